Background: an optimization exercise with open tools, aiming at a short achievable clock period. Do not read the settings as production practice.
In this exercise RTL edits were held to simulation tests only and were not proved equivalent to the original.
The runs stand in the order in which they began. Some may have run side by side, so a run need not build on the results above it, and the first need not be the original design.
Some runs may be left out. An edit can pass the tests and still lose a function that they never use.

==> design.v <==
`timescale 1ns / 1ps
module OM_top(x,y,z,clk,nReset,xY,yX);
parameter Stage_all = 19;
parameter N = Stage_all - 3;
parameter WL = 2*N;
parameter WL_out = 2*Stage_all;
	input [WL-1:0] x;
	input [WL-1:2] y;
	output [WL_out-1:0] z;
	input clk;
	input nReset;
	input [(N+1)*(N-3)+8:0] xY;
	input [(N+1)*(N-3)+6:0] yX;
	reg [WL-1:0] x_reg;
	reg [WL-1:2] y_reg;
	reg [WL-1:0] z_reg;
	wire [WL-1:0] temp_z;
	function dec(input [1:0] dg, input b);
		dec = (dg[1] & ~dg[0] & b) | (~dg[1] & dg[0] & ~b);
	endfunction
	wire [2:0] Ws1;
	assign Ws1[0] = (x_reg[1] ^ x_reg[0]) & xY[0];
	assign Ws1[1] = (x_reg[0] & (xY[1] ^ xY[0])) | (x_reg[1] & xY[1]);
	assign Ws1[2] = (~xY[1] & xY[0] & x_reg[0]) | (xY[1] & x_reg[1]);
	wire [4:0] a2, d2, b2, s2;
	wire [5:0] h2;
	genvar i, j;
	generate
		for (i=0;i<5;i=i+1) begin:g2
			assign a2[i] = dec(x_reg[3:2], xY[2+(i<3?i:2)]);
			assign d2[i] = dec(y_reg[3:2], yX[(i<3?i:2)]);
		end
	endgenerate
	assign b2 = {Ws1, 2'b00};
	assign s2[0] = a2[0] ^ d2[0] ^ y_reg[2];
	wire [5:1] c2o;    
	assign c2o[1] = (a2[0] & d2[0]) | (a2[0] & y_reg[2]) | (d2[0] & y_reg[2]);
	assign h2[0] = 1'b0;
	generate
		for (i=1;i<5;i=i+1) begin:g2c
			wire s1 = a2[i] ^ b2[i];
			assign h2[i] = a2[i] & b2[i];
			assign s2[i] = s1 ^ d2[i] ^ h2[i-1];
			assign c2o[i+1] = (s1 & d2[i]) | (s1 & h2[i-1]) | (d2[i] & h2[i-1]);
		end
	endgenerate
	wire [5:0] Ws_s2 = {s2, 1'b0};
	wire [5:0] Wc_s2 = {c2o[4:1], x_reg[2], 1'b0};
	wire [6:0] a3, d3, s3;
	wire [6:0] h3;
	wire [7:1] c3o;
	generate
		for (i=0;i<7;i=i+1) begin:g3
			assign a3[i] = dec(x_reg[5:4], xY[5+(i<4?i:3)]);
			assign d3[i] = dec(y_reg[5:4], yX[3+(i<4?i:3)]);
		end
	endgenerate
	assign s3[0] = a3[0] ^ d3[0] ^ y_reg[4];
	assign c3o[1] = (a3[0] & d3[0]) | (a3[0] & y_reg[4]) | (d3[0] & y_reg[4]);
	assign h3[0] = 1'b0;
	generate
		for (i=1;i<7;i=i+1) begin:g3c
			wire bb = Ws_s2[i-1];
			wire cc = Wc_s2[i-1];
			wire s1 = a3[i] ^ bb ^ cc;
			assign h3[i] = (a3[i] & bb) | (a3[i] & cc) | (bb & cc);
			assign s3[i] = s1 ^ d3[i] ^ h3[i-1];
			assign c3o[i+1] = (s1 & d3[i]) | (s1 & h3[i-1]) | (d3[i] & h3[i-1]);
		end
	endgenerate
	wire [6:0] Ws_s3 = s3;
	wire [6:0] Wc_s3 = {c3o[6:1], x_reg[4]};
	wire [20:1] Ws [0:16];
	wire [20:1] Wc [0:16];
	assign Ws[0] = {Ws_s3, 13'b0};
	assign Wc[0] = {Wc_s3, 13'b0};
	generate
		for (j=0;j<16;j=j+1) begin:row
			wire [2:0] W = Ws[j][20:18] + Wc[j][20:18];
			assign temp_z[2*j+1] = ~W[2] & (W[1] | W[0]);
			assign temp_z[2*j]   = W[2] & (~W[1] | ~W[0]);
			wire p = ((W[2] | W[0]) & ~W[1]) | (W[2] & W[0]);
			if (j < 13) begin:csa
				wire [1:0] xd = x_reg[2*j+7:2*j+6];
				wire [1:0] yd = y_reg[2*j+7:2*j+6];
				wire [17:0] a, d, s;
				wire [17:0] h;
				wire [18:1] co;
				for (i=0;i<18;i=i+1) begin:dd
					assign a[i] = dec(xd, xY[17*j+9+(i<17?i:16)]);
					assign d[i] = dec(yd, yX[17*j+7+(i<17?i:16)]);
				end
				assign s[0] = a[0] ^ d[0] ^ yd[0];
				assign co[1] = (a[0] & d[0]) | (a[0] & yd[0]) | (d[0] & yd[0]);
				assign h[0] = 1'b0;
				for (i=1;i<18;i=i+1) begin:cc
					wire bb = Ws[j][i];
					wire cc = Wc[j][i];
					wire s1 = a[i] ^ bb ^ cc;
					assign h[i] = (a[i] & bb) | (a[i] & cc) | (bb & cc);
					assign s[i] = s1 ^ d[i] ^ h[i-1];
					assign co[i+1] = (s1 & d[i]) | (s1 & h[i-1]) | (d[i] & h[i-1]);
				end
				assign Ws[j+1] = {p, W[0], s};
				assign Wc[j+1] = {2'b00, co[17:1], xd[0]};
			end else begin:lsb
				assign Ws[j+1] = {p, W[0], Ws[j][17:1], 1'b0};
				assign Wc[j+1] = {2'b00, Wc[j][17:1], 1'b0};
			end
		end
	endgenerate
	always @ (posedge clk or negedge nReset)
	begin
		if(!nReset)
			{x_reg,y_reg,z_reg} <= 'b0;
		else begin
			z_reg	<= temp_z;
			x_reg	<= x;
			y_reg	<= y;
		end
	end
	assign z = {z_reg,6'b0};
endmodule
==> flow/run.sh <==
#!/bin/bash
set -euo pipefail
bash standard.sh ADDER_MAP_FILE= finish > standard_flow.log 2>&1
==> standard.sh <==
#!/bin/bash
# synth_recipe.tcl (not shown) runs the flow's synth.tcl, then flattens the netlist and writes it again
# the make line also repeats each setting of config.mk as NAME=value (left out here)
make -C /OpenROAD-flow-scripts/flow DESIGN_CONFIG=/design/flow/config.mk WORK_HOME=/design/flow/orfs CLKGATE_MAP_FILE= SYNTH_SCRIPT=/design/flow/synth_recipe.tcl "${@:-finish}"
==> config.mk <==
export PLATFORM = sky130hd
export DESIGN_NAME = OM_top
export DESIGN_NICKNAME = OM_top
export VERILOG_FILES = /design/flow/design.v
export SDC_FILE = /design/flow/constraint.sdc
export NUM_CORES = 4
export LEC_CHECK = 0
export CAP_MARGIN = 20
export CORE_MARGIN = 2
export CORE_UTILIZATION = 40
export SLEW_MARGIN = 20
==> constraint.sdc <==
create_clock -name core_clock -period 22.0 [get_ports {clk}]
set_input_delay 4.4000 -clock core_clock [delete_from_list [all_inputs] [get_ports {clk}]]
set_output_delay 4.4000 -clock core_clock [all_outputs]
set_load 0.01 [all_outputs]
==> results list, run 1 <==
* Signed area change from the synthesized netlist to the final layout: 27.0%
* Total of hold buffers inserted after clock tree synthesis: 0
* Maximum fanout along the worst path: 8
- Crit Path Class: primary input to flop
* Total number of H-tree levels: 3
- Setup repair after global routing left no endpoint under its margin.
- At the pin with the least slew margin, the transition time is 1.06 ns.
- Count of cells along the worst register-to-register path: 33
- Critical Path Source: yX[24]
- Synthesis inferred 94 register bits.
- The worst setup path is captured at a flop.
* Die height: 236 um
- For this design the top-level I/O count stands at 560.
- WP data required: 22.31 ns
- The slowest stage of the critical path belongs to the cell o311ai_0.
- The cell family contributing the most delay on the critical path is XOR/XNOR gates.
- The cell count after synthesis came out at 2858.
- STA classifies the critical path startpoint as a primary input.
* # Max-Cap Violations: 0
* Total Wirelength: 70000 um
- After synthesis, the cell types taking the most area are xnor2_1 16%, dfrtp_1 11%, maj3_1 9.4%.
- Worst setup slack before clock tree synthesis: around 7 ns
* Share of synthesized flip-flops with an asynchronous set or reset: 100%
* Number of port buffers: 478
- Count of final setup violators: 0
- The first TritonRoute pass finished after 5 iterations.
- Count of warnings emitted by yosys: 1
* Post-synth top area share: 16.2%
- Distinct cell type count of the synthesized netlist: 102
* Final setup slack of the worst path: around 7.3 ns
* Worst path bufs/invs: 1
* Total congestion overflow after global routing: 0
* Max incr delay on CP: 0.65 ns
- The number of hold violations in the final report is 0.
- Final weighted congestion in routability-driven placement: 0.892
- The count of nets left with antenna violations once routing finished came out at 0.
- Clock sink count: 94
- Proportion of layout cells with a drive suffix above 1: 4.59%
- Synthesized area divided by synthesized cell count: 7.51 um^2
* Post-CTS setup-driven buffer insertion count: 0
* Clock tree from TritonCTS: yes
- The initialized floorplan defines 84 standard-cell rows.
- The cell area that synthesis handed to floorplanning was 21500 um^2.
* Routed len/inst: approximately 17 um
- The number of antenna violations at the first check in global routing is 32.
- The most used flip-flop cell after synthesis is dfrtp_1.
- The die covers 55500 um^2.
* Crit path DAT: ~15 ns
- The clock passes through at most 2 buffers.
* Last element of the critical path: z_reg[31]
* First-pass GRT wire length: 109000 um
* DR DRC count: 0
- Using the TritonRoute via totals, the vias-per-cell ratio works out to 5.35.
- Worst r2r src: y_reg[7]
- Counting flops with a built-in enable in the synthesized netlist gives 0.
- Summed over all instances, the cell type with the most area after synthesis is xnor2_1.
* Tightest slew margin relative to the limit: 29.4%
- Maximum operating frequency: 68.0 MHz
- The region available for standard cell placement spans 52800 um^2.
- After routing, the total negative slack on setup checks comes to 0 ns.
- Share of synthesized area occupied by flip-flops and latches: 11.0%
- Post-CTS resize count: 0
- After clock tree synthesis, the clock-pin slew on the worst setup and hold paths is 0.08 ns.
- Setup slack on the worst reg-to-reg path comes out at about 11 ns.
* Source-to-sink clock delay at the later pin of the worst-skew pair: 0.42 ns
- The clock period could shrink to 14.71 ns.
- Status: no timing/DRC/antenna violations
- Class of the tightest hold or removal check: flop to flop
- Summing over every cut layer, the via total after detailed routing is 21400.
* Capture point of the worst reg-to-reg path: z_reg[31]
- From left edge to right edge, the die measures ~240 um.
* HPWL after DPL: 59900 um
- Cts bufs inserted: 9
* Via count of the first global-routing pass: 20700
- After the last flow step, the layout net total stands at 3810.
- The final critical path takes up roughly two thirds of the cycle.
- Global routing used 24.6% of the available tracks.
- Layout Skew: approximately 0.032 ns
- The total count of max-transition violations in the final report was 0.
- Cell chosen for the clock root: clkbuf_16
- For this configuration, the core starts out at a cell density of 40.7%.
- Entering global routing, the biggest net connects 59 pins.
- The critical path runs through a total of 33 cells.
* Iter 0 DRT Violations: 1030
cells in the final DEF (no fill, tap or decap), drive strengths merged, types with 13 or more instances in the layout:
cell / netlist / layout
o21ai: 224 / 224
clkdlybuf4s50: 0 / 477
and3: 18 / 18
a21oi: 272 / 272
mux2: 13 / 13
xor2: 131 / 131
diode: 0 / 23
maj3: 222 / 222
nand3b: 15 / 15
nor2b: 41 / 41
o21a: 47 / 47
xnor3: 53 / 53
nor2: 349 / 349
inv: 76 / 79
o22ai: 16 / 16
a31oi: 13 / 13
or2: 26 / 26
dfrtp: 94 / 94
xnor2: 416 / 416
xor3: 18 / 18
and3b: 13 / 13
a21o: 25 / 25
and2: 24 / 24
a211oi: 18 / 18
nand2b: 43 / 43
nor3b: 19 / 19
nand3: 37 / 37
nor3: 37 / 37
buf: 16 / 16
nand2: 296 / 296
mux2i: 39 / 39
o211ai: 13 / 13
per-layer routing:
layer,vias up,global-route usage (%),share of wire (%)
met5,-,0,0.22
met2,429,43.9,49
met3,98,3.73,4.0
li1,10900,-,-
met4,22,8.70,2.7
met1,9953,29.8,44
final cells by class:
cell class | count | area [um^2]
repair buffers | 493 | 4890
well taps | 688 | 861
clock inverters | 7 | 67.6
inverters | 76 | 285
diodes | 23 | 57.6
clock buffers | 9 | 225
flip-flops and latches | 94 | 2350
multi-input cells | 2614 | 18500
fillers | 5124 | 25500
cell families (layout without fill, tap and decap cells):
family / Yosys count / in the layout / synth area share, %
buffers and inverters: 155 / 585 / 2.91
flip-flops: 94 / 94 / 11.0
AND/OR/NAND/NOR: 974 / 974 / 21.3
multiplexers: 52 / 52 / 2.50
AO/OA/AOI/OAI: 742 / 742 / 21.1
adder cells (fa/ha/maj): 222 / 222 / 10.5
other: 1 / 29 / 0.0175
XOR/XNOR: 618 / 618 / 30.8
worst min path at each step:
stage | depth (start not counted) | slack [ns] | startpoint | end
final | 8 | 1.16 | y_reg[30] | z_reg[30]
after global routing | 8 | 1.24 | y_reg[30] | z_reg[30]
after CTS | 8 | 1.15 | y_reg[30] | z_reg[30]
after detailed placement | 8 | 1.13 | y_reg[30] | z_reg[30]
after global placement | 8 | 1.10 | y_reg[30] | z_reg[30]
after floorplan | 8 | 0.99 | y_reg[30] | z_reg[30]
per-stage QoR:
stage                     std cells  hold WS, ns  instance area (um^2)  util (%)
after floorplan                2863        0.994                 21500         -
after global placement         3964         1.10                 26900      51.0
after detailed placement       3965         1.13                 26900      51.0
after CTS                      3981         1.15                 27200      51.5
after global routing           4000         1.24                 27200      51.6
final                          4004         1.16                 27300      51.7
cell usage after synthesis, drive strengths merged (7+ instances only):
library cell  number
maj3             222
and3              18
or4                8
a211oi            18
nand3b            15
nor2             349
a2111oi           10
a21o              25
o31ai             10
o21a              47
nor4               7
xnor2            416
nor3b             19
mux2i             39
and3b             13
xor2             131
nor3              37
dfrtp             94
nand4             10
o211ai            13
a221oi            10
or2               26
xnor3             53
clkbuf            63
inv               76
nand2            296
o21ai            224
nor2b             41
or3                8
a31oi             13
nand3             37
o22ai             16
or3b              10
a211o             10
mux2              13
xor3              18
buf               16
and2              24
nand2b            43
and4               9
a21oi            272
o211a              7
worst min-delay path, delay by kind of cell (launching register included):
kind	cells	cell delay, ns
DFF	1	0.35
AOI/OAI and AO/OA	2	0.18
and+or+nand+nor	6	0.58
Power of run 1 is not shown: default switching activity piles up to over one toggle a cycle in this logic, so the estimate is an artifact.
==> run 2: changes to the inputs <==
==> flow/run.sh (replaced) <==
#!/bin/bash
set -euo pipefail
bash standard.sh ADDER_MAP_FILE= SETUP_SLACK_MARGIN=12 finish > standard_flow.log 2>&1
==> run 2 against run 1 <==
Compared with the run above:
- critical path type unchanged
- routed wire length grew 8.4%
- register-to-register slack better by 1.1 ns
- highest routed layer unchanged
- non-clock buffer count is 196 higher
- final area up 17%
- sequential cell count unchanged
- clock skew fell by 0.0070 ns
- synthesized cell count unchanged
- critical endpoint unchanged
- setup slack improved by 1.4 ns
- hold slack better by 0.050 ns
==> results list, run 2 <==
* Worst path bufs/invs: 2 (was 1)
- The post-synth design cell area came to 21500 um^2 (unchanged).
- Sum Neg Setup Slack: 0 ns (unchanged)
- Total global routing track utilization: 25.8% (was 24.6%)
* Overall die area: 55500 um^2 (unchanged)
* Synthesized area divided by synthesized cell count: 7.51 um^2 (unchanged)
- Slew Viols, Final: 0 (unchanged)
- The total core area is 52800 um^2 (unchanged).
- Initial cell density of the core: 40.7% (unchanged)
- Die outline width: 236 um (unchanged)
- The count of synthesis-stage warnings from yosys is 1 (unchanged).
- Top cells by area in the synthesized netlist: xnor2_1 16%, dfrtp_1 11%, maj3_1 9.4% (unchanged)
* Crit path DAT: 13.63 ns (was 15.01 ns)
- The number of global-route vias before repair was 21800 (was 20700).
- The distinct cell type count after synthesis came to 102 (unchanged).
- Total Wirelength: 75900 um (was 70000 um)
- The worst clock skew was 0.0247 ns (was 0.0317 ns).
- The primary flip-flop cell chosen by synthesis mapping is dfrtp_1 (unchanged).
* Clock tree from TritonCTS: yes (unchanged)
* Die height: 236 um (unchanged)
- Type of origin of the critical path: primary input (unchanged)
- Proportion of layout cells with a drive suffix above 1: 23.2% (was 4.59%)
- Final weighted congestion in routability-driven placement: 0.905 (was 0.892)
- Filler cells: 4652 (was 5124)
- Largest delay contributor family on the critical path: XOR/XNOR gates (unchanged)
- Crit Path Class: primary input to flop (unchanged)
- The number of hold violations in the final report was 0 (unchanged).
* Cell with the most instances after synthesis: xnor2_1 (unchanged)
- Leading cell types in the layout, fill and taps excluded: 447 x clkdlybuf4s50_1, 325 x nor2_1, 304 x xnor2_1, 285 x nand2_1, 251 x a21oi_1 (was 477 x clkdlybuf4s50_1, 396 x xnor2_1, 349 x nor2_1, 295 x nand2_1, 271 x a21oi_1).
- The residual overflow from global routing is 0 (unchanged).
- Share of synthesized flip-flops with an asynchronous set or reset: 100% (unchanged)
* Most frequent cell on the critical path: xnor2_2
- The post-detailed-route via-to-cell ratio came to 5.42 (was 5.35).
- Number of port buffers: 478 (unchanged)
- The worst path required time is 22.29 ns (was 22.31 ns).
* Cell with the largest stage delay on the worst path: xnor3_2 (was o311ai_0)
- The cell row count came to 84 (unchanged).
* Area of the multi-input gates: 21500 um^2 (was 18500 um^2)
- The post-route fraction of the period consumed by the critical path came to 60.6% (was 66.8%).
* Clock edge transition at the registers on the reported setup and hold paths: 0.08 ns (about the same)
- IO Pins: 560 (unchanged)
- The number of synthesized flops with an enable pin came to 0 (unchanged).
- The number of nets with antenna violations after routing came to 0 (unchanged).
* Post-synth top area share: 16.2% (unchanged)
- The number of H-tree levels came to 3 (unchanged).
- Source-to-sink clock delay at the later pin of the worst-skew pair: 0.41 ns (was 0.42 ns)
- Via count: 22700 (was 21400)
* Status: no timing/DRC/antenna violations (unchanged)
- Tightest slew margin relative to the limit: 19.1% (was 29.4%)
- The total number of clock tree sinks is 94 (unchanged).
* First-pass GRT wire length: 115000 um (was 109000 um)
- Sequential cell area in the final layout: 2350 um^2 (unchanged)
* Count of mapped cells out of synthesis: 2858 (unchanged)
- The kind of path behind the tightest hold check is flop to flop (unchanged).
* Worst Setup End Kind: flop (unchanged)
- Synth Register Bits: 94 (unchanged)
- The most common cell after layout, fill and taps aside is clkdlybuf4s50_1 (unchanged).
- Post-route minimum period: 13.33 ns (was 14.71 ns)
* Number of iterations in the first detailed-routing pass: 5 (unchanged)
* Maximum number of pins on one net before global-route repair: 58 (was 59)
- Cell chosen for the clock root: clkbuf_16 (unchanged)
- Unrepaired setup endpoints after global routing: true (was false)
- The transition time at the pin with the least slew margin was 1.20 ns (was 1.06 ns).
- Most numerous cell types in the synthesized netlist: 396 x xnor2_1, 349 x nor2_1, 295 x nand2_1, 271 x a21oi_1, 208 x o21ai_0 (unchanged)
- # Max-Cap Violations: 0 (unchanged)
* Worst setup slack before clock tree synthesis: 7.46 ns (was 6.94 ns)
- Maximum operating frequency: 75.0 MHz (was 68.0 MHz)
- The number of antenna violations at the first check in global routing is 34 (was 32).
* Cts bufs inserted: 9 (unchanged)
- Share of synthesized area occupied by flip-flops and latches: 11.0% (unchanged)
* Max incr delay on CP: 0.51 ns (was 0.65 ns)
- Post-synth top area cell: xnor2_1 (unchanged)
- The highest fanout seen on the critical path came to 5 (was 8).
- The DRC marker count from the first detailed-route iteration is 1018 (was 1030).
* Fin nets: 4006 (was 3810)
* Signed area change from the synthesized netlist to the final layout: 48.3% (was 27.0%)
- Final setup slack of the worst path: 8.67 ns (was 7.29 ns)
* HPWL after DPL: 60100 um (was 59900 um)
* Routed len/inst: 18.1 um (was 17.5 um)
* Count of final setup violators: 0 (unchanged)
- The clock tree buffer depth is 2 (unchanged).
- The count of unresolved DRC violations after routing came to 0 (unchanged).
## run 2: worst paths after layout
| check | from | to | slack (ns) | cells after the start |
|---|---|---|---|---|
| worst min-delay path | y_reg[30] | z_reg[29] | 1.21 | 8 |
| worst min register to register | y_reg[30] | z_reg[29] | 1.21 | 8 |
| worst max register to register | y_reg[7] | z_reg[29] | 11.58 | 34 |
| max in group asynchronous | nReset | x_reg[11] | 16.74 | 2 |
| min in group asynchronous | nReset | x_reg[2] | 4.00 | 1 |
| worst max-delay path | xY[26] | z_reg[31] | 8.67 | 36 |
## run 2: worst register-to-register path: cells and delay by family (launching register included)
family / cells / cell delay (ns)
adder cells (fa/ha/maj): 3 / 1.08
AO/OA/AOI/OAI: 3 / 0.87
XOR/XNOR: 16 / 4.93
multiplexers: 1 / 0.23
AND/OR/NAND/NOR: 8 / 2.11
flip-flops: 1 / 0.72
buffers and inverters: 3 / 0.40
## run 2: per-layer routing
metal | share of wire [%] | global-route usage [%]
met1 | 41 | 30.2
met2 | 51 | 47.3
met3 | 5.5 | 5.29
met4 | 2.3 | 7.26
met5 | 0.23 | 0
## run 2: through the flow
step | util (%) | hold slack (ns) | instance area [um^2] | instances
floorplan | - | 0.995 | 22100 | 2863
global placement | 52.1 | 1.11 | 27500 | 3965
detailed placement | 52.1 | 1.16 | 27500 | 3965
CTS | 57.7 | 1.14 | 30500 | 4124
global route | 60.3 | 1.30 | 31800 | 4192
finish | 60.4 | 1.21 | 31800 | 4200
## run 2: cells by family after synthesis
kind of cell,synth area share [%]
xor+xnor,30.8
other cells,0.0175
flops,11.0
mux,2.50
compound gates,21.1
buf+inv,2.91
simple gates,21.3
fa+ha+maj,10.5
## run 2: timing repair
action	4_1_cts	5_1_grt
setup endpoints to repair	20	20
pin swaps	187	95
hold buffers	0	0
buffers inserted	143	53
resized for setup	362	193
cloned	0	0
## run 2: cell type report
class | instances | share of cell area, %
Tap cell | 688 | 2.70
Clock buffer | 10 | 0.719
Inverter | 76 | 0.896
Timing Repair Buffer | 689 | 20.2
Antenna cell | 23 | 0.181
Clock inverter | 6 | 0.240
Multi-Input combinational cell | 2614 | 67.6
Sequential cell | 94 | 7.39
Power of run 2 is left out for the same reason.
==> run 3: changes to the inputs <==
--- a/config.mk
+++ b/config.mk
@@ -7,5 +7,5 @@
 export LEC_CHECK = 0
 export CAP_MARGIN = 20
 export CORE_MARGIN = 2
-export CORE_UTILIZATION = 40
+export CORE_UTILIZATION = 60
 export SLEW_MARGIN = 20
==> run 3 against run 2 <==
Compared with the run above:
- the flow now stops in global routing (5_1_grt)
- synthesized area unchanged
- synthesized cell count unchanged
==> results list, run 3 <==
- The global-route repair_timing pass left the worst setup endpoint at z_reg[29]$_DFF_PN0_/D.
- HPWL after DPL: 56000 um (was 60100 um)
- The post-synth design cell area came to 21500 um^2 (unchanged).
* Initial cell density of the core: 60.7% (was 40.7%)
- Die outline width: 193 um (was 236 um)
* Number of synthesized flops with an enable pin: 0 (unchanged)
- Entering global routing, the biggest net connects 68 pins.
- Number of placement rows: 69 (was 84)
- Total congestion overflow after global routing: about 150
* Count of mapped cells out of synthesis: 2858 (unchanged)
* Total global routing track utilization: 75.9%
- The primary flip-flop cell chosen by synthesis mapping is dfrtp_1 (unchanged).
* Final weighted congestion in routability-driven placement: 0.927 (was 0.905)
- IO Pins: 560 (unchanged)
- Total number of H-tree levels: 3 (unchanged)
* Status: aborted with a tool error (was no timing/DRC/antenna violations)
- Top cells by area in the synthesized netlist: xnor2_1 16%, dfrtp_1 11%, maj3_1 9.4% (unchanged).
- Synthesized area divided by synthesized cell count: 7.51 um^2 (unchanged)
- The fraction of registers with async set or reset after synthesis is 100% (unchanged).
- Die height: 193 um (was 236 um)
* Instance area after placement: 27200 um^2 (was 27500 um^2)
- Err: [ERROR GRT-0232] Routing congestion too high. Check the congestion heatmap in the GUI.
* Longest Clk Path Bufs: 2 (unchanged)
- Share of synthesized area occupied by flip-flops and latches: 11.0% (unchanged)
* Synth Register Bits: 94 (unchanged)
* Count of warnings emitted by yosys: 1 (unchanged)
* Clock sink count: 94 (unchanged)
- Halt Stage: global routing (5_1_grt)
* Post-synth top area cell: xnor2_1 (unchanged)
- The number of clock buffers inserted by TritonCTS came to 9 (unchanged).
- The clock root buffer is clkbuf_16 (unchanged).
* Kind of the worst endpoint: sequential cell input
- Distinct cell type count of the synthesized netlist: 102 (unchanged)
- Cell with the most instances after synthesis: xnor2_1 (unchanged)
- The number of port buffers is 478 (unchanged).
- The fraction of synthesized cell area taken by the top area cell type was 16.2% (unchanged).
- Most numerous cell types in the synthesized netlist: 396 x xnor2_1, 349 x nor2_1, 295 x nand2_1, 271 x a21oi_1, 208 x o21ai_0 (unchanged)
run 3: cells by family after synthesis:
group / count (synthesis) / share of synthesized area, %
buffers and inverters: 155 / 2.91
AO/OA/AOI/OAI: 742 / 21.1
XOR/XNOR: 618 / 30.8
multiplexers: 52 / 2.50
AND/OR/NAND/NOR: 974 / 21.3
adder cells (fa/ha/maj): 222 / 10.5
flip-flops: 94 / 11.0
other: 1 / 0.0175
run 3: per-layer routing:
metal	GRT usage, %	overflow
met1	73.2	1
met2	94.5	99
met3	59.0	3
met4	81.0	42
met5	28.4	0
run 3: stage by stage:
stage,std cells,utilization [%],setup slack [ns]
4_1_cts,3897,84.7,8.77
3_5_place_dp,3735,76.8,7.46
2_1_floorplan,2863,-,9.02
3_3_place_gp,3735,76.8,7.85
run 3: what timing repair did:
action,CTS
cloned,0
endpoints found under the setup margin,20
pin swaps,184
setup buffers,146
resized for setup,325
hold buffers,0
run 3: how the worst max path moves through the flow:
stage,endpoint,slack [ns],depth (start not counted)
after floorplan,z_reg[31],9.02,34
after global placement,z_reg[31],7.85,33
after detailed placement,z_reg[31],7.46,35
after CTS,z_reg[31],8.77,36
==> run 4: changes to the inputs <==
==> flow/run.sh (replaced) <==
#!/bin/bash
set -euo pipefail
W=$PWD
R=$W/orfs/results/sky130hd/OM_top/base
LIB=$FLOW_HOME/platforms/sky130hd/lib/sky130_fd_sc_hd__tt_025C_1v80.lib
DU=$(cat $W/flow/dont_use.txt)
bash standard.sh ADDER_MAP_FILE= $R/1_2_yosys.v > synth_flow.log 2>&1
cp $R/1_2_yosys.v $W/1_2_yosys_std.v
printf 'set_driving_cell sky130_fd_sc_hd__buf_1\nset_load 5\n' > $W/abc_resynth.constr
cat > $W/resynth.ys <<EOT
read_liberty -ignore_miss_func $LIB
setattr -mod -set keep_hierarchy 1 sky130_fd_sc_hd__df*
read_verilog $W/1_2_yosys_std.v
hierarchy -top OM_top
flatten
opt_clean -purge
delete A:keep_hierarchy
read_liberty -lib -nooverwrite $LIB
abc -script $W/flow/abc_delay.script -liberty $LIB $DU -constr $W/abc_resynth.constr -D 10 OM_top
opt_clean -purge
hilomap -singleton -hicell sky130_fd_sc_hd__conb_1 HI -locell sky130_fd_sc_hd__conb_1 LO OM_top
splitnets OM_top
insbuf -buf sky130_fd_sc_hd__buf_4 A X OM_top
opt_clean -purge
check -assert OM_top
stat -liberty $LIB OM_top
select OM_top
write_verilog -noattr -nohex -nodec -selected $W/1_2_yosys_resynth.v
EOT
yosys -l $W/resynth.log -s $W/resynth.ys > /dev/null 2>&1
cp $W/1_2_yosys_resynth.v $R/1_2_yosys.v
bash standard.sh ADDER_MAP_FILE= SETUP_SLACK_MARGIN=12 finish > standard_flow.log 2>&1
==> flow/abc_delay.script (new file) <==
&get -n
&st
&b -d
&syn2
&dch -f
&if -g -K 6
&sopb
&dsdb
&synch2
&nf
&st
&b -d
&dch -f
&if -g -K 6
&sopb
&synch2
&nf
&st
&syn2
&if -g -K 6
&synch2
&nf
&st
&syn2
&if -g -K 6
&synch2
&nf
&put
buffer -c
topo
stime -c
upsize -c
dnsize -c
==> flow/dont_use.txt (new file) <==
-dont_use sky130_fd_sc_hd__probe_p_8 -dont_use sky130_fd_sc_hd__probec_p_8 -dont_use sky130_fd_sc_hd__lpflow_bleeder_1 -dont_use sky130_fd_sc_hd__lpflow_clkbufkapwr_1 -dont_use sky130_fd_sc_hd__lpflow_clkbufkapwr_16 -dont_use sky130_fd_sc_hd__lpflow_clkbufkapwr_2 -dont_use sky130_fd_sc_hd__lpflow_clkbufkapwr_4 -dont_use sky130_fd_sc_hd__lpflow_clkbufkapwr_8 -dont_use sky130_fd_sc_hd__lpflow_clkinvkapwr_1 -dont_use sky130_fd_sc_hd__lpflow_clkinvkapwr_16 -dont_use sky130_fd_sc_hd__lpflow_clkinvkapwr_2 -dont_use sky130_fd_sc_hd__lpflow_clkinvkapwr_4 -dont_use sky130_fd_sc_hd__lpflow_clkinvkapwr_8 -dont_use sky130_fd_sc_hd__lpflow_decapkapwr_12 -dont_use sky130_fd_sc_hd__lpflow_decapkapwr_3 -dont_use sky130_fd_sc_hd__lpflow_decapkapwr_4 -dont_use sky130_fd_sc_hd__lpflow_decapkapwr_6 -dont_use sky130_fd_sc_hd__lpflow_decapkapwr_8 -dont_use sky130_fd_sc_hd__lpflow_inputiso0n_1 -dont_use sky130_fd_sc_hd__lpflow_inputiso0p_1 -dont_use sky130_fd_sc_hd__lpflow_inputiso1n_1 -dont_use sky130_fd_sc_hd__lpflow_inputiso1p_1 -dont_use sky130_fd_sc_hd__lpflow_inputisolatch_1 -dont_use sky130_fd_sc_hd__lpflow_isobufsrc_1 -dont_use sky130_fd_sc_hd__lpflow_isobufsrc_16 -dont_use sky130_fd_sc_hd__lpflow_isobufsrc_2 -dont_use sky130_fd_sc_hd__lpflow_isobufsrc_4 -dont_use sky130_fd_sc_hd__lpflow_isobufsrc_8 -dont_use sky130_fd_sc_hd__lpflow_isobufsrckapwr_16 -dont_use sky130_fd_sc_hd__lpflow_lsbuf_lh_hl_isowell_tap_1 -dont_use sky130_fd_sc_hd__lpflow_lsbuf_lh_hl_isowell_tap_2 -dont_use sky130_fd_sc_hd__lpflow_lsbuf_lh_hl_isowell_tap_4 -dont_use sky130_fd_sc_hd__lpflow_lsbuf_lh_isowell_4 -dont_use sky130_fd_sc_hd__lpflow_lsbuf_lh_isowell_tap_1 -dont_use sky130_fd_sc_hd__lpflow_lsbuf_lh_isowell_tap_2 -dont_use sky130_fd_sc_hd__lpflow_lsbuf_lh_isowell_tap_4 -dont_use sky130_fd_sc_hd__fill_1 -dont_use sky130_fd_sc_hd__fill_2 -dont_use sky130_fd_sc_hd__fill_4 -dont_use sky130_fd_sc_hd__fill_8 
--- a/config.mk
+++ b/config.mk
@@ -7,5 +7,5 @@
 export LEC_CHECK = 0
 export CAP_MARGIN = 20
 export CORE_MARGIN = 2
-export CORE_UTILIZATION = 60
+export CORE_UTILIZATION = 40
 export SLEW_MARGIN = 20
==> run 4 against run 3 <==
Compared with the run above:
- now clean on timing, DRC and antenna
- synthesized area up 4.4%
- synthesized cell count up 9.5%
==> results list, run 4 <==
- Number of antenna violations at the first check in global routing: 34
- Count of final setup violators: 0
* Leading cell type in the layout, fill and taps excluded: clkdlybuf4s50_1
- Count of cells along the worst register-to-register path: 34
* DR DRC count: 0
- Proportion of layout cells with a drive suffix above 1: a little under a fifth
- Filler cells: 5069
- Placed instance count: 4269 (was 3735)
- Type of origin of the critical path: primary input
- Slack of the worst reg-to-reg path: 11.70 ns
- Clock edge transition at the registers on the reported setup and hold paths: roughly 0.1 ns
- Worst Setup End Kind: flop
- The post-synth design cell area was 22400 um^2 (was 21500 um^2).
- Clock sink count: 94 (unchanged)
- Routed len/inst: approximately 17 um
- The min-delay analysis places its worst path in the category flop to flop.
* Total global routing track utilization: between 20% and 30%
- The sequential cells in the finished layout cover a total of 2350 um^2.
- Detailed-route vias per instance: 5.33
- The clock tree buffer depth came to 2 (unchanged).
* Worst r2r src: x_reg[8]
* Synthesized area divided by synthesized cell count: 7.16 um^2 (was 7.51 um^2)
- The pre-antenna-repair detailed-routing pass consisted of 5 iterations.
- The total count of max-transition violations in the final report is 0.
* Cell chosen for the clock root: clkbuf_16 (unchanged)
* Core area: 55200 um^2
- Crit Path Class: primary input to flop
- The number of hold violations in the final report was 0.
* Slew at the pin with the worst max-slew slack: 1.16 ns
- Overall die area: 58000 um^2
- The first global-routing pass estimated 118000 um of wire.
* Area of the multi-input gates: 21900 um^2
- The top cell types in the final layout, fill and taps aside, are 448 x clkdlybuf4s50_1, 443 x nor2_1, 399 x nand2_1, 288 x xnor2_1, 278 x a21oi_1.
- The number of global-route vias before repair is between 20000 and 25000.
- The post-detailed-placement half-perimeter wirelength came to 62700 um (was 56000 um).
- Worst hold slack: 1.09 ns
- Max incr delay on CP: 0.52 ns
* Critical hold path startpoint: y_reg[30]
- Count of warnings emitted by yosys: 1 (unchanged)
- Source-to-sink clock delay at the later pin of the worst-skew pair: between 0.4 and 0.5 ns
- Capture point of the worst reg-to-reg path: z_reg[31]
- For the worst setup path, the data required time is around 22 ns.
* IO Pins: 560 (unchanged)
- The cell row count was 86 (was 69).
- Sum Neg Setup Slack: 0 ns
* Total number of H-tree levels: 3 (unchanged)
- The routed layout has 23700 vias.
* Fin nets: 4201
- In this run the tightest slew margin relative to its limit is 22.7%.
* Total Wirelength: 77100 um
- Maximum fanout along the worst path: 4
- The most critical setup path has its endpoint at z_reg[31].
- Maximum operating frequency: around 76 MHz
- The effective utilization at floorplan was 40.6% (was 60.7%).
* Layout Skew: 0.0288 ns
- The synthesized instance count was 3129 (was 2858).
- After global routing the overflow that remains totals 0.
- Setup repair after global routing could not meet its margin everywhere.
* Post-route minimum period: about 13 ns
* Most frequent cell on the critical path: maj3_2
- The chip width was 241 um (was 193 um).
- Crit path DAT: 13.44 ns
* Cts bufs inserted: 9 (unchanged)
- Critical Path Source: xY[9]
* Fraction of the cycle the final worst path needs: 59.9%
- TritonCTS built the clock tree.
- The die outline height was 241 um (was 193 um).
- # Max-Cap Violations: 0
- In this run the remaining antenna-violating nets after routing total 0.
* Post-layout instance count excluding filler cells: 4451
- Maximum number of pins on one net before global-route repair: 57
- The slowest stage of the critical path belongs to the cell or4b_4.
- Number of port buffers: 478 (unchanged)
- Status: no timing/DRC/antenna violations (was aborted with a tool error).
* Signed area change from the synthesized netlist to the final layout: 42.5%
- Counting instances, the worst hold path has a depth of 7.
- The last weighted congestion value of the routability-driven placer is 0.892 (was 0.927).
* Iter 0 DRT Violations: 1069
==> run 4: worst max-delay path: cells and delay by family <==
kind	cells	cell delay [ns]
adder cells (fa/ha/maj)	4	1.46
multiplexers	1	0.33
buffers and inverters	3	0.39
AO/OA/AOI/OAI	6	1.14
AND/OR/NAND/NOR	10	2.47
XOR/XNOR	12	3.24
==> run 4: metal layers <==
layer  GRT usage (%)  routed length [um]  vias up
met4            6.88                1740       30
met3            4.91                4190      120
li1                -                   -    12000
met5               0                 197        -
met2            46.2               38200      553
met1            31.6               32800    11100
==> run 4: repair_timing <==
item	in CTS	in global routing
endpoints found under the setup margin	18	22
resized for setup	325	181
hold buffers	0	0
setup buffers	111	36
pin swaps	185	109
==> run 4: worst min path at each step <==
stage | endpoint | slack (ns)
floorplan | z_reg[30] | 0.86
global placement | z_reg[30] | 0.97
detailed placement | z_reg[30] | 0.99
CTS | z_reg[30] | 1.06
global route | z_reg[30] | 1.22
finish | z_reg[30] | 1.09
==> run 4: final cells by class <==
| type | count | area share [%] |
|---|---|---|
| diodes | 19 | 0.149 |
| clock buffers | 10 | 0.748 |
| clock inverters | 6 | 0.306 |
| inverters | 75 | 0.897 |
| multi-input cells | 2860 | 68.7 |
| flip-flops and latches | 94 | 7.36 |
| well taps | 748 | 2.93 |
| repair buffers | 639 | 18.9 |
==> run 4: through the flow <==
| stage | utilization [%] | worst slack [ns] | cell area [um^2] |
|---|---|---|---|
| CTS | 55.8 | 8.92 | 30800 |
| global route | 57.8 | 8.45 | 31900 |
| floorplan | - | 8.90 | 22700 |
| detailed placement | 50.9 | 7.39 | 28100 |
| finish | 57.9 | 8.82 | 31900 |
| global placement | 50.9 | 7.52 | 28100 |
Power of run 4 is left out for the same reason.
==> run 5: changes to the inputs <==
==> flow/abc_delay.script (replaced) <==
strash
dch -f
map -D 10
topo
buffer -c
upsize -c
dnsize -c
==> run 5 against run 4 <==
Compared with the run above:
- die area grew 29%
- sequential share of layout area shrank 1.8 points
- final area grew 31%
- hold slack gained 0.068 ns
- synthesized area grew 30%
- clock-buffer cell count is the same
- first-iteration DRC count grew to 3.2 times the previous value
- routed wire length grew 59%
- critical path type unchanged
==> results list, run 5 <==
- Post-synthesis instance area: 29100 um^2 (was 22400 um^2)
* Source-to-sink clock delay at the later pin of the worst-skew pair: 0.42 ns (was 0.41 ns)
- The global-route wire length before repair was 186000 um (was 118000 um).
- The TritonCTS clock tree was yes (unchanged).
- Count of final setup violators: 0 (unchanged)
* Die height: 274 um (was 241 um)
- Clock edge transition at the registers on the reported setup and hold paths: 0.08 ns (was 0.10 ns)
- IO Pins: 560 (unchanged)
- WP data required: 22.33 ns (was 22.26 ns)
* Crit Path Class: primary input to flop (unchanged)
* Sum Neg Setup Slack: 0 ns (unchanged)
* Unrepaired setup endpoints after global routing: true (unchanged)
- Final weighted congestion in routability-driven placement: 0.911 (was 0.892)
* Slew Viols, Final: 0 (unchanged)
- Overall die area: 74900 um^2 (was 58000 um^2)
* Clock sink count: 94 (unchanged)
- The shortest clock period the worst path allows after layout is 11.17 ns (was 13.18 ns).
- Type of origin of the critical path: primary input (unchanged)
* Total congestion overflow after global routing: 0 (unchanged)
- Cell chosen for the clock root: clkbuf_16 (unchanged)
- Longest Clk Path Bufs: 2 (unchanged)
- Via count of the first global-routing pass: 36800 (was 22700)
* Signed area change from the synthesized netlist to the final layout: 44.0% (was 42.5%)
- Fraction of the cycle the final worst path needs: 50.8% (was 59.9%)
- The highest-delay cell along the critical path is nand4_1 (was or4b_4).
- Sequential cell area in the final layout: 2350 um^2 (unchanged)
- Via count: 41300 (was 23700)
- Synthesized area divided by synthesized cell count: 5.52 um^2 (was 7.16 um^2)
- Crit path DAT: 11.50 ns (was 13.44 ns)
- The cell repeated most along the worst path is nand4_1 (was maj3_2).
- Area of the multi-input gates: 29200 um^2 (was 21900 um^2)
* Number of antenna violations at the first check in global routing: 39 (was 34)
- Leading cell type in the layout, fill and taps excluded: nand2_1 (was clkdlybuf4s50_1)
* Worst path bufs/invs: 9 (was 3)
* Detailed-route vias per instance: 5.90 (was 5.33)
* Routed len/inst: 17.5 um (was 17.3 um)
* Number of placement rows: 98 (was 86)
* Class of the tightest hold or removal check: flop to flop (unchanged)
* Maximum fanout along the worst path: 6 (was 4)
- The count of unresolved DRC violations after routing was 0 (unchanged).
- The DRC marker count from the first detailed-route iteration was 3383 (was 1069).
* Fin nets: 6539 (was 4201)
- Die outline width: 274 um (was 241 um)
- The max-capacitance violation count came to 0 (unchanged).
- Maximum number of pins on one net before global-route repair: 52 (was 57)
- The transition time at the pin with the least slew margin is 1.11 ns (was 1.16 ns).
- The number of clock buffers inserted by TritonCTS was 9 (unchanged).
- The worst clock skew was 0.0211 ns (was 0.0288 ns).
* Max incr delay on CP: 0.28 ns (was 0.52 ns)
- The number of fillers in the final layout was 7099 (was 5069).
- Number of port buffers: 478 (unchanged)
* Tightest slew margin relative to the limit: 25.9% (was 22.7%)
- The count of synthesis-stage warnings from yosys was 1 (unchanged).
- Core area: 71700 um^2 (was 55200 um^2)
- The number of nets with antenna violations after routing came to 0 (unchanged).
- The fraction of final layout cells sized beyond drive strength 1 is 20.4% (was 19.1%).
* Count of mapped cells out of synthesis: 5272 (was 3129)
* Total global routing track utilization: 30.2% (was 25.8%)
* Total of hold buffers inserted after clock tree synthesis: 0 (unchanged)
- The number of H-tree levels came to 3 (unchanged).
* Largest delay contributor family on the critical path: simple AND/OR/NAND/NOR gates (was XOR/XNOR gates)
* Number of iterations in the first detailed-routing pass: 6 (was 5)
- The post-detailed-placement half-perimeter wirelength was 96100 um (was 62700 um).
- The type of destination of the critical path is a flop (unchanged).
* Status: no timing/DRC/antenna violations (unchanged)
- Total Wirelength: 123000 um (was 77100 um)
- Final hold violations: 0 (unchanged)
- The effective utilization at floorplan is 40.6% (about the same).
* Leading cell types in the layout, fill and taps excluded: 1153 x nand2_1, 808 x nand3_1, 484 x nand4_1, 450 x clkdlybuf4s50_1, 442 x inv_1 (was 448 x clkdlybuf4s50_1, 443 x nor2_1, 399 x nand2_1, 288 x xnor2_1, 278 x a21oi_1)
- Maximum operating frequency: 89.5 MHz (was 75.9 MHz)
-- run 5: changes by cell type in the layout (fill, tap and decap cells not counted), moves of 78 or more --
cell | before | now
nand4_1 | 9 | 484
xnor2_2 | 105 | 1
maj3_1 | 127 | 4
nand2_1 | 399 | 1153
nand3_2 | 3 | 349
nand3_1 | 33 | 808
nand3b_1 | 13 | 91
nand2_2 | 9 | 126
buf_4 | 146 | 277
inv_1 | 73 | 442
a21oi_1 | 278 | 188
xnor2_1 | 288 | 31
-- run 5: layer usage --
layer	up-vias	GRT usage, %	part of all wire, %
met5	-	0	0.19
li1	20600	-	-
met4	36	7.68	2.2
met2	1200	52.3	47
met1	19200	38.2	43
met3	177	5.97	7.8
-- run 5: final cells by class --
class                   count  area share (%)
flip-flops and latches     94            5.61
diodes                     23           0.137
repair buffers            771            16.8
multi-input cells        4667            69.7
inverters                 474            4.26
clock buffers              10           0.546
clock inverters             6           0.164
well taps                 950            2.84
-- run 5: tightest hold or removal path, stage by stage, from the launching register on --
cell and delay [ns]:
dfrtp_1 0.32, inv_1 0.04, nand2_1 0.09, nand2_1 0.05
o21ai_0 0.19, o21ai_2 0.12, nand2_2 0.10, a211o_1 0.13
nand3_1 0.07
-- run 5: timing repair --
| item | 4_1_cts | 5_1_grt |
|---|---|---|
| resized for setup | 556 | 428 |
| cloned | 3 | 0 |
| endpoints found under the setup margin | 16 | 18 |
| endpoints found under the hold margin | 0 | 0 |
| pin swaps | 231 | 240 |
| buffers inserted | 145 | 131 |
-- run 5: final timing paths --
| check | startpoint | to | slack (ns) | cells past startpoint |
|---|---|---|---|---|
| setup reg to reg | y_reg[7] | z_reg[29] | 13.28 | 41 |
| hold / removal | y_reg[30] | z_reg[30] | 1.15 | 8 |
| max in group asynchronous | nReset | z_reg[13] | 16.75 | 2 |
| min in group asynchronous | nReset | y_reg[6] | 4.01 | 1 |
| setup / recovery | xY[28] | z_reg[29] | 10.83 | 43 |
| hold reg to reg | y_reg[30] | z_reg[30] | 1.15 | 8 |
-- run 5: metrics by stage --
| step | util (%) | hold slack, ns | cell area, um^2 | worst slack (ns) | std cells |
|---|---|---|---|---|---|
| 2_1_floorplan | - | 0.986 | 29100 | 12.01 | 5277 |
| 3_3_place_gp | 48.7 | 1.15 | 34900 | 10.27 | 6677 |
| 3_5_place_dp | 48.7 | 1.16 | 34900 | 10.19 | 6677 |
| 4_1_cts | 54.2 | 1.18 | 38900 | 11.05 | 6841 |
| 5_1_grt | 58.4 | 1.32 | 41900 | 10.38 | 6988 |
| 6_report | 58.4 | 1.15 | 41900 | 10.83 | 6995 |
Power of run 5 is left out for the same reason.
==> run 6: changes to the inputs <==
--- a/flow/run.sh
+++ b/flow/run.sh
@@ -29,4 +29,4 @@
 EOT
 yosys -l $W/resynth.log -s $W/resynth.ys > /dev/null 2>&1
 cp $W/1_2_yosys_resynth.v $R/1_2_yosys.v
-bash standard.sh ADDER_MAP_FILE= SETUP_SLACK_MARGIN=12 finish > standard_flow.log 2>&1
+bash standard.sh ADDER_MAP_FILE= SETUP_SLACK_MARGIN=12 SETUP_MOVE_SEQUENCE=unbuffer,sizeup,swap,clone finish > standard_flow.log 2>&1
==> flow/abc_delay.script (replaced) <==
strash
dch -f
map -D 10
strash
dch -f
map -D 10
strash
dch -f
map -D 10
topo
buffer -c
upsize -c
dnsize -c
==> run 6 against run 5 <==
Compared with the run above:
- still clean
- fmax increased by 1.8%
- sequential cell count unchanged
- sequential share of layout area increased by 0.56 points
- largest cell class unchanged
==> results list, run 6 <==
- Status: no timing/DRC/antenna violations (unchanged)
- The shortest clock period the worst path allows after layout came to 10.98 ns (was 11.17 ns).
* Clock tree from TritonCTS: yes (unchanged)
- The count of buffers added by post-CTS timing repair for setup is 0 (was 145).
- The post-route fraction of the period consumed by the critical path came to 49.9% (was 50.8%).
- The I/O pin total came to 560 (unchanged).
* Worst setup slack before clock tree synthesis: 10.33 ns (was 10.19 ns)
* First-pass GRT wire length: 179000 um (was 186000 um)
- Leading cell types in the layout, fill and taps excluded: 1295 x nand2_1, 1135 x nand3_1, 453 x clkdlybuf4s50_1, 439 x nand4_1, 418 x inv_1 (was 1153 x nand2_1, 808 x nand3_1, 484 x nand4_1, 450 x clkdlybuf4s50_1, 442 x inv_1).
* Number of antenna violations at the first check in global routing: 48 (was 39)
* Max incr delay on CP: 0.66 ns (was 0.28 ns)
- The number of fillers in the final layout was 7323 (was 7099).
- Maximum fanout along the worst path: 7 (was 6)
- Total of hold buffers inserted after clock tree synthesis: 0 (unchanged)
* Type of origin of the critical path: primary input (unchanged)
- Largest delay contributor family on the critical path: simple AND/OR/NAND/NOR gates (unchanged)
* HPWL after DPL: 95300 um (was 96100 um)
- Number of port buffers: 478 (unchanged)
- Source-to-sink clock delay at the later pin of the worst-skew pair: 0.42 ns (about the same)
- The area occupied by registers is 2350 um^2 (unchanged).
* Detailed-route vias per instance: 5.96 (was 5.90)
* Cell with the largest stage delay on the worst path: o21ai_0 (was nand4_1)
- The pin count of the biggest net entering global routing is 60 (was 52).
- Proportion of layout cells with a drive suffix above 1: 11.4% (was 20.4%)
- The area of all placed cells without fillers was 38100 um^2 (was 41900 um^2).
- The clock slew seen by the registers of the worst setup and hold paths was 0.09 ns (was 0.08 ns).
* Die outline width: 273 um (was 274 um)
- Final hold violations: 0 (unchanged)
- The post-detailed-placement cell area was 34700 um^2 (was 34900 um^2).
- The routed length per instance came to 17.1 um (was 17.5 um).
- The most common cell after layout, fill and taps aside is nand2_1 (unchanged).
- The DRC marker count from the first detailed-route iteration came to 2968 (was 3383).
- The maximum clock frequency was 91.1 MHz (was 89.5 MHz).
- Cell chosen for the clock root: clkbuf_16 (unchanged)
* Class of the tightest hold or removal check: flop to flop (unchanged)
* WP data required: 22.31 ns (was 22.33 ns)
- The final setup violation count came to 0 (unchanged).
- The headroom to the max-slew limit is 18.8% (was 25.9%).
- Unrepaired setup endpoints after global routing: true (unchanged).
- The number of global-route vias before repair is 36500 (was 36800).
* Longest Clk Path Bufs: 2 (unchanged)
* Worst Setup End Kind: flop (unchanged)
- The growth of design area from synthesis to finish was 32.0% (was 44.0%).
* Final weighted congestion in routability-driven placement: 0.927 (was 0.911)
- The critical path buffer and inverter count was 1 (was 9).
- Area of the multi-input gates: 27700 um^2 (was 29200 um^2)
- Sum Neg Setup Slack: 0 ns (unchanged)
- The cell repeated most along the worst path is nand4_1 (unchanged).
- The max-capacitance violation count came to 0 (unchanged).
- The first-pass iteration count of the detailed router is 8 (was 6).
* Initial cell density of the core: 40.4% (was 40.6%)
* Count of mapped cells out of synthesis: 5372 (was 5272)
* Total Wirelength: 116000 um (was 123000 um)
* Overall die area: 74400 um^2 (was 74900 um^2)
- Layout Skew: 0.0252 ns (was 0.0211 ns)
* Number of placement rows: 98 (unchanged)
* Die height: 273 um (was 274 um)
- Slew at the pin with the worst max-slew slack: 1.22 ns (was 1.11 ns)
- Core area: 71500 um^2 (was 71700 um^2)
* Total congestion overflow after global routing: 0 (unchanged)
- The routed via count is 40600 (was 41300).
- The count of unresolved DRC violations after routing was 0 (unchanged).
- Crit path DAT: 11.28 ns (was 11.50 ns)
- The worst path setup slack after routing came to 11.02 ns (was 10.83 ns).
- The global-route total usage across every layer was 29.3% (was 30.2%).
* Total number of H-tree levels: 3 (unchanged)
- Synthesized area divided by synthesized cell count: 5.38 um^2 (was 5.52 um^2)
- The final layout net count is 6353 (was 6539).
- The kind of critical path is primary input to flop (unchanged).
- Cts bufs inserted: 9 (unchanged)
- The count of synthesis-stage warnings from yosys was 1 (unchanged).
- Slew Viols, Final: 0 (unchanged)
* Clock sink count: 94 (unchanged)
- The post-synth design cell area is 28900 um^2 (was 29100 um^2).
- Antenna violation net count after detailed routing: 0 (unchanged)
[run 6: what timing repair did]
action,in CTS,in global routing
gates cloned,2,1
pin swaps,181,215
resized for setup,371,314
endpoints found under the setup margin,14,18
[run 6: through the flow]
stage / hold slack (ns) / instances / utilization [%]
after CTS: 1.13 / 6785 / 51.2
after detailed placement: 1.12 / 6767 / 48.6
after floorplan: 0.975 / 5377 / -
after global placement: 1.14 / 6766 / 48.6
final: 1.17 / 6819 / 53.3
after global routing: 1.28 / 6811 / 53.3
[run 6: per-layer routing]
metal	up-vias	GRT usage [%]	part of all wire, %
met5	-	0	0.18
met4	34	10.3	2.6
met3	171	5.86	7.3
met2	1158	50.4	47
met1	18700	36.1	43
li1	20600	-	-
[run 6: final cells by class]
cell class / instances / area share [%]
multi-input combinational: 4796 / 72.6
timing repair buffer: 494 / 12.8
sequential: 94 / 6.17
inverter: 436 / 4.30
tap: 950 / 3.12
clock buffer: 9 / 0.591
antenna: 33 / 0.217
clock inverter: 7 / 0.187
[run 6: path summary, 6_finish.rpt]
| kind | endpoint | start | depth (start not counted) | slack, ns |
|---|---|---|---|---|
| setup / recovery | z_reg[28] | xY[48] | 34 | 11.02 |
| hold / removal | z_reg[24] | y_reg[28] | 6 | 1.17 |
| setup reg to reg | z_reg[28] | y_reg[7] | 37 | 13.58 |
| hold reg to reg | z_reg[24] | y_reg[28] | 6 | 1.17 |
| max in group asynchronous | y_reg[4] | nReset | 2 | 16.65 |
| min in group asynchronous | x_reg[7] | nReset | 1 | 3.98 |
[run 6: worst min-delay path: stages (launching register included)]
cell and delay (ns):
dfrtp_1 0.37, nor2_1 0.11, o21ai_0 0.16, buf_4 0.17
a21boi_2 0.09, nand4_1 0.16, nand2_1 0.08
Power of run 6 is not shown: the default activity estimate is doubtful for this run.
==> run 7: changes to the inputs <==
--- a/flow/run.sh
+++ b/flow/run.sh
@@ -29,4 +29,4 @@
 EOT
 yosys -l $W/resynth.log -s $W/resynth.ys > /dev/null 2>&1
 cp $W/1_2_yosys_resynth.v $R/1_2_yosys.v
-bash standard.sh ADDER_MAP_FILE= SETUP_SLACK_MARGIN=12 SETUP_MOVE_SEQUENCE=unbuffer,sizeup,swap,clone finish > standard_flow.log 2>&1
+bash standard.sh ADDER_MAP_FILE= SETUP_SLACK_MARGIN=12 finish > standard_flow.log 2>&1
==> run 7 against run 6 <==
Compared with the run above:
- still clean
- synthesized cell count is the same
- synthesized area unchanged
- via count rose by 3.7%
- sequential cell count is the same
- sequential share of layout area shrank 0.49 points
- register-to-register slack gained 0.11 ns
- final area increased by 8.5%
- die area unchanged
- critical path depth increased by 12
- routed wire length is 4.6% higher
==> results list, run 7 <==
* Status: no timing/DRC/antenna violations (unchanged)
- The post-detailed-route via-to-cell ratio came to 5.98 (was 5.96).
* Post-synthesis instance area: 28900 um^2 (unchanged)
- Slew at the pin with the worst max-slew slack: 1.20 ns (was 1.22 ns)
- The number of nets with antenna violations after routing is 0 (unchanged).
* Routed len/inst: 17.3 um (was 17.1 um)
* Number of antenna violations at the first check in global routing: 45 (was 48)
- Count of warnings emitted by yosys: 1 (unchanged)
* Number of port buffers: 478 (unchanged)
- The detailed-route wire length was 122000 um (was 116000 um).
- The count of unresolved DRC violations after routing was 0 (unchanged).
- The worst hold path startpoint was y_reg[28] (unchanged).
- The clock root buffer is clkbuf_16 (unchanged).
- IO Pins: 560 (unchanged)
* Count of final setup violators: 0 (unchanged)
* Proportion of layout cells with a drive suffix above 1: 19.1% (was 11.4%)
- The synthesized area divided by synthesized cell count was 5.38 um^2 (unchanged).
* Max incr delay on CP: 0.28 ns (was 0.66 ns)
* Filler cells: 6995 (was 7323)
- The worst reg-to-reg setup slack was 13.69 ns (was 13.58 ns).
* Worst Setup End Kind: flop (unchanged)
- The number of global-route vias before repair is 38400 (was 36500).
- Cell with the largest stage delay on the worst path: nand4_1 (was o21ai_0)
- Crit path DAT: 11.25 ns (was 11.28 ns)
- Source-to-sink clock delay at the later pin of the worst-skew pair: 0.42 ns (about the same)
* Via count: 42100 (was 40600)
* Initial cell density of the core: 40.4% (unchanged)
- Critical Path Source: xY[26] (was xY[48])
- The total count of max-transition violations in the final report came to 0 (unchanged).
- Maximum fanout along the worst path: 7 (unchanged)
- Number of iterations in the first detailed-routing pass: 6 (was 8)
- The chip width was 273 um (unchanged).
- Cts bufs inserted: 9 (unchanged)
- The hold buffer count at CTS is 0 (unchanged).
- The post-detailed-placement half-perimeter wirelength came to 95300 um (unchanged).
- Total global routing track utilization: 30.6% (was 29.3%)
* Final weighted congestion in routability-driven placement: 0.927 (unchanged)
- The total number of clock tree sinks came to 94 (unchanged).
* WP data required: 22.31 ns (about the same)
- Unrepaired setup endpoints after global routing: true (unchanged).
- Core area: 71500 um^2 (unchanged)
- The maximum clock frequency is 91.4 MHz (was 91.1 MHz).
- The residual overflow from global routing came to 0 (unchanged).
- Crit Path Class: primary input to flop (unchanged)
- Capture point of the worst reg-to-reg path: z_reg[28] (unchanged)
* Worst r2r src: y_reg[7] (unchanged)
- # Max-Cap Violations: 0 (unchanged)
- The worst clock skew came to 0.0260 ns (was 0.0252 ns).
* Type of origin of the critical path: primary input (unchanged)
* Clock edge transition at the registers on the reported setup and hold paths: 0.09 ns (about the same)
* Final hold violations: 0 (unchanged)
* Die height: 273 um (unchanged)
- Maximum number of pins on one net before global-route repair: 60 (unchanged)
- The global-route wire length before repair was 188000 um (was 179000 um).
- The clock tree buffer depth came to 2 (unchanged).
- Count of cells along the worst register-to-register path: 44 (was 37)
* Tightest slew margin relative to the limit: 19.5% (was 18.8%)
- The post-route fraction of the period consumed by the critical path came to 49.7% (was 49.9%).
- The shortest clock period the worst path allows after layout came to 10.94 ns (was 10.98 ns).
* Count of mapped cells out of synthesis: 5372 (unchanged)
- The TritonCTS clock tree is yes (unchanged).
* Leading cell type in the layout, fill and taps excluded: nand2_1 (unchanged)
- Fin nets: 6584 (was 6353)
* Hold endpoint: z_reg[24] (unchanged)
* Class of the tightest hold or removal check: flop to flop (unchanged)
* Cell depth of the worst hold path: 6 (unchanged)
* Total number of H-tree levels: 3 (unchanged)
- Leading cell types in the layout, fill and taps excluded: 1259 x nand2_1, 944 x nand3_1, 457 x clkdlybuf4s50_1, 439 x nand4_1, 427 x nand3_2 (was 1295 x nand2_1, 1135 x nand3_1, 453 x clkdlybuf4s50_1, 439 x nand4_1, 418 x inv_1).
- The growth of design area from synthesis to finish is 43.3% (was 32.0%).
- The cell row count came to 98 (unchanged).
- Iter 0 DRT Violations: 2935 (was 2968)
- Overall die area: 74400 um^2 (unchanged)
- The sum of negative setup slack was 0 ns (unchanged).
run 7: what timing repair did:
item	in CTS	in global routing
setup buffers	166	66
gates resized for setup	657	311
pin swaps	293	193
gates cloned	2	0
endpoints found under the setup margin	14	16
run 7: layout make-up:
class / instances / area (um^2) / area share, %
antenna: 27 / 67.6 / 0.163
clock buffer: 9 / 225 / 0.544
clock inverter: 7 / 71.3 / 0.172
inverter: 436 / 1640 / 3.96
multi-input combinational: 4795 / 29200 / 70.5
sequential: 94 / 2350 / 5.68
tap: 950 / 1190 / 2.87
timing repair buffer: 726 / 6680 / 16.1
run 7: how the worst max path moves through the flow:
stage,end,slack (ns)
after CTS,z_reg[28],11.51
after detailed placement,z_reg[28],10.33
after global placement,z_reg[28],10.47
final,z_reg[28],11.06
after global routing,z_reg[31],10.60
after floorplan,z_reg[28],12.29
run 7: worst max-delay path, delay by kind of cell:
| kind | cells | cell delay (ns) |
|---|---|---|
| AND/OR/NAND/NOR | 39 | 5.60 |
| buffers and inverters | 5 | 0.95 |
| AO/OA/AOI/OAI | 2 | 0.27 |
run 7: per-layer routing:
metal	part of all wire, %	vias up	GRT usage [%]
met5	0.24	-	0
met4	3.0	46	9.41
met3	7.3	235	6.33
met2	47	1272	54.0
met1	42	19500	37.0
li1	-	21000	-
run 7: stage by stage:
step           hold slack (ns)  setup WS, ns  util, %  cell area [um^2]  instances
4_1_cts                   1.13         11.51     54.9             39300       6951
2_1_floorplan            0.975         12.29        -             28900       5377
3_5_place_dp              1.12         10.33     48.6             34700       6767
6_report                  1.18         11.06     57.9             41400       7044
5_1_grt                   1.27         10.60     57.9             41400       7035
3_3_place_gp              1.14         10.47     48.6             34700       6766
Power of run 7 is not shown: the default activity estimate is doubtful for this run.
==> run 8: changes to the inputs <==
--- a/config.mk
+++ b/config.mk
@@ -8,4 +8,5 @@
 export CAP_MARGIN = 20
 export CORE_MARGIN = 2
 export CORE_UTILIZATION = 40
+export PLACE_DENSITY = 0.75
 export SLEW_MARGIN = 20
==> run 8 against run 7 <==
Compared with the run above:
- clock skew increased by 0.0063 ns
- synthesized area unchanged
- fmax decreased by 5.0%
- core utilization increased by 1.0 points
- largest cell class unchanged
- critical path type unchanged
- first-iteration DRC count increased by 48%
- via count increased by 4.9%
- non-clock buffer count increased by 1
- final cell count increased by 0.40%
- clock-buffer cell count increased by 1
==> results list, run 8 <==
- The highest-delay cell along the critical path is clkdlybuf4s50_1 (was nand4_1).
- The post-detailed-placement cell area came to 34700 um^2 (about the same).
- Post-route minimum period: 11.51 ns (was 10.94 ns)
* Fraction of the cycle the final worst path needs: 52.3% (was 49.7%)
* Core area: 71500 um^2 (unchanged)
- Class of the tightest hold or removal check: flop to flop (unchanged)
- The number of global-route vias before repair is 37400 (was 38400).
- The cell row count came to 98 (unchanged).
- IO Pins: 560 (unchanged)
- Via count: 44200 (was 42100)
- Clock sink count: 94 (unchanged)
- Clock tree from TritonCTS: yes (unchanged)
- Sequential cell area in the final layout: 2350 um^2 (unchanged)
- Total number of H-tree levels: 3 (unchanged)
- The effective utilization at floorplan was 40.4% (unchanged).
- The number of nets with antenna violations after routing was 0 (unchanged).
* Crit path DAT: 11.81 ns (was 11.25 ns)
- Total non-filler cell area in the finished layout: 42100 um^2 (was 41400 um^2)
* Signed area change from the synthesized netlist to the final layout: 45.7% (was 43.3%)
* # Max-Cap Violations: 0 (unchanged)
* Synthesized area divided by synthesized cell count: 5.38 um^2 (unchanged)
- First-pass GRT wire length: 179000 um (was 188000 um)
- The global-route total usage across every layer was 29.0% (was 30.6%).
- Total of hold buffers inserted after clock tree synthesis: 0 (unchanged)
* Slew at the pin with the worst max-slew slack: 1.38 ns (was 1.20 ns)
- The number of antenna violations at the first check in global routing was 74 (was 45).
* Die height: 273 um (unchanged)
- Detailed-route vias per instance: 6.25 (was 5.98)
* Leading cell type in the layout, fill and taps excluded: nand2_1 (unchanged)
* Count of warnings emitted by yosys: 1 (unchanged)
- Layout Skew: 0.0323 ns (was 0.0260 ns)
- Proportion of layout cells with a drive suffix above 1: 20.3% (was 19.1%)
- Cts bufs inserted: 9 (unchanged)
- Leading cell types in the layout, fill and taps excluded: 1227 x nand2_1, 913 x nand3_1, 456 x clkdlybuf4s50_1, 439 x nand4_1, 426 x nand3_2 (was 1259 x nand2_1, 944 x nand3_1, 457 x clkdlybuf4s50_1, 439 x nand4_1, 427 x nand3_2).
- Final hold violations: 0 (unchanged)
- The count of unresolved DRC violations after routing came to 0 (unchanged).
* HPWL after DPL: 93500 um (was 95300 um)
* Maximum operating frequency: 86.9 MHz (was 91.4 MHz)
- Number of port buffers: 478 (unchanged)
- Source-to-sink clock delay at the later pin of the worst-skew pair: 0.44 ns (was 0.42 ns)
- The last weighted congestion value of the routability-driven placer came to 0.943 (was 0.927).
* Iter 0 DRT Violations: 4345 (was 2935)
- The detailed-route wire length is 128000 um (was 122000 um).
- The residual overflow from global routing is 0 (unchanged).
- Most frequent cell on the critical path: nand4_1
- The routed length per instance was 18.2 um (was 17.3 um).
- Overall die area: 74400 um^2 (unchanged)
- The clock slew seen by the registers of the worst setup and hold paths came to 0.10 ns (was 0.09 ns).
* Sum Neg Setup Slack: 0 ns (unchanged)
- Type of origin of the critical path: primary input (unchanged)
* Tightest slew margin relative to the limit: 7.72% (was 19.5%)
- The startpoint of the lowest-slack register-to-register path was y_reg[7] (unchanged).
- The beginning of the critical path is xY[46] (was xY[26]).
* Longest Clk Path Bufs: 2 (unchanged)
- Post-synthesis instance area: 28900 um^2 (unchanged)
- Post-Route Utilization: 58.9% (was 57.9%)
* Area of the multi-input gates: 29800 um^2 (was 29200 um^2)
* Critical hold path startpoint: x_reg[2] (was y_reg[28])
* Cell chosen for the clock root: clkbuf_16 (unchanged)
* WP data required: 22.30 ns (was 22.31 ns)
- Slew Viols, Final: 0 (unchanged)
- Status: no timing/DRC/antenna violations (unchanged)
- The final layout net count came to 6586 (was 6584).
* Maximum fanout along the worst path: 5 (was 7)
- Count of final setup violators: 0 (unchanged)
- The chip width came to 273 um (unchanged).
* Unrepaired setup endpoints after global routing: true (unchanged)
- Crit Path Class: primary input to flop (unchanged)
* Maximum number of pins on one net before global-route repair: 57 (was 60)
- Max incr delay on CP: 0.45 ns (was 0.28 ns)
* Number of iterations in the first detailed-routing pass: 9 (was 6)
- Count of mapped cells out of synthesis: 5372 (unchanged)
* Filler cells: 6446 (was 6995)
- Worst hold slack: 1.20 ns (was 1.18 ns)
* Worst Setup End Kind: flop (unchanged)
==> run 8: final cells by class <==
cell class              count  share of cell area, %
diodes                     53                  0.315
clock buffers              10                  0.568
clock inverters             6                  0.163
inverters                 436                   3.89
multi-input cells        4796                   70.7
flip-flops and latches     94                   5.59
well taps                 950                   2.82
repair buffers            727                   16.0
==> run 8: worst paths after layout <==
path                             endpoint  slack [ns]  depth (start not counted)
worst min-delay path             z_reg[3]        1.20                          6
worst max-delay path            z_reg[28]       10.49                         35
min in group asynchronous       x_reg[27]        3.94                          1
worst min register to register   z_reg[3]        1.20                          6
worst max register to register  z_reg[28]       13.31                         37
max in group asynchronous        z_reg[2]       16.79                          2
==> run 8: routing by layer <==
layer,GRT usage (%),up-vias,wire length (um)
li1,-,21100,-
met1,33.7,20400,48600
met2,51.3,2178,60500
met3,7.08,531,12900
met4,11.0,52,6160
met5,0,-,328
==> run 8: metrics by stage <==
| stage | setup slack [ns] | instances |
|---|---|---|
| after global placement | 10.59 | 6768 |
| final | 10.49 | 7072 |
| after CTS | 11.30 | 6849 |
| after floorplan | 12.29 | 5377 |
| after global routing | 10.19 | 7056 |
| after detailed placement | 10.38 | 6768 |
==> run 8: timing repair <==
action / CTS / global route
setup endpoints to repair: 14 / 18
gates resized for setup: 216 / 866
pin swaps: 127 / 425
gates cloned: 0 / 3
setup buffers: 65 / 167
==> run 8: critical path: cells and delay by family <==
kind	cells	cell delay (ns)
AO/OA/AOI/OAI	6	1.38
buffers and inverters	4	0.90
AND/OR/NAND/NOR	25	5.08
Power of run 8 is not shown: the default activity estimate is doubtful for this run.
==> run 9: changes to the inputs <==
--- a/flow/run.sh
+++ b/flow/run.sh
@@ -29,4 +29,6 @@
 EOT
 yosys -l $W/resynth.log -s $W/resynth.ys > /dev/null 2>&1
 cp $W/1_2_yosys_resynth.v $R/1_2_yosys.v
-bash standard.sh ADDER_MAP_FILE= SETUP_SLACK_MARGIN=12 finish > standard_flow.log 2>&1
+# The layout also leaves out the platform's delay cells (dlygate, dlymetal, clkdlybuf),
+# which the resizer otherwise sometimes picks as the port buffer on the critical input path.
+bash standard.sh ADDER_MAP_FILE= SETUP_SLACK_MARGIN=12 "DONT_USE_CELLS=$(cat $W/flow/layout_dont_use.txt)" finish > standard_flow.log 2>&1
==> flow/layout_dont_use.txt (new file) <==
sky130_fd_sc_hd__probe_p_8 sky130_fd_sc_hd__probec_p_8 sky130_fd_sc_hd__lpflow_bleeder_1 sky130_fd_sc_hd__lpflow_clkbufkapwr_1 sky130_fd_sc_hd__lpflow_clkbufkapwr_16 sky130_fd_sc_hd__lpflow_clkbufkapwr_2 sky130_fd_sc_hd__lpflow_clkbufkapwr_4 sky130_fd_sc_hd__lpflow_clkbufkapwr_8 sky130_fd_sc_hd__lpflow_clkinvkapwr_1 sky130_fd_sc_hd__lpflow_clkinvkapwr_16 sky130_fd_sc_hd__lpflow_clkinvkapwr_2 sky130_fd_sc_hd__lpflow_clkinvkapwr_4 sky130_fd_sc_hd__lpflow_clkinvkapwr_8 sky130_fd_sc_hd__lpflow_decapkapwr_12 sky130_fd_sc_hd__lpflow_decapkapwr_3 sky130_fd_sc_hd__lpflow_decapkapwr_4 sky130_fd_sc_hd__lpflow_decapkapwr_6 sky130_fd_sc_hd__lpflow_decapkapwr_8 sky130_fd_sc_hd__lpflow_inputiso0n_1 sky130_fd_sc_hd__lpflow_inputiso0p_1 sky130_fd_sc_hd__lpflow_inputiso1n_1 sky130_fd_sc_hd__lpflow_inputiso1p_1 sky130_fd_sc_hd__lpflow_inputisolatch_1 sky130_fd_sc_hd__lpflow_isobufsrc_1 sky130_fd_sc_hd__lpflow_isobufsrc_16 sky130_fd_sc_hd__lpflow_isobufsrc_2 sky130_fd_sc_hd__lpflow_isobufsrc_4 sky130_fd_sc_hd__lpflow_isobufsrc_8 sky130_fd_sc_hd__lpflow_isobufsrckapwr_16 sky130_fd_sc_hd__lpflow_lsbuf_lh_hl_isowell_tap_1 sky130_fd_sc_hd__lpflow_lsbuf_lh_hl_isowell_tap_2 sky130_fd_sc_hd__lpflow_lsbuf_lh_hl_isowell_tap_4 sky130_fd_sc_hd__lpflow_lsbuf_lh_isowell_4 sky130_fd_sc_hd__lpflow_lsbuf_lh_isowell_tap_1 sky130_fd_sc_hd__lpflow_lsbuf_lh_isowell_tap_2 sky130_fd_sc_hd__lpflow_lsbuf_lh_isowell_tap_4 sky130_fd_sc_hd__fill_1 sky130_fd_sc_hd__fill_2 sky130_fd_sc_hd__fill_4 sky130_fd_sc_hd__fill_8 sky130_fd_sc_hd__clkdlybuf4s15_1 sky130_fd_sc_hd__clkdlybuf4s15_2 sky130_fd_sc_hd__clkdlybuf4s18_1 sky130_fd_sc_hd__clkdlybuf4s18_2 sky130_fd_sc_hd__clkdlybuf4s25_1 sky130_fd_sc_hd__clkdlybuf4s25_2 sky130_fd_sc_hd__clkdlybuf4s50_1 sky130_fd_sc_hd__clkdlybuf4s50_2 sky130_fd_sc_hd__dlygate4sd1_1 sky130_fd_sc_hd__dlygate4sd2_1 sky130_fd_sc_hd__dlygate4sd3_1 sky130_fd_sc_hd__dlymetal6s2s_1 sky130_fd_sc_hd__dlymetal6s4s_1 sky130_fd_sc_hd__dlymetal6s6s_1 
--- a/config.mk
+++ b/config.mk
@@ -8,5 +8,4 @@
 export CAP_MARGIN = 20
 export CORE_MARGIN = 2
 export CORE_UTILIZATION = 40
-export PLACE_DENSITY = 0.75
 export SLEW_MARGIN = 20
==> run 9 against run 8 <==
Compared with the run above:
- still clean on timing, DRC and antenna
- core utilization down 8.7 points
- synthesized area stayed put
- first-iteration DRC count is 21% lower
- critical path type unchanged
- critical endpoint unchanged
- largest cell class unchanged
==> results list, run 9 <==
- Status: no timing/DRC/antenna violations (unchanged).
* Total of hold buffers inserted after clock tree synthesis: 0 (unchanged)
* Clock sink count: 94 (unchanged)
- The count of synthesis-stage warnings from yosys came to 1 (unchanged).
* Total congestion overflow after global routing: 0 (unchanged)
* Antenna violation net count after detailed routing: 0 (unchanged)
- The most common cell after layout, fill and taps aside was nand2_1 (unchanged).
- The kind of critical path is primary input to flop (unchanged).
* Iter 0 DRT Violations: 3413 (was 4345)
* Synthesized area divided by synthesized cell count: 5.38 um^2 (unchanged)
- The number of port buffers came to 478 (unchanged).
* Initial cell density of the core: 40.4% (unchanged)
- Layout Skew: 0.0259 ns (was 0.0323 ns)
* Clock tree from TritonCTS: yes (unchanged)
* Routed len/inst: 16.3 um (was 18.2 um)
- Total number of H-tree levels: 3 (unchanged)
- Clock edge transition at the registers on the reported setup and hold paths: 0.07 ns (was 0.10 ns)
- The number of antenna violations at the first check in global routing came to 64 (was 74).
- The highest fanout seen on the critical path came to 6 (was 5).
- Crit path DAT: 11.24 ns (was 11.81 ns)
- The fraction of final layout cells sized beyond drive strength 1 was 12.3% (was 20.3%).
- The chip width was 273 um (unchanged).
- The critical path launch point type is a primary input (unchanged).
* Overall die area: 74400 um^2 (unchanged)
- Unrepaired setup endpoints after global routing: true (unchanged).
* DR DRC count: 0 (unchanged)
- The shortest clock period the worst path allows after layout is 10.94 ns (was 11.51 ns).
- Signed area change from the synthesized netlist to the final layout: 24.3% (was 45.7%)
- The max-capacitance violation count was 0 (unchanged).
* Filler cells: 7601 (was 6446)
- The area of the multi-input gates came to 27400 um^2 (was 29800 um^2).
- The global-route wire length before repair came to 176000 um (was 179000 um).
- Via count: 41500 (was 44200)
* Maximum operating frequency: 91.4 MHz (was 86.9 MHz)
- IO Pins: 560 (unchanged)
* Die height: 273 um (unchanged)
- Count of mapped cells out of synthesis: 5372 (unchanged)
- The total core area is 71500 um^2 (unchanged).
- Cell with the largest stage delay on the worst path: a32oi_4 (was clkdlybuf4s50_1)
- Source-to-sink clock delay at the later pin of the worst-skew pair: 0.42 ns (was 0.44 ns)
- Leading cell types in the layout, fill and taps excluded: 1312 x nand2_1, 1104 x nand3_1, 585 x buf_1, 439 x nand4_1, 427 x inv_1 (was 1227 x nand2_1, 913 x nand3_1, 456 x clkdlybuf4s50_1, 439 x nand4_1, 426 x nand3_2).
- Worst Setup End Kind: flop (unchanged)
- WP data required: 22.29 ns (was 22.30 ns)
* Final weighted congestion in routability-driven placement: 0.935 (was 0.943)
* Total global routing track utilization: 28.5% (was 29.0%)
* Total Wirelength: 114000 um (was 128000 um)
- The transition time at the pin with the least slew margin was 1.15 ns (was 1.38 ns).
- Sequential cell area in the final layout: 2350 um^2 (unchanged)
- Class of the tightest hold or removal check: flop to flop (unchanged)
* Most frequent cell on the critical path: nand4_1 (unchanged)
* Maximum number of pins on one net before global-route repair: 36 (was 57)
- Detailed-route vias per instance: 5.91 (was 6.25)
* Via count of the first global-routing pass: 36500 (was 37400)
- The number of hold violations in the final report is 0 (unchanged).
- The post-route fraction of the period consumed by the critical path came to 49.7% (was 52.3%).
* Number of placement rows: 98 (unchanged)
- Cts bufs inserted: 9 (unchanged)
- The sum of negative setup slack is 0 ns (unchanged).
* Number of iterations in the first detailed-routing pass: 6 (was 9)
- The post-detailed-placement half-perimeter wirelength was 91000 um (was 93500 um).
- The headroom to the max-slew limit is 23.1% (was 7.72%).
- Post-synthesis instance area: 28900 um^2 (unchanged)
- The clock tree buffer depth came to 2 (unchanged).
- The final setup violation count is 0 (unchanged).
- Fin nets: 6560 (was 6586)
- The clock root buffer is clkbuf_16 (unchanged).
- The worst stage delay on the critical path was 0.36 ns (was 0.45 ns).
* Slew Viols, Final: 0 (unchanged)
run 9: cell type report:
type                       instances  share of cell area, %
inverter                         436                   4.56
sequential                        94                   6.55
multi-input combinational       4794                   76.3
timing repair buffer             703                   8.06
tap                              950                   3.31
clock buffer                      11                  0.648
antenna                           36                  0.251
clock inverter                     4                  0.334
run 9: per-stage QoR:
stage	setup slack, ns	cell area, um^2	hold WS, ns	std cells	utilization (%)
finish	11.06	35900	1.19	7028	50.2
global route	10.64	35900	1.28	7016	50.2
CTS	11.65	33800	1.19	6901	47.3
detailed placement	10.76	31700	1.18	6769	44.3
global placement	10.82	31700	1.13	6769	44.3
floorplan	12.29	28900	0.975	5377	-
run 9: path summary, 6_finish.rpt:
path,from,endpoint,slack [ns],cells after the start
worst max-delay path,yX[7],z_reg[28],11.06,40
worst min-delay path,x_reg[2],z_reg[3],1.19,6
max in group asynchronous,nReset,x_reg[0],16.64,2
min in group asynchronous,nReset,y_reg[11],4.00,1
worst min register to register,x_reg[2],z_reg[3],1.19,6
worst max register to register,y_reg[7],z_reg[28],13.61,38
run 9: per-layer routing:
metal / track usage (%) / up-vias / share of wire, %
li1: - / 21000 / -
met1: 33.6 / 19000 / 41
met2: 49.6 / 1234 / 47
met3: 7.08 / 230 / 8.4
met4: 10.4 / 62 / 3.3
met5: 0 / - / 0.36
run 9: what timing repair did:
action	CTS	global route
endpoints found under the setup margin	14	16
gates resized for setup	246	324
pin swaps	127	159
gates cloned	1	0
setup buffers	116	91
run 9: worst max-delay path, delay by kind of cell:
kind	cells	cell delay (ns)
buffers and inverters	5	0.74
AO/OA/AOI/OAI	8	1.93
AND/OR/NAND/NOR	27	4.14
Power of run 9 is not shown: the default activity estimate is doubtful for this run.
==> run 10: changes to the inputs <==
--- a/flow/run.sh
+++ b/flow/run.sh
@@ -29,6 +29,4 @@
 EOT
 yosys -l $W/resynth.log -s $W/resynth.ys > /dev/null 2>&1
 cp $W/1_2_yosys_resynth.v $R/1_2_yosys.v
-# The layout also leaves out the platform's delay cells (dlygate, dlymetal, clkdlybuf),
-# which the resizer otherwise sometimes picks as the port buffer on the critical input path.
-bash standard.sh ADDER_MAP_FILE= SETUP_SLACK_MARGIN=12 "DONT_USE_CELLS=$(cat $W/flow/layout_dont_use.txt)" finish > standard_flow.log 2>&1
+bash standard.sh ADDER_MAP_FILE= SETUP_SLACK_MARGIN=12 finish > standard_flow.log 2>&1
==> flow/abc_delay.script (replaced) <==
strash
dch -f
map -D 10
strash
dch -f
map -D 10
strash
dch -f
map -D 10
topo
removed: flow/layout_dont_use.txt
==> run 10 against run 9 <==
Compared with the run above:
- still clean
- final area increased by 14%
- routed wire length increased by 6.9%
- global-route usage is 2.4 points higher
- fmax down 0.45%
- setup slack got worse by 0.049 ns
- final cell count rose by 0.31%
- critical endpoint unchanged
==> results list, run 10 <==
* Leading cell types in the layout, fill and taps excluded: 1258 x nand2_1, 1027 x nand3_1, 456 x clkdlybuf4s50_1, 450 x nand4_1, 422 x clkinv_1 (was 1312 x nand2_1, 1104 x nand3_1, 585 x buf_1, 439 x nand4_1, 427 x inv_1)
- Count of final setup violators: 0 (unchanged)
- Longest Clk Path Bufs: 2 (unchanged)
- The transition time at the pin with the least slew margin is 1.15 ns (about the same).
- The max-capacitance violation count is 0 (unchanged).
- The sum of negative setup slack came to 0 ns (unchanged).
- Final hold violations: 0 (unchanged)
- The area of the multi-input gates came to 28700 um^2 (was 27400 um^2).
- The pin count of the biggest net entering global routing came to 49 (was 36).
- The global-route total usage across every layer is 30.9% (was 28.5%).
- The post-detailed-route via-to-cell ratio was 6.03 (was 5.91).
* Tightest slew margin relative to the limit: 22.8% (was 23.1%)
- Synthesized area divided by synthesized cell count: 5.31 um^2 (was 5.38 um^2)
- Total congestion overflow after global routing: 0 (unchanged)
- IO Pins: 560 (unchanged)
- Via count: 42500 (was 41500)
- Critical hold path startpoint: x_reg[2] (unchanged)
- Crit Path Class: primary input to flop (unchanged)
- The highest fanout seen on the critical path was 6 (unchanged).
- Crit path DAT: 11.29 ns (was 11.24 ns)
- Status: no timing/DRC/antenna violations (unchanged)
- The number of stages on the worst hold path is 6 (unchanged).
* Cell with the largest stage delay on the worst path: a21boi_4 (was a32oi_4)
- The area occupied by registers came to 2350 um^2 (unchanged).
- Layout Skew: 0.0225 ns (was 0.0259 ns)
- Most frequent cell on the critical path: nand4_1 (unchanged)
- Count of warnings emitted by yosys: 1 (unchanged)
* Final weighted congestion in routability-driven placement: 0.919 (was 0.935)
* Critical Path Source: xY[9] (was yX[7])
* Class of the tightest hold or removal check: flop to flop (unchanged)
- The worst path required time came to 22.30 ns (was 22.29 ns).
- The TritonCTS clock tree is yes (unchanged).
- Core area: 70000 um^2 (was 71500 um^2)
* Largest delay contributor family on the critical path: simple AND/OR/NAND/NOR gates (unchanged)
- The maximum clock frequency was 91.0 MHz (was 91.4 MHz).
* Via count of the first global-routing pass: 37700 (was 36500)
- Worst Setup End Kind: flop (unchanged)
- Clock sink count: 94 (unchanged)
- The count of unresolved DRC violations after routing came to 0 (unchanged).
* Fin nets: 6604 (was 6560)
* Slack of the worst reg-to-reg path: 13.27 ns (was 13.61 ns)
* Total of hold buffers inserted after clock tree synthesis: 0 (unchanged)
* Overall die area: 72800 um^2 (was 74400 um^2)
- The post-route fraction of the period consumed by the critical path came to 50.0% (was 49.7%).
* Die outline width: 270 um (was 273 um)
* Number of antenna violations at the first check in global routing: 38 (was 64)
- Count of cells along the worst register-to-register path: 43 (was 38)
- Count of mapped cells out of synthesis: 5324 (was 5372)
- Filler cells: 6846 (was 7601)
* Iter 0 DRT Violations: 3254 (was 3413)
- The shortest clock period the worst path allows after layout was 10.99 ns (was 10.94 ns).
* Number of placement rows: 97 (was 98)
- The routed length per instance was 17.3 um (was 16.3 um).
- Source-to-sink clock delay at the later pin of the worst-skew pair: 0.42 ns (about the same)
* Cell chosen for the clock root: clkbuf_16 (unchanged)
- Die height: 270 um (was 273 um)
- Unrepaired setup endpoints after global routing: true (unchanged).
* Leading cell type in the layout, fill and taps excluded: nand2_1 (unchanged)
* Total number of H-tree levels: 3 (unchanged)
- Initial cell density of the core: 40.4% (about the same)
- Post-synthesis instance area: 28300 um^2 (was 28900 um^2)
- Total Wirelength: 122000 um (was 114000 um)
- The total count of max-transition violations in the final report came to 0 (unchanged).
* Number of port buffers: 478 (unchanged)
- Signed area change from the synthesized netlist to the final layout: 45.2% (was 24.3%)
- Antenna violation net count after detailed routing: 0 (unchanged)
- First-pass GRT wire length: 188000 um (was 176000 um)
- Worst r2r src: x_reg[7] (was y_reg[7])
* Number of iterations in the first detailed-routing pass: 8 (was 6)
* Type of origin of the critical path: primary input (unchanged)
- Proportion of layout cells with a drive suffix above 1: 18.9% (was 12.3%)
- The post-detailed-placement half-perimeter wirelength is 96000 um (was 91000 um).
- Cts bufs inserted: 9 (unchanged)
- The critical path buffer and inverter count was 10 (was 5).
- Max incr delay on CP: 0.26 ns (was 0.36 ns)
- The clock slew seen by the registers of the worst setup and hold paths came to 0.08 ns (was 0.07 ns).
* Logic depth of the worst setup path including buffers: 44 (was 40)
run 10: worst register-to-register path: cells and delay by family, from the launching register on:
family | cells | cell delay (ns)
AND/OR/NAND/NOR | 29 | 5.27
buffers and inverters | 7 | 1.32
flip-flops | 1 | 0.83
AO/OA/AOI/OAI | 7 | 1.20
run 10: final cells by class:
cell class                      instances  share of cell area [%]
Clock buffer                            9                   0.549
Timing Repair Buffer                  748                    16.7
Tap cell                              940                    2.87
Inverter                              436                    4.02
Antenna cell                           23                   0.140
Clock inverter                          7                   0.189
Multi-Input combinational cell       4793                    69.8
Sequential cell                        94                    5.73
run 10: timing repair:
| action | 4_1_cts | 5_1_grt |
|---|---|---|
| buffers inserted | 156 | 96 |
| gates resized for setup | 615 | 388 |
| pin swaps | 296 | 224 |
| setup endpoints to repair | 16 | 18 |
run 10: metal layers:
| metal | up-vias | track usage (%) | share of wire, % |
|---|---|---|---|
| met3 | 241 | 5.73 | 7.2 |
| met5 | - | 0 | 0.21 |
| met4 | 38 | 10.1 | 3.3 |
| met2 | 1397 | 54.4 | 47 |
| met1 | 19700 | 37.7 | 42 |
| li1 | 21100 | - | - |
run 10: path summary, 6_finish.rpt:
kind / to
worst max-delay path: z_reg[28]
max in group asynchronous: y_reg[22]
min in group asynchronous: y_reg[15]
worst min register to register: z_reg[3]
worst max register to register: z_reg[28]
worst min-delay path: z_reg[3]
run 10: stage by stage:
step / cells / setup slack (ns) / hold WS (ns) / area (um^2) / utilization (%)
after global placement: 6759 / 10.12 / 1.13 / 34400 / 49.1
after floorplan: 5329 / 12.00 / 0.985 / 28300 / -
after CTS: 6931 / 11.45 / 1.17 / 38500 / 54.9
final: 7050 / 11.01 / 1.16 / 41000 / 58.6
after global routing: 7044 / 10.52 / 1.28 / 41000 / 58.6
after detailed placement: 6759 / 9.96 / 1.15 / 34400 / 49.1
Power of run 10 is not shown: the default activity estimate is doubtful for this run.
==> run 11: changes to the inputs <==
--- a/flow/run.sh
+++ b/flow/run.sh
@@ -29,4 +29,4 @@
 EOT
 yosys -l $W/resynth.log -s $W/resynth.ys > /dev/null 2>&1
 cp $W/1_2_yosys_resynth.v $R/1_2_yosys.v
-bash standard.sh ADDER_MAP_FILE= SETUP_SLACK_MARGIN=12 finish > standard_flow.log 2>&1
+bash standard.sh ADDER_MAP_FILE= SETUP_SLACK_MARGIN=15 finish > standard_flow.log 2>&1
==> flow/abc_delay.script (replaced) <==
strash
dch -f
map -D 10
strash
dch -f
map -D 10
strash
dch -f
map -D 10
topo
buffer -c
upsize -c
dnsize -c
==> run 11 against run 10 <==
Compared with the run above:
- still clean
- synthesized cell count rose by 0.90%
- non-clock buffer count rose by 160
- first-iteration DRC count fell by 7.0%
- highest routed layer unchanged
==> results list, run 11 <==
- Count of warnings emitted by yosys: 1 (unchanged)
* Number of antenna violations at the first check in global routing: 49 (was 38)
- The hold buffer count at CTS was 0 (unchanged).
- IO Pins: 560 (unchanged)
* Die outline width: 273 um (was 270 um)
* Number of placement rows: 98 (was 97)
- Count of cells along the worst register-to-register path: 45 (was 43)
- The clock tree buffer depth came to 2 (unchanged).
* Total non-filler cell area in the finished layout: 45300 um^2 (was 41000 um^2)
- Post-route minimum period: 11.04 ns (was 10.99 ns)
- Cell with the largest stage delay on the worst path: o211ai_1 (was a21boi_4)
- Maximum number of pins on one net before global-route repair: 59 (was 49)
- GR Util met3: 7.08% (was 5.73%)
* HPWL after DPL: 97100 um (was 96000 um)
- The number of stages on the worst hold path is 8 (was 6).
* Met2 usage in global routing: 55.9% (was 54.4%)
* Signed area change from the synthesized netlist to the final layout: 56.9% (was 45.2%)
- The setup slack at placement is 10.34 ns (was 9.96 ns).
* Slack of the worst reg-to-reg path: 13.58 ns (was 13.27 ns)
- Number of iterations in the first detailed-routing pass: 7 (was 8)
- Overall die area: 74400 um^2 (was 72800 um^2)
* DR DRC count: 0 (unchanged)
- Via count of the first global-routing pass: 39400 (was 37700)
* Cell chosen for the clock root: clkbuf_16 (unchanged)
* Placed instance count: 6768 (was 6759)
- The clock latency on the worst-skew pair was 0.43 ns (was 0.42 ns).
- Worst Setup End Kind: flop (unchanged)
- Clock sink count: 94 (unchanged)
- Worst r2r src: y_reg[7] (was x_reg[7])
- Total congestion overflow after global routing: 0 (unchanged)
- Total global routing track utilization: 31.8% (was 30.9%)
- Crit Path Class: primary input to flop (unchanged)
- Final setup slack of the worst path: 10.96 ns (was 11.01 ns)
* Clock edge transition at the registers on the reported setup and hold paths: 0.08 ns (about the same)
- The post-detailed-placement cell area is 35900 um^2 (was 34400 um^2).
- The headroom to the max-slew limit came to 19.2% (was 22.8%).
- The worst stage delay on the critical path is 0.37 ns (was 0.26 ns).
- Maximum operating frequency: 90.6 MHz (was 91.0 MHz)
- The post-route fraction of the period consumed by the critical path is 50.2% (was 50.0%).
- The synthesized instance count is 5372 (was 5324).
* Cts bufs inserted: 9 (unchanged)
- The effective utilization at floorplan was 40.4% (about the same).
- The number of H-tree levels came to 3 (unchanged).
- The cell repeated most along the worst path is nand4_1 (unchanged).
* Die height: 273 um (was 270 um)
- The TritonCTS clock tree is yes (unchanged).
- The transition time at the pin with the least slew margin came to 1.21 ns (was 1.15 ns).
* First-pass GRT wire length: 195000 um (was 188000 um)
- The final layout net count came to 6765 (was 6604).
- Layout Skew: 0.0253 ns (was 0.0225 ns)
* Critical hold path startpoint: y_reg[31] (was x_reg[2])
* Routed len/inst: 17.9 um (was 17.3 um)
- Iter 0 DRT Violations: 3027 (was 3254)
- The routed via count was 43400 (was 42500).
- Synthesized area divided by synthesized cell count: 5.38 um^2 (was 5.31 um^2)
- Post-layout instance count excluding filler cells: 7227 (was 7050)
* Detailed-route vias per instance: 6.01 (was 6.03)
- The last weighted congestion value of the routability-driven placer is 0.921 (was 0.919).
- The sum of negative setup slack is 0 ns (unchanged).
- Number of port buffers: 478 (unchanged)
- The most utilized layer in the global route result is met2 (unchanged).
- Slew Viols, Final: 0 (unchanged)
- The fraction of final layout cells sized beyond drive strength 1 was 28.0% (was 18.9%).
- Count of final setup violators: 0 (unchanged)
- Hold endpoint: z_reg[28] (was z_reg[3])
- Total Wirelength: 129000 um (was 122000 um)
- Class of the tightest hold or removal check: flop to flop (unchanged)
- Status: no timing/DRC/antenna violations (unchanged)
- Type of origin of the critical path: primary input (unchanged)
- The capture point of the worst reg-to-reg path is z_reg[28] (unchanged).
- Final hold violations: 0 (unchanged)
* # Max-Cap Violations: 0 (unchanged)
* Post-synthesis instance area: 28900 um^2 (was 28300 um^2)
- Core area: 71500 um^2 (was 70000 um^2)
* Unrepaired setup endpoints after global routing: true (unchanged)
* WP data required: 22.35 ns (was 22.30 ns)
- The highest fanout seen on the critical path came to 5 (was 6).
* GR met1 Demand/Resource: 37.6% (was 37.7%)
- Leading cell type in the layout, fill and taps excluded: nand2_1 (unchanged)
* Crit path DAT: 11.39 ns (was 11.29 ns)
- The number of nets with antenna violations after routing came to 0 (unchanged).
* Leading cell types in the layout, fill and taps excluded: 1137 x nand2_1, 886 x nand3_1, 439 x nand4_1, 425 x nand3_2, 420 x clkdlybuf4s50_1 (was 1258 x nand2_1, 1027 x nand3_1, 456 x clkdlybuf4s50_1, 450 x nand4_1, 422 x clkinv_1)
## run 11: worst max path at each step
stage	start	endpoint	slack (ns)	cells past startpoint
final	xY[9]	z_reg[28]	10.96	41
after global routing	xY[9]	z_reg[30]	10.51	40
after CTS	yX[59]	z_reg[28]	11.37	39
after detailed placement	yX[7]	z_reg[28]	10.34	40
after global placement	yX[7]	z_reg[28]	10.50	40
after floorplan	xY[27]	z_reg[30]	12.38	40
## run 11: per-stage QoR
| step | hold slack, ns | util, % |
|---|---|---|
| 3_5_place_dp | 1.19 | 50.2 |
| 2_1_floorplan | 0.967 | - |
| 3_3_place_gp | 1.17 | 50.2 |
| 6_report | 1.23 | 63.4 |
| 5_1_grt | 1.31 | 63.4 |
| 4_1_cts | 1.24 | 60.0 |
## run 11: worst max-delay path: cells and delay by family
kind / cells / cell delay, ns
compound gates: 8 / 1.68
buf+inv: 6 / 1.01
simple gates: 27 / 4.27
## run 11: per-layer routing
layer / routed length [um] / share of wire (%)
met2: 61500 / 48
met1: 52600 / 41
met4: 4960 / 3.8
met5: 282 / 0.22
met3: 10000 / 7.8
## run 11: area by class of cell
class                      count  area, um^2
multi-input combinational   4794       31700
fill                        6558       26100
timing repair buffer         908        8120
sequential                    94        2350
inverter                     436        1650
tap                          950        1190
clock buffer                   9         225
antenna                       29        72.6
clock inverter                 7        63.8
## run 11: what timing repair did
item,in CTS,in global routing
pin swaps,458,297
gates resized for setup,1089,344
hold endpoints to repair,0,0
buffers inserted,308,105
cloned,1,0
setup endpoints to repair,30,29
Power of run 11 is not shown: the default activity estimate is doubtful for this run.
==> run 12: changes to the inputs <==
--- a/flow/run.sh
+++ b/flow/run.sh
@@ -29,4 +29,4 @@
 EOT
 yosys -l $W/resynth.log -s $W/resynth.ys > /dev/null 2>&1
 cp $W/1_2_yosys_resynth.v $R/1_2_yosys.v
-bash standard.sh ADDER_MAP_FILE= SETUP_SLACK_MARGIN=15 finish > standard_flow.log 2>&1
+bash standard.sh ADDER_MAP_FILE= SETUP_SLACK_MARGIN=12 finish > standard_flow.log 2>&1
--- a/config.mk
+++ b/config.mk
@@ -7,5 +7,5 @@
 export LEC_CHECK = 0
 export CAP_MARGIN = 20
 export CORE_MARGIN = 2
-export CORE_UTILIZATION = 40
+export CORE_UTILIZATION = 50
 export SLEW_MARGIN = 20
==> run 12 against run 11 <==
Compared with the run above:
- non-clock buffer count shrank 183
- critical path type unchanged
- clock skew rose by 0.00054 ns
- sequential share of layout area grew 0.48 points
==> results list, run 12 <==
- The met2 track demand over resource was 60.8% (was 55.9%).
* # Max-Cap Violations: 0 (unchanged)
* Crit path DAT: 11.86 ns (was 11.39 ns)
* Total number of H-tree levels: 3 (unchanged)
* Via count of the first global-routing pass: 36500 (was 39400)
- Type of origin of the critical path: primary input (unchanged)
- The post-detailed-placement half-perimeter wirelength came to 90100 um (was 97100 um).
* Overall die area: 59700 um^2 (was 74400 um^2)
- The kind of critical path is primary input to flop (unchanged).
* Maximum operating frequency: 86.9 MHz (was 90.6 MHz)
* Count of mapped cells out of synthesis: 5372 (unchanged)
- The final setup violation count came to 0 (unchanged).
* GR Util met3: 6.09% (was 7.08%)
- Clock edge transition at the registers on the reported setup and hold paths: 0.09 ns (was 0.08 ns)
- GR met1 Demand/Resource: 44.3% (was 37.6%)
- Final hold violations: 0 (unchanged)
- Unrepaired setup endpoints after global routing: true (unchanged)
- The detailed-route wire length is 127000 um (was 129000 um).
* Detailed-route vias per instance: 6.44 (was 6.01)
- The effective utilization at floorplan came to 50.4% (was 40.4%).
* Maximum number of pins on one net before global-route repair: 55 (was 59)
- Fraction of the cycle the final worst path needs: 52.3% (was 50.2%)
- The clock root buffer was clkbuf_16 (unchanged).
* Sum Neg Setup Slack: 0 ns (unchanged)
- The number of port buffers is 478 (unchanged).
- Most frequent cell on the critical path: nand4_1 (unchanged)
* Tightest slew margin relative to the limit: 12.5% (was 19.2%)
* Slew at the pin with the worst max-slew slack: 1.30 ns (was 1.21 ns)
* First-pass GRT wire length: 176000 um (was 195000 um)
- Iter 0 DRT Violations: 4748 (was 3027)
- The final layout net count is 6582 (was 6765).
- The global-route total usage across every layer was 35.3% (was 31.8%).
- Total congestion overflow after global routing: 0 (unchanged)
- The I/O pin total was 560 (unchanged).
- The fraction of final layout cells sized beyond drive strength 1 is 18.7% (was 28.0%).
* Worst Setup End Kind: flop (unchanged)
* Via count: 44100 (was 43400)
- Post-Route Utilization: 72.3% (was 63.4%)
* Max incr delay on CP: 1.03 ns (was 0.37 ns)
* Clock tree from TritonCTS: yes (unchanged)
* Core area: 57400 um^2 (was 71500 um^2)
* Leading cell types in the layout, fill and taps excluded: 1255 x nand2_1, 971 x nand3_1, 452 x clkdlybuf4s50_1, 439 x nand4_1, 421 x inv_1 (was 1137 x nand2_1, 886 x nand3_1, 439 x nand4_1, 425 x nand3_2, 420 x clkdlybuf4s50_1)
* Source-to-sink clock delay at the later pin of the worst-skew pair: 0.42 ns (was 0.43 ns)
- The number of clock buffers inserted by TritonCTS is 9 (unchanged).
* Slew Viols, Final: 0 (unchanged)
- The count of synthesis-stage warnings from yosys was 1 (unchanged).
- Final weighted congestion in routability-driven placement: 0.950 (was 0.921)
* Longest Clk Path Bufs: 2 (unchanged)
- The most utilized layer in the global route result was met2 (unchanged).
- Post-route minimum period: 11.51 ns (was 11.04 ns)
- The chip width came to 244 um (was 273 um).
* Post-synthesis instance area: 28900 um^2 (unchanged)
- Number of antenna violations at the first check in global routing: 34 (was 49)
- Cell with the largest stage delay on the worst path: o21ai_0 (was o211ai_1)
- Signed area change from the synthesized netlist to the final layout: 43.6% (was 56.9%)
- Antenna violation net count after detailed routing: 0 (unchanged)
- Synthesized area divided by synthesized cell count: 5.38 um^2 (unchanged)
- Routed len/inst: 18.6 um (was 17.9 um)
* Class of the tightest hold or removal check: flop to flop (unchanged)
- Die height: 244 um (was 273 um)
* Leading cell type in the layout, fill and taps excluded: nand2_1 (unchanged)
- Clock sink count: 94 (unchanged)
- The count of unresolved DRC violations after routing was 0 (unchanged).
* Status: no timing/DRC/antenna violations (unchanged)
- The worst path required time was 22.35 ns (about the same).
* Number of iterations in the first detailed-routing pass: 12 (was 7)
- The number of fillers in the final layout came to 4812 (was 6558).
- The worst clock skew came to 0.0259 ns (was 0.0253 ns).
- Number of placement rows: 88 (was 98)
- Maximum fanout along the worst path: 7 (was 5)
-- run 12: cell types whose count changed in the layout (fill, tap and decap cells not counted), moves of 30 or more --
cell | before | now
buf_4 | 387 | 233
nand2_1 | 1137 | 1255
nand2_2 | 201 | 105
nand3_1 | 886 | 971
nand3_2 | 425 | 373
o21ai_0 | 263 | 315
a21oi_1 | 128 | 168
nor2_1 | 251 | 290
buf_6 | 47 | 14
nand3_4 | 123 | 90
a21oi_2 | 45 | 13
clkdlybuf4s50_1 | 420 | 452
o21ai_2 | 48 | 18
-- run 12: area by class of cell --
class	instances	area (um^2)	share of cell area [%]
well taps	765	957	2.31
clock buffers	9	225	0.543
flip-flops and latches	94	2350	5.67
diodes	19	47.5	0.115
multi-input cells	4794	29400	70.9
inverters	436	1640	3.95
clock inverters	7	87.6	0.211
repair buffers	725	6750	16.3
-- run 12: what timing repair did --
action	in CTS	in global routing
hold endpoints to repair	0	0
gates cloned	0	1
endpoints found under the setup margin	14	18
resized for setup	267	742
hold buffers	0	0
pin swaps	120	337
buffers inserted	60	169
-- run 12: per-stage QoR --
step / hold WS, ns / instances / setup slack [ns] / cell area (um^2)
3_3_place_gp: 1.18 / 6583 / 10.54 / 34500
5_1_grt: 1.32 / 6841 / 10.16 / 41500
4_1_cts: 1.21 / 6660 / 11.30 / 36500
3_5_place_dp: 1.20 / 6584 / 10.43 / 34500
6_report: 1.20 / 6849 / 10.49 / 41500
2_1_floorplan: 0.975 / 5377 / 12.29 / 28900
-- run 12: worst paths after layout --
path | start | to | slack, ns | cells after the start
setup / recovery | yX[47] | z_reg[28] | 10.49 | 38
hold / removal | x_reg[2] | z_reg[1] | 1.20 | 7
setup reg to reg | y_reg[7] | z_reg[28] | 13.24 | 42
hold reg to reg | x_reg[2] | z_reg[1] | 1.20 | 7
max in group asynchronous | nReset | y_reg[24] | 16.72 | 2
min in group asynchronous | nReset | y_reg[7] | 4.02 | 1
-- run 12: per-layer routing --
metal	vias up	part of all wire (%)
li1	21000	-
met4	32	5.8
met1	20100	38
met3	691	11
met5	-	0.16
met2	2246	45
-- run 12: critical path: cells and delay by family --
| family | cells | cell delay, ns |
|---|---|---|
| AOI/OAI and AO/OA | 6 | 1.88 |
| buffers and inverters | 6 | 1.50 |
| and+or+nand+nor | 26 | 4.08 |
Power of run 12 is not shown: the default activity estimate is doubtful for this run.
==> run 13: changes to the inputs <==
--- a/config.mk
+++ b/config.mk
@@ -7,5 +7,6 @@
 export LEC_CHECK = 0
 export CAP_MARGIN = 20
 export CORE_MARGIN = 2
-export CORE_UTILIZATION = 50
+export CORE_UTILIZATION = 40
+export GPL_ROUTABILITY_DRIVEN = 0
 export SLEW_MARGIN = 20
==> run 13 against run 12 <==
Compared with the run above:
- final area down 0.70%
- routed wire length down 3.8%
- via count down 4.2%
- die area rose by 25%
- non-clock buffer count up 27
- hold slack got worse by 0.013 ns
- highest routed layer unchanged
==> results list, run 13 <==
* Status: no timing/DRC/antenna violations (unchanged)
* Signed area change from the synthesized netlist to the final layout: 42.6% (was 43.6%)
- The number of hold violations in the final report was 0 (unchanged).
- Leading cell type in the layout, fill and taps excluded: nand2_1 (unchanged)
- WP data required: 22.35 ns (about the same)
- Type of origin of the critical path: primary input (unchanged)
* Cts bufs inserted: 9 (unchanged)
- The number of port buffers was 478 (unchanged).
- The total core area is 71500 um^2 (was 57400 um^2).
- Grt peak-use layer: met2 (unchanged)
- The count of synthesis-stage warnings from yosys came to 1 (unchanged).
* Number of antenna violations at the first check in global routing: 46 (was 34)
* Synthesized area divided by synthesized cell count: 5.38 um^2 (unchanged)
- Maximum fanout along the worst path: 5 (was 7)
* Total congestion overflow after global routing: 0 (unchanged)
- The number of H-tree levels came to 3 (unchanged).
- The category of cells accounting for the largest share of critical-path delay is simple AND/OR/NAND/NOR gates (unchanged).
- First-pass GRT wire length: 188000 um (was 176000 um)
- Die outline width: 273 um (was 244 um)
- The global-route total usage across every layer is 30.5% (was 35.3%).
- Crit path DAT: 11.25 ns (was 11.86 ns)
- The routed via count was 42200 (was 44100).
* Tightest slew margin relative to the limit: 18.3% (was 12.5%)
* Post-synthesis instance area: 28900 um^2 (unchanged)
- Leading cell types in the layout, fill and taps excluded: 1254 x nand2_1, 1033 x nand3_1, 455 x clkdlybuf4s50_1, 439 x nand4_1, 422 x inv_1 (was 1255 x nand2_1, 971 x nand3_1, 452 x clkdlybuf4s50_1, 439 x nand4_1, 421 x inv_1).
- The first-pass iteration count of the detailed router was 6 (was 12).
- Cell with the largest stage delay on the worst path: a32oi_4 (was o21ai_0)
* Sum Neg Setup Slack: 0 ns (unchanged)
- The TritonCTS clock tree is yes (unchanged).
- The clock latency on the worst-skew pair came to 0.42 ns (about the same).
* Worst path bufs/invs: 7 (was 6)
- The total number of clock tree sinks was 94 (unchanged).
- Final setup slack of the worst path: 11.10 ns (was 10.49 ns)
* # Max-Cap Violations: 0 (unchanged)
- The total count of max-transition violations in the final report is 0 (unchanged).
- The synthesized instance count was 5372 (unchanged).
- Routed len/inst: 17.3 um (was 18.6 um)
- The worst-case hold slack is 1.19 ns (was 1.20 ns).
- Unrepaired setup endpoints after global routing: true (unchanged).
- The effective utilization at floorplan is 40.4% (was 50.4%).
- The count of unresolved DRC violations after routing was 0 (unchanged).
- Max incr delay on CP: 0.33 ns (was 1.03 ns)
* Post-route minimum period: 10.90 ns (was 11.51 ns)
* Filler cells: 7036 (was 4812)
- The maximum clock frequency came to 91.7 MHz (was 86.9 MHz).
- The I/O pin total came to 560 (unchanged).
- Layout Skew: 0.0242 ns (was 0.0259 ns)
* Longest Clk Path Bufs: 2 (unchanged)
- The met3 track demand over resource is 6.34% (was 6.09%).
* Iter 0 DRT Violations: 3298 (was 4748)
- The post-route fraction of the period consumed by the critical path is 49.5% (was 52.3%).
- Via count of the first global-routing pass: 38200 (was 36500)
- The pin count of the biggest net entering global routing is 58 (was 55).
- The cell row count came to 98 (was 88).
- The met2 track demand over resource is 53.0% (was 60.8%).
* Clock edge transition at the registers on the reported setup and hold paths: 0.09 ns (about the same)
- Total of hold buffers inserted after clock tree synthesis: 0 (unchanged)
- The global routing met1 resource utilization came to 37.4% (was 44.3%).
- The clock root buffer is clkbuf_16 (unchanged).
- Fin nets: 6611 (was 6582)
- Overall die area: 74400 um^2 (was 59700 um^2)
* Detailed-route vias per instance: 5.97 (was 6.44)
* Most frequent cell on the critical path: nand4_1 (unchanged)
- The transition time at the pin with the least slew margin was 1.22 ns (was 1.30 ns).
- The number of nets with antenna violations after routing is 0 (unchanged).
- The final setup violation count came to 0 (unchanged).
- HPWL after DPL: 95100 um (was 90100 um)
* Total Wirelength: 122000 um (was 127000 um)
- Worst Setup End Kind: flop (unchanged)
* Worst setup slack before clock tree synthesis: 10.40 ns (was 10.43 ns)
- The die outline height came to 273 um (was 244 um).
- Class of the tightest hold or removal check: flop to flop (unchanged)
- Crit Path Class: primary input to flop (unchanged)
- Proportion of layout cells with a drive suffix above 1: 18.2% (was 18.7%)
[run 13: area by class of cell]
cell class	instances	area (um^2)	area share, %
antenna	32	80.1	0.194
clock buffer	9	225	0.547
clock inverter	7	71.3	0.173
inverter	436	1640	3.98
multi-input combinational	4796	28800	69.9
sequential	94	2350	5.71
tap	950	1190	2.88
timing repair buffer	752	6850	16.6
[run 13: worst paths after layout]
kind | slack (ns) | depth (start not counted) | startpoint | to
worst min-delay path | 1.19 | 6 | x_reg[2] | z_reg[3]
min in group asynchronous | 4.00 | 1 | nReset | x_reg[7]
worst max register to register | 13.62 | 41 | y_reg[7] | z_reg[30]
worst max-delay path | 11.10 | 41 | xY[28] | z_reg[30]
worst min register to register | 1.19 | 6 | x_reg[2] | z_reg[3]
max in group asynchronous | 16.68 | 2 | nReset | z_reg[6]
[run 13: what timing repair did]
action	in CTS	in global routing
setup endpoints to repair	16	16
gates resized for setup	573	335
pin swaps	267	245
buffers inserted	161	96
cloned	2	1
[run 13: metrics by stage]
stage | cell area, um^2 | util [%] | std cells
global placement | 34700 | 48.6 | 6767
detailed placement | 34700 | 48.6 | 6768
CTS | 38800 | 54.3 | 6947
global route | 41200 | 57.6 | 7067
finish | 41200 | 57.6 | 7076
floorplan | 28900 | - | 5377
[run 13: worst min-delay path: stages, from the launching register on]
cell      delay [ns]
dfrtp_1         0.39
nand4_1         0.09
o221ai_1        0.09
xor2_1          0.09
xor2_1          0.15
and2_1          0.23
a211oi_1        0.10
[run 13: routing by layer]
| layer | share of wire (%) | vias up |
|---|---|---|
| met4 | 2.9 | 32 |
| li1 | - | 21100 |
| met2 | 47 | 1352 |
| met5 | 0.16 | - |
| met1 | 42 | 19500 |
| met3 | 7.6 | 242 |
Power of run 13 is not shown: the default activity estimate is doubtful for this run.

re-timing with driven ports:
The flow's constraints put no driver on any port. The routed layouts listed below were extracted and timed again, unchanged, in two steps.
Step 1 (the two cells are an assumption about what drives the block):
set clk [get_ports {clk}]
set_driving_cell -lib_cell sky130_fd_sc_hd__clkbuf_16 $clk
set_driving_cell -lib_cell sky130_fd_sc_hd__buf_2 [delete_from_list [all_inputs] $clk]
Step 2, shift: input delay + t, output delay - t, t = (earliest + latest rising clock arrival at the registers) / 2. This alone moves slack from input paths to output paths.
Slacks: ideal / step 1 / step 2; pairs: ideal / step 1.
| run | t, ns | setup WS [ns] | hold WS [ns] | slew at the worst register clock pin (ns) |
|---|---|---|---|---|
| run 1 | 0.462 | 7.295 / 7.326 / 6.865 | 1.156 / 1.156 / 1.156 | 0.11 / 0.11 |
| run 2 | 0.453 | 8.668 / 8.697 / 8.244 | 1.206 / 1.206 / 1.206 | 0.10 / 0.10 |
| run 4 | 0.455 | 8.824 / 8.845 / 8.390 | 1.085 / 1.085 / 1.085 | 0.10 / 0.10 |
| run 5 | 0.479 | 10.830 / 10.868 / 10.390 | 1.153 / 1.153 / 1.153 | 0.10 / 0.10 |
| run 6 | 0.479 | 11.025 / 11.062 / 10.584 | 1.166 / 1.166 / 1.166 | 0.10 / 0.10 |
| run 7 | 0.478 | 11.064 / 11.108 / 10.630 | 1.181 / 1.181 / 1.181 | 0.10 / 0.10 |
| run 8 | 0.483 | 10.491 / 10.532 / 10.049 | 1.204 / 1.204 / 1.204 | 0.10 / 0.10 |
| run 9 | 0.474 | 11.057 / 11.106 / 10.632 | 1.186 / 1.186 / 1.186 | 0.09 / 0.09 |
| run 10 | 0.474 | 11.009 / 11.023 / 10.549 | 1.157 / 1.157 / 1.157 | 0.10 / 0.10 |
| run 11 | 0.482 | 10.959 / 10.966 / 10.484 | 1.230 / 1.230 / 1.230 | 0.11 / 0.11 |
| run 12 | 0.474 | 10.487 / 10.529 / 10.055 | 1.202 / 1.202 / 1.202 | 0.10 / 0.10 |
| run 13 | 0.478 | 11.100 / 11.118 / 10.640 | 1.188 / 1.188 / 1.188 | 0.10 / 0.10 |
After both steps every run listed still meets setup and hold. For run 11, which loses most, drivers alone change the setup slack by +0.007 ns; drivers and shift together by -0.475 ns.
